This is an optimization exercise on Yosys and OpenROAD, whose aim is small area, not a production implementation. Function was checked by simulation only, so behaviour that the tests miss may differ from the original. Order is by start time. A run may have started before the one above it ended, and the first run may already hold edits. Not every run is shown, and edits may drop behaviour that the tests do not exercise. Power is estimated from default activity; no workload was simulated.

$ cat flow/design.v
module simpleuart #(
	parameter [31:0] DEFAULT_DIV = 104  
) (
	input clk,
	input resetn,
	output ser_tx,
	input  ser_rx,
	input   [3:0] reg_div_we,
	input  [31:0] reg_div_di,
	output [31:0] reg_div_do,
	input         reg_dat_we,
	input         reg_dat_re,
	input  [31:0] reg_dat_di,
	output [31:0] reg_dat_do,
	output        reg_dat_valid,
	output        reg_dat_busy,
	output        reg_dat_wait
);
	reg [31:0] cfg_divider;
	reg [3:0] recv_state;
	reg [31:0] recv_divcnt;
	reg [7:0] recv_pattern;
	reg [7:0] recv_buf_data;
	reg recv_buf_valid;
	reg [9:0] send_pattern;
	reg [3:0] send_bitcnt;
	reg [31:0] send_divcnt;
	reg send_dummy;
	assign reg_div_do = cfg_divider;
	assign reg_dat_wait = reg_dat_we && (send_bitcnt || send_dummy);
	assign reg_dat_do = recv_buf_valid ? recv_buf_data : ~0;
	assign reg_dat_busy = send_bitcnt || send_dummy;
        assign reg_dat_valid = recv_buf_valid;
	always @(posedge clk) begin
		if (!resetn) begin
			cfg_divider <= DEFAULT_DIV;
		end else begin
			if (reg_div_we[0]) cfg_divider[ 7: 0] <= reg_div_di[ 7: 0];
			if (reg_div_we[1]) cfg_divider[15: 8] <= reg_div_di[15: 8];
			if (reg_div_we[2]) cfg_divider[23:16] <= reg_div_di[23:16];
			if (reg_div_we[3]) cfg_divider[31:24] <= reg_div_di[31:24];
		end
	end
	always @(posedge clk) begin
		if (!resetn) begin
			recv_state <= 0;
			recv_divcnt <= 0;
			recv_pattern <= 0;
			recv_buf_data <= 0;
			recv_buf_valid <= 0;
		end else begin
			recv_divcnt <= recv_divcnt + 1;
			if (reg_dat_re)
				recv_buf_valid <= 0;
			case (recv_state)
				0: begin
					if (!ser_rx)
						recv_state <= 1;
					recv_divcnt <= 0;
				end
				1: begin
					if (2*recv_divcnt > cfg_divider) begin
						recv_state <= 2;
						recv_divcnt <= 0;
					end
				end
				10: begin
					if (recv_divcnt > cfg_divider) begin
						recv_buf_data <= recv_pattern;
						recv_buf_valid <= 1;
						recv_state <= 0;
					end
				end
				default: begin
					if (recv_divcnt > cfg_divider) begin
						recv_pattern <= {ser_rx, recv_pattern[7:1]};
						recv_state <= recv_state + 1;
						recv_divcnt <= 0;
					end
				end
			endcase
		end
	end
	assign ser_tx = send_pattern[0];
	always @(posedge clk) begin
		if (reg_div_we)
			send_dummy <= 1;
		send_divcnt <= send_divcnt + 1;
		if (!resetn) begin
			send_pattern <= ~0;
			send_bitcnt <= 0;
			send_divcnt <= 0;
			send_dummy <= 1;
		end else begin
			if (send_dummy && !send_bitcnt) begin
				send_pattern <= ~0;
				send_bitcnt <= 15;
				send_divcnt <= 0;
				send_dummy <= 0;
			end else
			if (reg_dat_we && !send_bitcnt) begin
				send_pattern <= {1'b1, reg_dat_di[7:0], 1'b0};
				send_bitcnt <= 10;
				send_divcnt <= 0;
			end else
			if (send_divcnt > cfg_divider && send_bitcnt) begin
				send_pattern <= {1'b1, send_pattern[9:1]};
				send_bitcnt <= send_bitcnt - 1;
				send_divcnt <= 0;
			end
		end
	end
endmodule
module dtm #(
	parameter [31:0] DEFAULT_DIV = 1  
) (
	output ser_tx,
	input  ser_rx,
        output reg        dmi_valid,
        input             dmi_ready,
        output reg        dmi_write,
        output reg [ 6:0] dmi_addr,
        output reg [31:0] dmi_wdata,
        input      [31:0] dmi_rdata,
	input resetn,
	input clk
);
        wire uart_tx_busy;
        reg  uart_tx_vld;
        wire uart_rx_rdy;
        reg  [31:0] uart_tx_data;
        wire [31:0] uart_rx_data;
        parameter MAGIC_NUMBER = 8'h5A;
        parameter STATE_IDLE       = 0;
        parameter STATE_MAGICNUM   = 1;
        parameter STATE_ADDR       = 2;
        parameter STATE_DATA_BYTE0 = 3;
        parameter STATE_DATA_BYTE1 = 4;
        parameter STATE_DATA_BYTE2 = 5;
        parameter STATE_DATA_BYTE3 = 6;
        parameter STATE_CHECKSUM   = 7;
        wire dmi_match = dmi_valid && dmi_ready;
        reg [3:0] rx_state;
        reg [7:0] rx_checksum;
        always @(posedge clk) begin
                if (!resetn) begin
                        dmi_write <= 0;
                        dmi_addr  <= 0;
                        dmi_wdata <= 0;
                        dmi_valid <= 0;
                        rx_state  <= STATE_IDLE;
                end else if (dmi_match) begin
                        dmi_valid <= 0;
                end else if (uart_rx_rdy) begin
                        rx_checksum <= rx_checksum ^ uart_rx_data[7:0];
                        case(rx_state)
                                STATE_IDLE: begin
                                        rx_checksum <= 0;
                                        if(uart_rx_data[7:0] == MAGIC_NUMBER)
                                                rx_state <= STATE_ADDR;
                                end
                                STATE_ADDR: begin
                                        dmi_write <= uart_rx_data[7];
                                        dmi_addr  <= uart_rx_data[6:0];
                                        rx_state  <= STATE_DATA_BYTE0;
                                end
                                STATE_DATA_BYTE0: begin
                                        dmi_wdata[7:0] <= uart_rx_data[7:0];
                                        rx_state       <= STATE_DATA_BYTE1;
                                end
                                STATE_DATA_BYTE1: begin
                                        dmi_wdata[15:8] <= uart_rx_data[7:0];
                                        rx_state        <= STATE_DATA_BYTE2;
                                end
                                STATE_DATA_BYTE2: begin
                                        dmi_wdata[23:16] <= uart_rx_data[7:0];
                                        rx_state         <= STATE_DATA_BYTE3;
                                end
                                STATE_DATA_BYTE3: begin
                                        dmi_wdata[31:24] <= uart_rx_data[7:0];
                                        rx_state         <= STATE_CHECKSUM;
                                end
                                STATE_CHECKSUM: begin
                                        rx_state <= STATE_IDLE;
                                        if(rx_checksum == uart_rx_data[7:0])
                                                dmi_valid <= 1;
                                end
                        endcase
                end
        end
        reg [3:0] tx_state;
        reg [7:0] tx_checksum;
        always @(posedge clk) begin
                if (!resetn) begin
                        tx_state <= STATE_IDLE;
                        uart_tx_vld  <= 0;
                        uart_tx_data <= 0;
                        tx_checksum  <= 0;
                end else begin
                        uart_tx_vld  <= 0;
                        case(tx_state)
                                STATE_IDLE: begin
                                        if(dmi_match && !dmi_write) begin
                                                tx_state     <= STATE_MAGICNUM;
                                                uart_tx_vld  <= 1;
                                                uart_tx_data <= MAGIC_NUMBER;
                                                tx_checksum  <= 0;
                                        end
                                end
                                STATE_MAGICNUM: begin
                                        if(~uart_tx_vld && ~uart_tx_busy) begin
                                                tx_state     <= STATE_ADDR;
                                                uart_tx_vld  <= 1;
                                                uart_tx_data <= {dmi_write, dmi_addr};
                                                tx_checksum  <= tx_checksum ^ {dmi_write, dmi_addr};
                                        end
                                end
                                STATE_ADDR: begin
                                        if(~uart_tx_vld && ~uart_tx_busy) begin
                                                tx_state     <= STATE_DATA_BYTE0;
                                                uart_tx_vld  <= 1;
                                                uart_tx_data <= dmi_rdata[7:0];
                                                tx_checksum  <= tx_checksum ^ dmi_rdata[7:0];
                                        end
                                end
                                STATE_DATA_BYTE0: begin
                                        if(~uart_tx_vld && ~uart_tx_busy) begin
                                                tx_state     <= STATE_DATA_BYTE1;
                                                uart_tx_vld  <= 1;
                                                uart_tx_data <= dmi_rdata[15:8];
                                                tx_checksum  <= tx_checksum ^ dmi_rdata[15:8];
                                        end
                                end
                                STATE_DATA_BYTE1: begin
                                        if(~uart_tx_vld && ~uart_tx_busy) begin
                                                tx_state     <= STATE_DATA_BYTE2;
                                                uart_tx_vld  <= 1;
                                                uart_tx_data <= dmi_rdata[23:16];
                                                tx_checksum  <= tx_checksum ^ dmi_rdata[23:16];
                                        end
                                end
                                STATE_DATA_BYTE2: begin
                                        if(~uart_tx_vld && ~uart_tx_busy) begin
                                                tx_state     <= STATE_DATA_BYTE3;
                                                uart_tx_vld  <= 1;
                                                uart_tx_data <= dmi_rdata[31:24];
                                                tx_checksum  <= tx_checksum ^ dmi_rdata[31:24];
                                        end
                                end
                                STATE_DATA_BYTE3: begin
                                        if(~uart_tx_vld && ~uart_tx_busy) begin
                                                tx_state     <= STATE_CHECKSUM;
                                                uart_tx_vld  <= 1;
                                                uart_tx_data <= tx_checksum;
                                        end
                                end
                                STATE_CHECKSUM: begin
                                        if(~uart_tx_vld && ~uart_tx_busy) begin
                                                tx_state <= STATE_IDLE;
                                        end
                                end
                        endcase
                end
        end
	simpleuart #(
                .DEFAULT_DIV(DEFAULT_DIV)
        ) simpleuart (
		.clk         (clk),
		.resetn      (resetn),
		.ser_tx      (ser_tx),
		.ser_rx      (ser_rx),
		.reg_div_we  (4'h0),
		.reg_div_di  (32'h0),
		.reg_div_do  (),
		.reg_dat_we  (uart_tx_vld),
		.reg_dat_re  (uart_rx_rdy),
		.reg_dat_di  (uart_tx_data),
		.reg_dat_do  (uart_rx_data),
	        .reg_dat_valid(uart_rx_rdy),
	        .reg_dat_busy(uart_tx_busy),
		.reg_dat_wait()
	);
endmodule
module dm_rom #(
        parameter ROM_SIZE = 'h0
) (
        input  [11:0] fix_reg,
        input  [ 1:0] fix_size,
        input  [ 9:0] addr,
        output [31:0] rdata
);
        assign rdata = rom[addr[9:2]];
        reg  [ 7:0] rom_file [0:ROM_SIZE-1];
        wire [31:0] rom      [0:ROM_SIZE/4-1];
        initial begin
                $readmemh("dm_rom.hex", rom_file);
        end
        genvar gvi;
        generate
                for (gvi = 0; gvi < ROM_SIZE; gvi = gvi + 4) begin
                        case(gvi)
                                'h0d0 :    assign rom[gvi/4] = (fix_size<<12)|(fix_reg<< 7) | {rom_file[gvi+3],rom_file[gvi+2],rom_file[gvi+1],rom_file[gvi+0]};
                                'h0e0 :    assign rom[gvi/4] = (fix_size<<12)|(fix_reg<<20) | {rom_file[gvi+3],rom_file[gvi+2],rom_file[gvi+1],rom_file[gvi+0]};
                                'h0f4     :    assign rom[gvi/4] = (fix_reg<<20) | {rom_file[gvi+3],rom_file[gvi+2],rom_file[gvi+1],rom_file[gvi+0]};
                                'h104     :    assign rom[gvi/4] = (fix_reg<<20) | {rom_file[gvi+3],rom_file[gvi+2],rom_file[gvi+1],rom_file[gvi+0]};
                                'h0f0    :    assign rom[gvi/4] = (fix_size<<12) | {rom_file[gvi+3],rom_file[gvi+2],rom_file[gvi+1],rom_file[gvi+0]};
                                'h108    :    assign rom[gvi/4] = (fix_size<<12) | {rom_file[gvi+3],rom_file[gvi+2],rom_file[gvi+1],rom_file[gvi+0]};
                                'h128    :    assign rom[gvi/4] = (fix_size<<12) | {rom_file[gvi+3],rom_file[gvi+2],rom_file[gvi+1],rom_file[gvi+0]};
                                'h144    :    assign rom[gvi/4] = (fix_size<<12) | {rom_file[gvi+3],rom_file[gvi+2],rom_file[gvi+1],rom_file[gvi+0]};
                                default:                      assign rom[gvi/4] =                  {rom_file[gvi+3],rom_file[gvi+2],rom_file[gvi+1],rom_file[gvi+0]};
                        endcase
                end
        endgenerate
endmodule
module dm #(
	parameter NUM_HART = 1
) (
        output            interrupt,
        output reg        ndmreset,
        input             dmi_valid,
        output reg        dmi_ready,
        input             dmi_write,
        input [ 8:2]      dmi_addr,
        input [31:0]      dmi_wdata,
        output reg [31:0] dmi_rdata,
	input             bus_valid,
	output reg        bus_ready,
	input             bus_write,
	input   [19:0]    bus_addr,
	input   [31:0]    bus_wdata,
	output reg [31:0] bus_rdata,
	input resetn,
	input clk
);
        localparam ROM_SIZE = 'h164;
        localparam DMREG_SIZE = 'h41;
parameter BUS_ADDR_CORE_HALT      =  'h400;
parameter BUS_ADDR_CORE_RESUME    =  'h404;
parameter BUS_ADDR_CORE_EXCEPTION =  'h408;
parameter BUS_ADDR_DM_REQUEST     =  'h420;
parameter BUS_ADDR_DATA0     =  'h440;
parameter BUS_ADDR_DATA1     =  'h444;
parameter DMI_ADDR_DATA0          = 7'h04;
parameter DMI_ADDR_DATA1          = 7'h05;
parameter DMI_ADDR_DMCONTROL      = 7'h10;
parameter DMI_ADDR_DMSTATUS       = 7'h11;
parameter DMI_ADDR_ABSTRACTCS     = 7'h16;
parameter DMI_ADDR_COMMAND        = 7'h17;
parameter HARTSEL_MSB  = 19;
parameter HARTSEL_LSB  =  0;
parameter DMREG_MSB  = 31;
parameter DMREG_LSB  =  0;
parameter HALTREQ_MSB          = 31;
parameter HALTREQ_LSB          = 31;
parameter RESUMEREQ_MSB        = 30;
parameter RESUMEREQ_LSB        = 30;
parameter HARTRESET_MSB        = 29;
parameter HARTRESET_LSB        = 29;
parameter ACKHAVERESET_MSB     = 28;
parameter ACKHAVERESET_LSB     = 28;
parameter HASEL_MSB            = 26;
parameter HASEL_LSB            = 26;
parameter HARTSELLO_MSB        = 25;
parameter HARTSELLO_LSB        = 16;
parameter HARTSELHI_MSB        = 15;
parameter HARTSELHI_LSB        =  6;
parameter SETRESETHALTREQ_MSB  =  3;
parameter SETRESETHALTREQ_LSB  =  3;
parameter CLRRESETHALTREQ_MSB  =  2;
parameter CLRRESETHALTREQ_LSB  =  2;
parameter NDMRESET_MSB         =  1;
parameter NDMRESET_LSB         =  1;
parameter DMACTIVE_MSB         =  0;
parameter DMACTIVE_LSB         =  0;
parameter IMPEBREAK_MSB          = 22;
parameter IMPEBREAK_LSB          = 22;
parameter ALLHAVERESET_MSB       = 19;
parameter ALLHAVERESET_LSB       = 19;
parameter ANYHAVERESET_MSB       = 18;
parameter ANYHAVERESET_LSB       = 18;
parameter ALLRESUMEACK_MSB       = 17;
parameter ALLRESUMEACK_LSB       = 17;
parameter ANYRESUMEACK_MSB       = 16;
parameter ANYRESUMEACK_LSB       = 16;
parameter ALLNONEEXISTENT_MSB    = 15;
parameter ALLNONEEXISTENT_LSB    = 15;
parameter ANYNONEEXISTENT_MSB    = 14;
parameter ANYNONEEXISTENT_LSB    = 14;
parameter ALLUNAVAIL_MSB         = 13;
parameter ALLUNAVAIL_LSB         = 13;
parameter ANYUNAVAIL_MSB         = 12;
parameter ANYUNAVAIL_LSB         = 12;
parameter ALLRUNNING_MSB         = 11;
parameter ALLRUNNING_LSB         = 11;
parameter ANYRUNNING_MSB         = 10;
parameter ANYRUNNING_LSB         = 10;
parameter ALLHALTED_MSB          =  9;
parameter ALLHALTED_LSB          =  9;
parameter ANYHALTED_MSB          =  8;
parameter ANYHALTED_LSB          =  8;
parameter AUTHENTICATED_MSB      =  7;
parameter AUTHENTICATED_LSB      =  7;
parameter AUTHBUSY_MSB           =  6;
parameter AUTHBUSY_LSB           =  6;
parameter HASRESETHALTREQ_MSB    =  5;
parameter HASRESETHALTREQ_LSB    =  5;
parameter CONFSTRPTRVALID_MSB    =  4;
parameter CONFSTRPTRVALID_LSB    =  4;
parameter VERSION_MSB            =  3;
parameter VERSION_LSB            =  0;
parameter VERSION_NOPRESENT  = 4'h0;
parameter VERSION_011        = 4'h1;
parameter VERSION_013        = 4'h2;
parameter VERSION_NOTCONFORM = 4'hf;
parameter PROGBUFSIZE_MSB  = 28;
parameter PROGBUFSIZE_LSB  = 24;
parameter BUSY_MSB         = 12;
parameter BUSY_LSB         = 12;
parameter CMDERR_MSB       = 10;
parameter CMDERR_LSB       =  8;
parameter DATACOUNT_MSB    =  3;
parameter DATACOUNT_LSB    =  0;
parameter CMDERR_NONE           = 3'h0;
parameter CMDERR_BUSY           = 3'h1;
parameter CMDERR_NOTSUPPORTED   = 3'h2;
parameter CMDERR_EXCEPTION      = 3'h3;
parameter CMDERR_HALTRESUME     = 3'h4;
parameter CMDERR_BUS            = 3'h5;
parameter CMDERR_OTHER          = 3'h7;
parameter CMDTYPE_MSB           = 31;
parameter CMDTYPE_LSB           = 24;
parameter AARSIZE_MSB           = 22;
parameter AARSIZE_LSB           = 20;
parameter AARPOSTINCREMENT_MSB  = 19;
parameter AARPOSTINCREMENT_LSB  = 19;
parameter POSTEXEC_MSB          = 18;
parameter POSTEXEC_LSB          = 18;
parameter TRANSFER_MSB          = 17;
parameter TRANSFER_LSB          = 17;
parameter WRITE_MSB             = 16;
parameter WRITE_LSB             = 16;
parameter REGNO_MSB             = 15;
parameter REGNO_LSB             =  0;
parameter AAMVIRTUAL_MSB        = 23;
parameter AAMVIRTUAL_LSB        = 23;
parameter AAMSIZE_MSB           = 22;
parameter AAMSIZE_LSB           = 20;
parameter AAMPOSTINCREMENT_MSB  = 19;
parameter AAMPOSTINCREMENT_LSB  = 19;
parameter TARGETSPECIFIC_MSB    = 15;
parameter TARGETSPECIFIC_LSB    = 14;
parameter CMDTYPE_ACCESSREG   = 8'h0;
parameter CMDTYPE_QUICKACCESS = 8'h1;
parameter CMDTYPE_ACCESSMEM   = 8'h2;
parameter AARSIZE_32BITS      = 3'h2;
parameter AARSIZE_64BITS      = 3'h3;
parameter AARSIZE_128BITS     = 3'h4;
parameter REGNO_CSR_BASE      = 16'h0000;
parameter REGNO_GPR_BASE      = 16'h1000;
parameter REGNO_FPR_BASE      = 16'h1020;
parameter AAMVIRTUAL_PHYSICAL = 1'h0;
parameter AAMVIRTUAL_VIRTUAL  = 1'h1;
parameter AAMSIZE_8BITS       = 3'h0;
parameter AAMSIZE_16BITS      = 3'h1;
parameter AAMSIZE_32BITS      = 3'h2;
parameter AAMSIZE_64BITS      = 3'h3;
parameter AAMSIZE_128BITS     = 3'h4;
parameter REQUEST_VALID_MSB  = 31;
parameter REQUEST_VALID_LSB  = 31;
parameter REQUEST_NUMBER_MSB = 25;
parameter REQUEST_NUMBER_LSB = 20;
parameter REQUEST_NUMBER_RESUME  =  0;
parameter REQUEST_NUMBER_SET_GPR =  1;
parameter REQUEST_NUMBER_GET_GPR =  2;
parameter REQUEST_NUMBER_SET_CSR =  3;
parameter REQUEST_NUMBER_GET_CSR =  4;
parameter REQUEST_NUMBER_SET_MEM =  5;
parameter REQUEST_NUMBER_GET_MEM =  6;
parameter CSR_DPC = 12'h7B1;
parameter GPR_S0  = 5'h8;
parameter GPR_S1  = 5'h9;
        integer i;
        assign interrupt = haltreq;
        wire [BUSY_MSB:BUSY_LSB] busy = |dm_request[REQUEST_NUMBER_MSB:REQUEST_NUMBER_LSB];
        wire dmi_match = dmi_valid && dmi_ready;
        wire bus_match = bus_valid && bus_ready;
        always @(posedge clk) begin
                if(!resetn) begin
                        dmi_ready <= 0;
                end else if (dmi_match) begin
                        dmi_ready <= 0;
                end else if (dmi_valid) begin
                        dmi_ready <= 1;
                end
        end
        always @(posedge clk) begin
                if(!resetn) begin
                        bus_ready <= 0;
                end else if (bus_match) begin
                        bus_ready <= 0;
                end else if (bus_valid) begin
                        bus_ready <= 1;
                end
        end
        wire [DMREG_MSB:DMREG_LSB] dm_rom_rdata;
        reg  [11:0] fix_reg;
        reg  [ 1:0] fix_size;
        reg  [11:0] fix_reg_nx;
        reg  [11:0] fix_reg_gpr;
        reg  [11:0] fix_reg_csr;
        dm_rom #(
                .ROM_SIZE(ROM_SIZE)
        ) dm_rom (
                .fix_reg(fix_reg),
                .fix_size(fix_size),
                .addr(bus_addr[9:0]),
                .rdata(dm_rom_rdata)
        );
        always @(posedge clk) begin
                if(!resetn) begin
                        bus_rdata <= 0;
                end else if (bus_valid && !bus_write) begin
                        if(bus_addr < ROM_SIZE) begin
                                bus_rdata <= dm_rom_rdata;
                        end else begin
                                case(bus_addr)
                                BUS_ADDR_DM_REQUEST: bus_rdata <= dm_request;
                                BUS_ADDR_DATA0:      bus_rdata <= data0;
                                BUS_ADDR_DATA1:      bus_rdata <= data1;
                                endcase
                        end
                end
        end
        reg [DMREG_MSB:DMREG_LSB] dm_register [0:DMREG_SIZE-1];
        always @* begin
                for (i=0; i<DMREG_SIZE; i=i+1) begin
                        dm_register[i] = 32'h0;
                end
                dm_register[DMI_ADDR_DATA0] = data0;
                dm_register[DMI_ADDR_DATA1] = data1;
                dm_register[DMI_ADDR_DMCONTROL][HALTREQ_MSB:HALTREQ_LSB]   =  haltreq;
                dm_register[DMI_ADDR_DMCONTROL][NDMRESET_MSB:NDMRESET_LSB]  =  ndmreset;
                dm_register[DMI_ADDR_DMCONTROL][DMACTIVE_MSB:DMACTIVE_LSB]  =  dmactive;
                dm_register[DMI_ADDR_DMSTATUS][ALLHAVERESET_MSB:ALLHAVERESET_LSB] = hart_havereset;
                dm_register[DMI_ADDR_DMSTATUS][ANYHAVERESET_MSB:ANYHAVERESET_LSB] = hart_havereset;
                dm_register[DMI_ADDR_DMSTATUS][ALLRESUMEACK_MSB:ALLRESUMEACK_LSB] = hart_resumeack_sel;
                dm_register[DMI_ADDR_DMSTATUS][ANYRESUMEACK_MSB:ANYRESUMEACK_LSB] = hart_resumeack_sel;
                dm_register[DMI_ADDR_DMSTATUS][ALLRUNNING_MSB:ALLRUNNING_LSB] = ~hart_halt_sel;
                dm_register[DMI_ADDR_DMSTATUS][ANYRUNNING_MSB:ANYRUNNING_LSB] = ~hart_halt_sel;
                dm_register[DMI_ADDR_DMSTATUS][ALLHALTED_MSB:ALLHALTED_LSB]  =  hart_halt_sel;
                dm_register[DMI_ADDR_DMSTATUS][ANYHALTED_MSB:ANYHALTED_LSB]  =  hart_halt_sel;
                dm_register[DMI_ADDR_DMSTATUS][AUTHENTICATED_MSB:AUTHENTICATED_LSB]  = 1'h1;
                dm_register[DMI_ADDR_DMSTATUS][VERSION_MSB:VERSION_LSB]        = VERSION_013;
                dm_register[DMI_ADDR_ABSTRACTCS][BUSY_MSB:BUSY_LSB]     =  busy;
                dm_register[DMI_ADDR_ABSTRACTCS][CMDERR_MSB:CMDERR_LSB]   =  cmderr;
                dm_register[DMI_ADDR_ABSTRACTCS][DATACOUNT_MSB:DATACOUNT_LSB]=  4'h2;
        end
        always @(posedge clk) begin
                if(!resetn) begin
                        dmi_rdata <= 0;
                end else if (dmi_valid && ~dmi_write) begin
                        dmi_rdata <= (dmi_addr < DMREG_SIZE) ? dm_register[dmi_addr] : 32'h0;
                end
        end
        wire [HARTSEL_MSB:HARTSEL_LSB] dmi_wdata_hartsel = {dmi_wdata[HARTSELHI_MSB:HARTSELHI_LSB],dmi_wdata[HARTSELLO_MSB:HARTSELLO_LSB]};
        reg [HARTSEL_MSB:HARTSEL_LSB]  hartsel;
        reg [HALTREQ_MSB:HALTREQ_LSB]  haltreq;
        reg [DMACTIVE_MSB:DMACTIVE_LSB] dmactive;
        reg [CMDERR_MSB:CMDERR_LSB]   cmderr;
        reg [DMREG_MSB:DMREG_LSB] data0;
        reg [DMREG_MSB:DMREG_LSB] data1;
        always @(posedge clk) begin
                if(!resetn) begin
                        cmderr <= CMDERR_NONE;
                end else if(bus_match_write(BUS_ADDR_CORE_EXCEPTION)) begin
                        cmderr <= CMDERR_EXCEPTION;
                end else if(dmi_match_write(DMI_ADDR_ABSTRACTCS) && (&dmi_wdata[CMDERR_MSB:CMDERR_LSB])) begin
                        cmderr <= CMDERR_NONE;
                end
        end
        always @(posedge clk) begin
                if(!resetn) begin
                        ndmreset <= 1'h0;
                end else if(dmi_match_write(DMI_ADDR_DMCONTROL)) begin
                        ndmreset <= dmi_wdata[NDMRESET_MSB:NDMRESET_LSB];
                end
                if(!resetn) begin
                        dmactive <= 1'h0;
                end else if(dmi_match_write(DMI_ADDR_DMCONTROL)) begin
                        dmactive <= dmi_wdata[DMACTIVE_MSB:DMACTIVE_LSB];
                end
        end
        always @(posedge clk) begin
                if(!resetn || !dmactive) begin
                        haltreq <= 1'h0;
                end else if(dmi_match_write(DMI_ADDR_DMCONTROL)) begin
                        haltreq <= dmi_wdata[HALTREQ_MSB:HALTREQ_LSB];
                end
        end
        always @(posedge clk) begin
                if(!resetn || !dmactive) begin
                        hartsel <= 20'h0;
                end else if(dmi_match_write(DMI_ADDR_DMCONTROL)) begin
                        hartsel <= dmi_wdata_hartsel;
                end
        end
        always @(posedge clk) begin
                if(!resetn) begin
                        data0 <= 32'h0;
                end else if(dmi_match_write(DMI_ADDR_DATA0)) begin
                        data0 <= dmi_wdata;
                end else if (bus_match_write(BUS_ADDR_DATA0))begin
                        data0 <= bus_wdata;
                end
        end
        always @(posedge clk) begin
                if(!resetn) begin
                        data1 <= 32'h0;
                end else if(dmi_match_write(DMI_ADDR_DATA1)) begin
                        data1 <= dmi_wdata;
                end else if (bus_match_write(BUS_ADDR_DATA1))begin
                        data1 <= bus_wdata;
                end else if (bus_match_write(BUS_ADDR_DM_REQUEST) && aampostincrement) begin
                        data1 <= data1 + (1'h1 <<fix_size);
                end
        end
        reg hart_havereset;
        reg [NUM_HART-1:0] hart_resumeack;
        reg [NUM_HART-1:0] hart_halt;
        wire hart_resumeack_sel = (hartsel < NUM_HART) ? hart_resumeack[hartsel] : 1'b0;
        wire hart_halt_sel      = (hartsel < NUM_HART) ? hart_halt[hartsel]      : 1'b0;
        reg [DMREG_MSB:DMREG_LSB] dm_request;
        reg [AAMPOSTINCREMENT_MSB:AAMPOSTINCREMENT_LSB] aampostincrement;
        always @(posedge clk) begin
                if(!resetn) begin
                        hart_resumeack <= 0;
                end else if(dmi_match_write(DMI_ADDR_DMCONTROL) && dmi_wdata[RESUMEREQ_MSB:RESUMEREQ_LSB]) begin
                        if (dmi_wdata_hartsel < NUM_HART) hart_resumeack[dmi_wdata_hartsel] <= 1'h0;
                end else if(bus_match_write(BUS_ADDR_CORE_RESUME)) begin
                        if (bus_wdata < NUM_HART) hart_resumeack[bus_wdata] <= 1'h1;
                end
        end
        always @(posedge clk) begin
                if(!resetn) begin
                        hart_havereset <= 1'h0;
                end else if(dmi_match_write(DMI_ADDR_DMCONTROL) && dmi_wdata[ACKHAVERESET_MSB:ACKHAVERESET_LSB]) begin
                        hart_havereset <= 1'h0;
                end else if (ndmreset)begin
                        hart_havereset <= 1'h1;
                end
        end
        always @(posedge clk) begin
                if(!resetn) begin
                        hart_halt <= 0;
                end else if (bus_match_write(BUS_ADDR_CORE_HALT))begin
                        if (bus_wdata < NUM_HART) hart_halt[bus_wdata] <= 1;
                end else if (bus_match_write(BUS_ADDR_CORE_RESUME))begin
                        if (bus_wdata < NUM_HART) hart_halt[bus_wdata] <= 0;
                end
        end
        reg [DMREG_MSB:DMREG_LSB] dm_request_reg;
        reg [DMREG_MSB:DMREG_LSB] dm_request_gpr;
        reg [DMREG_MSB:DMREG_LSB] dm_request_csr;
        reg [DMREG_MSB:DMREG_LSB] dm_request_mem;
        always @* begin
                if(dmi_wdata[REGNO_MSB:REGNO_LSB]==REGNO_GPR_BASE+GPR_S0) begin
                        fix_reg_gpr  = 'h7b2;
                        if(dmi_wdata[WRITE_MSB:WRITE_LSB])  dm_request_gpr = dm_request_next(REQUEST_NUMBER_SET_CSR);
                        else                         dm_request_gpr = dm_request_next(REQUEST_NUMBER_GET_CSR);
                end else if(dmi_wdata[REGNO_MSB:REGNO_LSB]==REGNO_GPR_BASE+GPR_S1) begin
                        fix_reg_gpr  = 'h7b3;
                        if(dmi_wdata[WRITE_MSB:WRITE_LSB])  dm_request_gpr = dm_request_next(REQUEST_NUMBER_SET_CSR);
                        else                         dm_request_gpr = dm_request_next(REQUEST_NUMBER_GET_CSR);
                end else begin
                        fix_reg_gpr  = dmi_wdata[4:0];
                        if(dmi_wdata[WRITE_MSB:WRITE_LSB])  dm_request_gpr = dm_request_next(REQUEST_NUMBER_SET_GPR);
                        else                         dm_request_gpr = dm_request_next(REQUEST_NUMBER_GET_GPR);
                end
        end
        always @* begin
                fix_reg_csr  = dmi_wdata[11:0];
                if(dmi_wdata[WRITE_MSB:WRITE_LSB])  dm_request_csr = dm_request_next(REQUEST_NUMBER_SET_CSR);
                else                         dm_request_csr = dm_request_next(REQUEST_NUMBER_GET_CSR);
        end
        always @* begin
                if(dmi_wdata[WRITE_MSB:WRITE_LSB])  dm_request_mem = dm_request_next(REQUEST_NUMBER_SET_MEM);
                else                         dm_request_mem = dm_request_next(REQUEST_NUMBER_GET_MEM);
        end
        always @* begin
                fix_reg_nx   = 'b0;
                dm_request_reg  = 32'h0;
                if(dmi_wdata[TRANSFER_MSB:TRANSFER_LSB]) begin
                        if(REGNO_FPR_BASE <= dmi_wdata[REGNO_MSB:REGNO_LSB]) begin
                        end else if(REGNO_GPR_BASE <= dmi_wdata[REGNO_MSB:REGNO_LSB]) begin
                                fix_reg_nx     = fix_reg_gpr;
                                dm_request_reg = dm_request_gpr;
                        end else begin
                                fix_reg_nx     = fix_reg_csr;
                                dm_request_reg = dm_request_csr;
                        end
                end
        end
        always @(posedge clk) begin
                if(!resetn) begin
                        dm_request <= 0;
                        fix_reg    <= 0;
                        fix_size   <= 0;
                        aampostincrement <= 1'h0;
                end else if(dmi_match_write(DMI_ADDR_DMCONTROL) && dmi_wdata[RESUMEREQ_MSB:RESUMEREQ_LSB]) begin
                        dm_request <= dm_request_next(REQUEST_NUMBER_RESUME);
                end else if(dmi_match_write(DMI_ADDR_COMMAND) && (cmderr==CMDERR_NONE)) begin
                        fix_size  <= dmi_wdata[21:20];
                        case(dmi_wdata[CMDTYPE_MSB:CMDTYPE_LSB])
                                CMDTYPE_ACCESSREG: begin
                                        fix_reg    <= fix_reg_nx;
                                        dm_request <= dm_request_reg;
                                end
                                CMDTYPE_QUICKACCESS:begin
                                end
                                CMDTYPE_ACCESSMEM:begin
                                        dm_request <= dm_request_mem;
                                        aampostincrement <=  dmi_wdata[AAMPOSTINCREMENT_MSB:AAMPOSTINCREMENT_LSB];
                                end
                        endcase
                end else if (bus_match_write(BUS_ADDR_DM_REQUEST)||bus_match_write(BUS_ADDR_CORE_EXCEPTION)) begin
                        dm_request <= 32'h0;
                        aampostincrement <= 1'h0;
                end
        end
        function [DMREG_MSB:DMREG_LSB] dm_request_next;
                input [REQUEST_NUMBER_MSB:REQUEST_NUMBER_LSB] number;
                begin
                        dm_request_next = 32'h0;
                        dm_request_next[REQUEST_VALID_MSB:REQUEST_VALID_LSB]  = 1'h1;
                        dm_request_next[REQUEST_NUMBER_MSB:REQUEST_NUMBER_LSB] = number;
                        dm_request_next[HARTSEL_MSB:HARTSEL_LSB]        = hartsel;
                end
        endfunction
        function dmi_match_write;
                input [8:2] addr;
                begin
                        dmi_match_write = dmi_match && dmi_write && dmi_addr==addr;
                end
        endfunction
        function bus_match_write;
                input [19:0] addr;
                begin
                        bus_match_write = bus_match && bus_write && bus_addr==addr;
                end
        endfunction
endmodule
module debug_system (
        input         clk,
        input         resetn,
        input         ser_rx,
        output        ser_tx,
        output        interrupt,
        output        ndmreset,
        input         bus_valid,
        output        bus_ready,
        input         bus_write,
        input  [19:0] bus_addr,
        input  [31:0] bus_wdata,
        output [31:0] bus_rdata
);
        wire        dmi_valid;
        wire        dmi_ready;
        wire        dmi_write;
        wire [ 6:0] dmi_addr;
        wire [31:0] dmi_wdata;
        wire [31:0] dmi_rdata;
        dtm #(
                .DEFAULT_DIV(8)
        ) dtm (
                .ser_tx    (ser_tx),
                .ser_rx    (ser_rx),
                .dmi_valid (dmi_valid),
                .dmi_ready (dmi_ready),
                .dmi_write (dmi_write),
                .dmi_addr  (dmi_addr),
                .dmi_wdata (dmi_wdata),
                .dmi_rdata (dmi_rdata),
                .resetn    (resetn),
                .clk       (clk)
        );
        dm #(
                .NUM_HART(1)
        ) dm (
                .interrupt (interrupt),
                .ndmreset  (ndmreset),
                .dmi_valid (dmi_valid),
                .dmi_ready (dmi_ready),
                .dmi_write (dmi_write),
                .dmi_addr  (dmi_addr),
                .dmi_wdata (dmi_wdata),
                .dmi_rdata (dmi_rdata),
                .bus_valid (bus_valid),
                .bus_ready (bus_ready),
                .bus_write (bus_write),
                .bus_addr  (bus_addr),
                .bus_wdata (bus_wdata),
                .bus_rdata (bus_rdata),
                .resetn    (resetn),
                .clk       (clk)
        );
endmodule
$ cat flow/dm_rom.hex
@00000000
6F 00 80 01 6F 00 40 00 17 04 00 00 13 04 04 40
23 20 04 00 6F 00 C0 00 73 10 24 7B 73 90 34 7B
17 04 00 00 13 04 04 3E F3 24 40 F1 23 20 94 00
17 04 00 00 13 04 04 3F 03 24 04 00 E3 5A 04 FE
B7 04 10 00 93 84 F4 FF 33 74 94 00 F3 24 40 F1
E3 10 94 FE 17 04 00 00 13 04 C4 3C 03 24 04 00
13 54 44 01 13 74 F4 03 63 0C 04 02 93 04 10 00
63 0C 94 04 93 04 20 00 63 00 94 06 93 04 30 00
63 04 94 06 93 04 40 00 63 0A 94 06 93 04 50 00
63 00 94 08 93 04 60 00 63 0C 94 08 6F 00 00 00
F3 24 40 F1 17 04 00 00 13 04 04 36 23 20 94 00
17 04 00 00 13 04 04 37 23 20 94 00 73 24 20 7B
F3 24 30 7B 73 00 20 7B 17 04 00 00 13 04 84 37
03 00 04 00 6F 00 C0 07 17 04 00 00 13 04 84 36
23 00 04 00 6F 00 C0 06 17 04 00 00 13 04 84 35
83 04 04 00 73 90 04 00 6F 00 80 05 17 04 00 00
13 04 44 34 F3 24 00 00 23 00 94 00 6F 00 40 04
17 04 00 00 13 04 04 33 97 04 00 00 93 84 C4 32
03 24 04 00 83 A4 04 00 23 80 84 00 6F 00 40 02
17 04 00 00 13 04 04 31 97 04 00 00 93 84 C4 30
83 A4 04 00 83 84 04 00 23 20 94 00 6F 00 40 00
17 04 00 00 13 04 04 2D 23 20 04 00 6F F0 5F ED
6F 00 00 00
$ cat flow/run.sh
#!/bin/bash
# synth_recipe.tcl (not shown) runs the flow's synth.tcl, then flattens the netlist and writes it again
# the make line also repeats each setting of config.mk as NAME=value (left out here)
make -C /OpenROAD-flow-scripts/flow DESIGN_CONFIG=/design/flow/config.mk WORK_HOME=/design/flow/orfs CLKGATE_MAP_FILE= SYNTH_SCRIPT=/design/flow/synth_recipe.tcl finish
$ cat flow/config.mk
export PLATFORM = sky130hd
export DESIGN_NAME = debug_system
export DESIGN_NICKNAME = debug_system
export VERILOG_FILES = /design/flow/design.v
export SDC_FILE = /design/flow/constraint.sdc
export NUM_CORES = 4
export LEC_CHECK = 0
export CAP_MARGIN = 20
export CORE_MARGIN = 2
export CORE_UTILIZATION = 40
export SLEW_MARGIN = 20
$ cat flow/constraint.sdc
create_clock -name core_clock -period 8.0 [get_ports {clk}]
set_input_delay 1.6000 -clock core_clock [delete_from_list [all_inputs] [get_ports {clk}]]
set_output_delay 1.6000 -clock core_clock [all_outputs]
set_load 0.01 [all_outputs]
==> results.cfg, run 1 <==
[outcome]
status = finished clean

[routing]
firstDrtPassIters = 7
drt-initial-drc-count = 2365
drt-wirelength-per-cell_um = 24.3
antenna_left = 0
via_count = 19900
drt-total-wl_um = 77500
route.detailed.drc = 0
vias_per_cell = 6.22

[clocking]
hold_buffers = 0
cts_inserted_buffers = 42
clk_path_buf_depth = 3
post_cts_buffers = 0
htree_levels = 2
path_clk_slew_ps = 60
cts_resized = 0
clock_latency_ps = 590
cts-root-buf = clkbuf_16
clock-sinks = 367
cts_tree = yes

[pwr]
peakVddDrop_mv = 0.128
leakage_uw = 0.00797
powerDensity_mw_per_mm2 = 192
total_power_uw = 4380

[logic_synthesis]
netlist.area_leader.share_pct = 35.7
yosysSeqAreaShare_pct = 36.9
ys.flop_type = dfxtp_1
ys_warn_count = 5
netlist_area_mm2 = 0.0201
async_flop_share_pct = 0
syn-mean-instance-area_um2 = 8.02
syn-instance-count = 2508
syn-num-nets = 2586
synth_edf_count = 8
synthTopCellsByArea = dfxtp_1 36%, nor2_1 5.8%, a21oi_1 5.1%
ys_types = 94
netlist.top_cell.by_area = dfxtp_1
ys_ff_latch = 367

[critical_path]
cp.arrival_ps = 5840
cp_data_required_time_ps = 8510
slowest_stage = nor3b_1
start_kind = input port
slowest_delay_ps = 830
cp_max_fo = 24
end_kind = flip-flop
critical-path-top-delay-family = simple AND/OR/NAND/NOR gates
criticalPathCategory = in -> reg
reg2reg_slack_ps = 4560
rr_startpoint = dm.fix_size[1]
rr_endpoint = dm.data1[26]
path_buf_inv = 2
ff2ff_path_depth = 11
crit_chain = clkdlybuf4s50_1 > buf_4 > nor3b_1 > nand2_1 > nor3_2 > or3_1 > o211ai_1 > a21oi_1

[die]
initial_utilization_pct = 40.4
core_area_mm2 = 0.0499
io_pins = 93
dieArea_mm2 = 0.0521
std_cell_rows = 82
die_h_um = 228
fp.dieW_um = 228

[worst_hold_path]
hp-start = dm.bus_rdata[20]
worst_hold_path.num_cells = 2
hp-class = reg -> reg
min_to = dm.bus_rdata[20]

[placed_design]
place_area_mm2 = 0.0213
port_buffers = 92
hpwl_um = 56000
gp_congestion = 1.03

[grt]
grt_pass1_wl_um = 116000
antenna_found_initial = 0
grt_pass1_vias = 18600
grt_max_degree = 67
grt.overflow.total = 0
track_usage_pct = 28.8

[sta]
setup_viol = 0
fin_crit_ps = 5330
max_freq_mhz = 188
worst_pin_slew_ps = 1110
slew_headroom_pct = 25.8
fin_worst_skew_ps = 19.2
slew_violations = 0
hold_slack_ps = 452
fin_tns_setup_ps = 0
timing.final.crit_share_pct = 66.6
rsz0062_at_grt = false
final-hold-violation-count = 0

[layout]
nets = 2567
insertedDiodeCount = 0
final_common_cell = dfxtp_1
areaGrowthSynthToFinish_pct = 13.5
final_cell_mix = 359 x dfxtp_1, 308 x nor2_1, 233 x nand2_1, 206 x a21oi_1, 128 x o21ai_0
final_area_mm2 = 0.0228
drive_gt1_share_pct = 6.11

[flow_run]
drv_cap = 0
-- worst max-delay path by stage --
stage                      start          endpoint  slack, ps  depth (start not counted)
finish               bus_addr[6]       dm.data1[5]       2670                          8
floorplan           bus_addr[16]  dm.dm_request[0]       4430                          8
detailed placement   bus_addr[6]      dm.data1[24]       2260                          8
global placement     bus_addr[6]      dm.data1[24]       2290                          8
global route         bus_addr[6]      dm.data1[24]       2470                          8
CTS                  bus_addr[6]       dm.data1[5]       2820                          8
-- final cells by class --
cell class / count / area [um^2]
well taps: 672 / 841
fillers: 5032 / 27000
multi-input cells: 1905 / 11700
flip-flops and latches: 367 / 7430
repair buffers: 129 / 1190
inverters: 44 / 170
clock inverters: 14 / 196
clock buffers: 62 / 1280
-- power by group --
group          internal [uW]  leakage [uW]  switching, uW
logic                    136       0.00427            295
clock network           1240      0.000729            809
registers               1870       0.00297           33.3
-- worst register-to-register path, stage by stage, from the launching register on --
cell,delay [ps]
dfxtp_1,400
nor2_1,160
ha_1,180
inv_1,50
fa_1,390
nor2b_1,180
o21a_1,400
o2111ai_1,470
nor2_1,480
a311oi_1,200
a211o_1,260
and3_1,170
-- kinds of logic after synthesis --
| kind of cell | share of synthesized area (%) |
|---|---|
| xor+xnor | 4.35 |
| mux | 5.04 |
| compound gates | 23.7 |
| flops | 36.9 |
| buf+inv | 5.00 |
| simple gates | 23.7 |
| fa+ha+maj | 1.34 |
-- cells in the mapped netlist, drive strengths merged (9+ instances only) --
cell type,number
and3,21
mux2i,99
nand3,81
or3,27
a221oi,20
nand2b,34
nand2,233
o211ai,25
inv,42
and4,11
nor2b,21
buf,62
xnor2,45
nor4,50
xor2,55
ha,20
nand3b,15
o21ai,139
a22oi,61
dfxtp,359
a21oi,207
nand4,37
nor3b,15
o2111ai,9
a211oi,65
a31oi,22
a22o,41
nor3,52
nor2,313
a222oi,9
clkbuf,130
a21o,14
and2,17
-- metal layers --
layer  up-vias  GRT usage, %  wire length (um)
li1       9130             -                 -
met1      9605          40.0             33500
met2       942          43.5             33400
met3       173          6.64              7640
met4         0          10.6              2940
met5         -             0                 0
-- per-stage QoR --
stage	worst slack, ps	util (%)	std cells
2_1_floorplan	4430	-	2508
6_report	2670	45.8	3193
3_3_place_gp	2290	42.8	3116
4_1_cts	2820	45.8	3192
3_5_place_dp	2260	42.8	3116
5_1_grt	2470	45.8	3193
==> inputs of run 2 (changes only) <==
==> flow/design.v (replaced) <==
module simpleuart (
        input      clk,
        input      resetn,
        input      ser_rx,
        output     rx_bit_en,
        output     rx_bit,
        output reg rx_done
);
        reg [3:0] recv_state;
        reg [3:0] recv_divcnt;
        wire half = recv_divcnt[2] & recv_divcnt[0];
        wire full = recv_divcnt[3] & recv_divcnt[0];
        assign rx_bit_en = (recv_state != 0) && (recv_state != 1) && (recv_state != 10) && full;
        assign rx_bit    = ser_rx;
        always @(posedge clk) begin
                recv_divcnt <= recv_divcnt + 1;
                rx_done     <= 0;
                case (recv_state)
                        0: begin
                                if (!ser_rx)
                                        recv_state <= 1;
                                recv_divcnt <= 0;
                        end
                        1: begin
                                if (half) begin
                                        recv_state  <= 2;
                                        recv_divcnt <= 0;
                                end
                        end
                        10: begin
                                if (full) begin
                                        rx_done    <= 1;
                                        recv_state <= 0;
                                end
                        end
                        default: begin
                                if (full) begin
                                        recv_state  <= recv_state + 1;
                                        recv_divcnt <= 0;
                                end
                        end
                endcase
                if (!resetn) begin
                        recv_state <= 0;
                        rx_done    <= 0;
                end
        end
endmodule
module dtm (
        input             clk,
        input             resetn,
        input             ser_rx,
        output            ser_tx,
        output reg        dmi_valid,
        input             dmi_ready,
        output reg        dmi_write,
        output reg [ 6:0] dmi_addr,
        output reg [31:0] dmi_wdata,
        input      [31:0] dmi_rdata_nx       
);
        wire dmi_match = dmi_valid && dmi_ready;
        wire rx_bit_en, rx_bit, rx_done;
        simpleuart uart (
                .clk       (clk),
                .resetn    (resetn),
                .ser_rx    (ser_rx),
                .rx_bit_en (rx_bit_en),
                .rx_bit    (rx_bit),
                .rx_done   (rx_done)
        );
        localparam R_IDLE = 3'd0, R_ADDR = 3'd1, R_D0 = 3'd4, R_D1 = 3'd5, R_D2 = 3'd6,
                   R_D3 = 3'd7, R_CKS = 3'd2;
        reg [2:0] rx_state;
        reg [7:0] rx_cks;
        wire rx_data = rx_state[2];
        always @(posedge clk) begin
                if (rx_bit_en) begin
                        rx_cks <= {rx_bit ^ (rx_cks[0] & (rx_state != R_IDLE)), rx_cks[7:1]};
                        if (rx_data)
                                dmi_wdata <= {rx_bit, dmi_wdata[31:1]};
                end
                if (dmi_match)
                        dmi_valid <= 0;
                if (rx_done) begin
                        case (rx_state)
                                R_IDLE: begin
                                        rx_cks <= 0;
                                        if (rx_cks == 8'h5A)
                                                rx_state <= R_ADDR;
                                end
                                R_ADDR: begin
                                        {dmi_write, dmi_addr} <= rx_cks;
                                        rx_state <= R_D0;
                                end
                                R_D0:    rx_state <= R_D1;
                                R_D1:    rx_state <= R_D2;
                                R_D2:    rx_state <= R_D3;
                                R_D3:    rx_state <= R_CKS;
                                default: begin
                                        rx_state <= R_IDLE;
                                        if (rx_cks == 8'h00)
                                                dmi_valid <= 1;
                                end
                        endcase
                end
                if (!resetn) begin
                        dmi_valid <= 0;
                        rx_state  <= R_IDLE;
                end
        end
        reg [2:0] tx_byte;
        reg [3:0] tx_slot;      
        reg [3:0] tx_div;       
        reg [7:0] tx_cks;       
        reg [31:0] dmi_rdata;
        wire tx_first = (tx_slot == 6) && (tx_div == 8);
        wire tx_idle  = (tx_byte == 0) && tx_first;
        wire tx_go    = dmi_match && !dmi_write;
        wire tx_tick  = (tx_div == 9);
        wire tx_rdata = (tx_byte == 2) || (tx_byte == 3) || (tx_byte == 4) || (tx_byte == 5);
        wire [7:0] magic = 8'h5A;
        wire tx_bit = (tx_byte == 0) ? magic[tx_slot[2:0]] :
                      tx_rdata ? dmi_rdata[{tx_byte[2], tx_byte[0], tx_slot[2:0]}] : tx_cks[0];
        assign ser_tx = tx_slot[3] ? tx_bit : (tx_slot != 7);
        always @(posedge clk) begin
                if (tx_byte == 7) begin
                        tx_byte <= 0;
                end else if (tx_idle && !tx_go) begin
                end else if (tx_tick) begin
                        if (tx_slot == 0) begin
                                tx_slot <= 6;
                                tx_div  <= 8;
                                tx_byte <= tx_byte + 1;
                        end else begin
                                tx_slot <= tx_slot + 1;
                                tx_div  <= 0;
                        end
                end else begin
                        tx_div <= tx_div + 1;
                end
                if (!resetn) begin
                        tx_byte <= 0;
                        tx_slot <= 6;
                        tx_div  <= 8;
                end
        end
        always @(posedge clk) begin
                if ((tx_byte == 1) && tx_first)
                        tx_cks <= {dmi_write, dmi_addr};
                else if (tx_slot[3] && tx_tick)
                        tx_cks <= {tx_cks[0] ^ (tx_rdata & tx_bit), tx_cks[7:1]};
        end
        genvar gi;
        generate
                for (gi = 0; gi < 4; gi = gi + 1) begin : rdb
                        always @(posedge clk) begin
                                if (dmi_valid && !dmi_write && !(tx_byte == gi + 2))
                                        dmi_rdata[gi*8 +: 8] <= dmi_rdata_nx[gi*8 +: 8];
                        end
                end
        endgenerate
endmodule
module dm_rom (
        input      [11:0] fix_reg,
        input      [ 1:0] fix_size,
        input      [ 8:2] addr,       
        output     [31:0] rdata
);
        reg [31:0] word;
        always @* begin
                case (addr)
                7'd0: word = 32'h0180006f;
                7'd1: word = 32'h0040006f;
                7'd2: word = 32'h00000417;
                7'd3: word = 32'h40040413;
                7'd4: word = 32'h00042023;
                7'd5: word = 32'h00c0006f;
                7'd6: word = 32'h7b241073;
                7'd7: word = 32'h7b349073;
                7'd8: word = 32'h00000417;
                7'd9: word = 32'h3e040413;
                7'd10: word = 32'hf14024f3;
                7'd11: word = 32'h00942023;
                7'd12: word = 32'h00000417;
                7'd13: word = 32'h3f040413;
                7'd14: word = 32'h00042403;
                7'd15: word = 32'hfe045ae3;
                7'd16: word = 32'h001004b7;
                7'd17: word = 32'hfff48493;
                7'd18: word = 32'h00947433;
                7'd19: word = 32'hf14024f3;
                7'd20: word = 32'hfe9410e3;
                7'd21: word = 32'h00000417;
                7'd22: word = 32'h3cc40413;
                7'd23: word = 32'h00042403;
                7'd24: word = 32'h01445413;
                7'd25: word = 32'h03f47413;
                7'd26: word = 32'h02040c63;
                7'd27: word = 32'h00100493;
                7'd28: word = 32'h04940c63;
                7'd29: word = 32'h00200493;
                7'd30: word = 32'h06940063;
                7'd31: word = 32'h00300493;
                7'd32: word = 32'h06940463;
                7'd33: word = 32'h00400493;
                7'd34: word = 32'h06940a63;
                7'd35: word = 32'h00500493;
                7'd36: word = 32'h08940063;
                7'd37: word = 32'h00600493;
                7'd38: word = 32'h08940c63;
                7'd39: word = 32'h0000006f;
                7'd40: word = 32'hf14024f3;
                7'd41: word = 32'h00000417;
                7'd42: word = 32'h36040413;
                7'd43: word = 32'h00942023;
                7'd44: word = 32'h00000417;
                7'd45: word = 32'h37040413;
                7'd46: word = 32'h00942023;
                7'd47: word = 32'h7b202473;
                7'd48: word = 32'h7b3024f3;
                7'd49: word = 32'h7b200073;
                7'd50: word = 32'h00000417;
                7'd51: word = 32'h37840413;
                7'd52: word = 32'h00040003;
                7'd53: word = 32'h07c0006f;
                7'd54: word = 32'h00000417;
                7'd55: word = 32'h36840413;
                7'd56: word = 32'h00040023;
                7'd57: word = 32'h06c0006f;
                7'd58: word = 32'h00000417;
                7'd59: word = 32'h35840413;
                7'd60: word = 32'h00040483;
                7'd61: word = 32'h00049073;
                7'd62: word = 32'h0580006f;
                7'd63: word = 32'h00000417;
                7'd64: word = 32'h34440413;
                7'd65: word = 32'h000024f3;
                7'd66: word = 32'h00940023;
                7'd67: word = 32'h0440006f;
                7'd68: word = 32'h00000417;
                7'd69: word = 32'h33040413;
                7'd70: word = 32'h00000497;
                7'd71: word = 32'h32c48493;
                7'd72: word = 32'h00042403;
                7'd73: word = 32'h0004a483;
                7'd74: word = 32'h00848023;
                7'd75: word = 32'h0240006f;
                7'd76: word = 32'h00000417;
                7'd77: word = 32'h31040413;
                7'd78: word = 32'h00000497;
                7'd79: word = 32'h30c48493;
                7'd80: word = 32'h0004a483;
                7'd81: word = 32'h00048483;
                7'd82: word = 32'h00942023;
                7'd83: word = 32'h0040006f;
                7'd84: word = 32'h00000417;
                7'd85: word = 32'h2d040413;
                7'd86: word = 32'h00042023;
                7'd87: word = 32'hed5ff06f;
                7'd88: word = 32'h0000006f;
                default: word = 32'hxxxxxxxx;
                endcase
        end
        wire reg7  = addr == 7'h34;                                    
        wire reg20 = addr == 7'h38 || addr == 7'h3d || addr == 7'h41;   
        wire size  = addr == 7'h34 || addr == 7'h38 || addr == 7'h3c || addr == 7'h42 ||
                     addr == 7'h4a || addr == 7'h51;                      
        assign rdata = word | ({32{reg7}} & {13'b0, fix_reg, 7'b0}) | ({32{reg20}} & {fix_reg, 20'b0})
                            | ({32{size}} & {18'b0, fix_size, 12'b0});
endmodule
module dm (
        output            interrupt,
        output reg        ndmreset,
        input             dmi_valid,
        output reg        dmi_ready,
        input             dmi_write,
        input      [ 6:0] dmi_addr,
        input      [31:0] dmi_wdata,
        output reg [31:0] dmi_rdata_nx,     
        input             bus_valid,
        output reg        bus_ready,
        input             bus_write,
        input      [19:0] bus_addr,
        input      [31:0] bus_wdata,
        output reg [31:0] bus_rdata,
        input             resetn,
        input             clk
);
        wire dmi_wr     = dmi_valid && dmi_ready && dmi_write;
        wire wr_data0   = dmi_wr && dmi_addr == 7'h04;
        wire wr_data1   = dmi_wr && dmi_addr == 7'h05;
        wire wr_dmctrl  = dmi_wr && dmi_addr == 7'h10;
        wire wr_abscs   = dmi_wr && dmi_addr == 7'h16;
        wire wr_command = dmi_wr && dmi_addr == 7'h17;
        wire bus_mbox   = bus_addr[19:8] == 12'h004 && bus_addr[1:0] == 2'b00;
        wire a400       = bus_mbox && bus_addr[7:2] == 6'h00;
        wire a404       = bus_mbox && bus_addr[7:2] == 6'h01;
        wire a408       = bus_mbox && bus_addr[7:2] == 6'h02;
        wire a420       = bus_mbox && bus_addr[7:2] == 6'h08;
        wire a440       = bus_mbox && bus_addr[7:2] == 6'h10;
        wire a444       = bus_mbox && bus_addr[7:2] == 6'h11;
        wire bus_wr     = bus_valid && bus_ready && bus_write;
        wire bus_wdata0 = bus_wdata == 32'h0;
        always @(posedge clk) begin
                dmi_ready <= resetn && (dmi_valid ^ dmi_ready);
                bus_ready <= resetn && (bus_valid ^ bus_ready);
        end
        reg        haltreq, dmactive, cmderr, havereset, resumeack, halt;
        reg [19:0] hartsel;
        reg [31:0] data0, data1;
        reg        req_v;
        reg [ 2:0] req_n;
        reg [19:0] req_hs;
        reg [11:0] fix_reg;
        reg [ 1:0] fix_size;
        reg        aampost;
        assign interrupt = haltreq;
        wire busy = req_v && req_n != 0;
        wire [19:0] wdata_hartsel = {dmi_wdata[15:6], dmi_wdata[25:16]};
        always @(posedge clk) begin
                if (wr_dmctrl) begin
                        ndmreset <= dmi_wdata[1];
                        dmactive <= dmi_wdata[0];
                end
                if (!dmactive) begin
                        haltreq <= 0;
                        hartsel <= 0;
                end else if (wr_dmctrl) begin
                        haltreq <= dmi_wdata[31];
                        hartsel <= wdata_hartsel;
                end
                if (bus_wr && a408)
                        cmderr <= 1;
                else if (wr_abscs && (&dmi_wdata[10:8]))
                        cmderr <= 0;
                if (wr_dmctrl && dmi_wdata[28])
                        havereset <= 0;
                else if (ndmreset)
                        havereset <= 1;
                if (wr_dmctrl && dmi_wdata[30]) begin
                        if (wdata_hartsel == 0)
                                resumeack <= 0;
                end else if (bus_wr && a404 && bus_wdata0) begin
                        resumeack <= 1;
                end
                if (bus_wr && a400 && bus_wdata0)
                        halt <= 1;
                else if (bus_wr && a404 && bus_wdata0)
                        halt <= 0;
                if (!resetn) begin
                        ndmreset  <= 0;
                        dmactive  <= 0;
                        haltreq   <= 0;
                        hartsel   <= 0;
                        cmderr    <= 0;
                        havereset <= 0;
                        resumeack <= 0;
                        halt      <= 0;
                end
        end
        wire [31:0] data1_inc = data1 + (32'd1 << fix_size);
        always @(posedge clk) begin
                if (wr_data0)
                        data0 <= dmi_wdata;
                else if (bus_wr && a440)
                        data0 <= bus_wdata;
                if (wr_data1)
                        data1 <= dmi_wdata;
                else if (bus_wr && a444)
                        data1 <= bus_wdata;
                else if (bus_wr && a420 && aampost)
                        data1 <= data1_inc;
                if (!resetn) begin
                        data0 <= 0;
                        data1 <= 0;
                end
        end
        wire [15:0] regno   = dmi_wdata[15:0];
        wire        cmd_wr  = dmi_wdata[16];
        wire        cmd_gpr = regno[15:5] == 11'h080;           
        wire        cmd_csr = regno[15:12] == 4'h0;
        wire        cmd_s01 = regno[15:1] == 15'h0804;         
        reg  [11:0] fix_reg_nx;
        reg  [ 2:0] req_n_reg;
        always @* begin
                if (cmd_csr) begin
                        fix_reg_nx = regno[11:0];
                        req_n_reg  = cmd_wr ? 3'd3 : 3'd4;
                end else if (cmd_s01) begin
                        fix_reg_nx = {11'h3d9, regno[0]};   
                        req_n_reg  = cmd_wr ? 3'd3 : 3'd4;
                end else if (cmd_gpr) begin
                        fix_reg_nx = {7'h0, regno[4:0]};
                        req_n_reg  = cmd_wr ? 3'd1 : 3'd2;
                end else begin
                        fix_reg_nx = 12'h0;
                        req_n_reg  = 3'd0;
                end
                if (!dmi_wdata[17])
                        fix_reg_nx = 12'h0;
        end
        always @(posedge clk) begin
                if (wr_dmctrl && dmi_wdata[30]) begin
                        req_v  <= 1;
                        req_n  <= 0;
                        req_hs <= hartsel;
                end else if (wr_command && !cmderr) begin
                        fix_size <= dmi_wdata[21:20];
                        case (dmi_wdata[31:24])
                                8'h00: begin
                                        fix_reg <= fix_reg_nx;
                                        req_v   <= dmi_wdata[17] && (cmd_csr || cmd_gpr);
                                        req_n   <= req_n_reg;
                                        req_hs  <= hartsel;
                                end
                                8'h02: begin
                                        req_v   <= 1;
                                        req_n   <= cmd_wr ? 3'd5 : 3'd6;
                                        req_hs  <= hartsel;
                                        aampost <= dmi_wdata[19];
                                end
                                default: ;
                        endcase
                end else if (bus_wr && (a420 || a408)) begin
                        req_v   <= 0;
                        aampost <= 0;
                end
                if (!resetn) begin
                        req_v    <= 0;
                        fix_reg  <= 0;
                        fix_size <= 0;
                        aampost  <= 0;
                end
        end
        wire hart0 = hartsel == 0;
        always @* begin
                dmi_rdata_nx = 32'h0;
                case (dmi_addr)
                        7'h04: dmi_rdata_nx = data0;
                        7'h05: dmi_rdata_nx = data1;
                        7'h10: dmi_rdata_nx = {haltreq, 29'h0, ndmreset, dmactive};
                        7'h11: dmi_rdata_nx = {12'h0, havereset, havereset, {2{hart0 & resumeack}}, 4'h0,
                                               {2{~(hart0 & halt)}}, {2{hart0 & halt}}, 1'b1, 3'h0, 4'h2};
                        7'h16: dmi_rdata_nx = {19'h0, busy, 2'b00, cmderr, cmderr, 4'h0, 4'h2};
                        default: ;
                endcase
        end
        wire [31:0] rom_rdata;
        dm_rom dm_rom (
                .fix_reg  (fix_reg),
                .fix_size (fix_size),
                .addr     (bus_addr[8:2]),
                .rdata    (rom_rdata)
        );
        wire in_rom = bus_addr < 20'h164;
        always @(posedge clk) begin
                if (bus_valid && !bus_write) begin
                        if (in_rom)
                                bus_rdata <= rom_rdata;
                        else if (a420)
                                bus_rdata <= {req_v, 8'h0, {3{req_v}} & req_n, {20{req_v}} & req_hs};
                        else if (a440)
                                bus_rdata <= data0;
                        else if (a444)
                                bus_rdata <= data1;
                end
                if (!resetn)
                        bus_rdata <= 0;
        end
endmodule
module debug_system (
        input         clk,
        input         resetn,
        input         ser_rx,
        output        ser_tx,
        output        interrupt,
        output        ndmreset,
        input         bus_valid,
        output        bus_ready,
        input         bus_write,
        input  [19:0] bus_addr,
        input  [31:0] bus_wdata,
        output [31:0] bus_rdata
);
        wire        dmi_valid;
        wire        dmi_ready;
        wire        dmi_write;
        wire [ 6:0] dmi_addr;
        wire [31:0] dmi_wdata;
        wire [31:0] dmi_rdata_nx;
        dtm dtm (
                .clk          (clk),
                .resetn       (resetn),
                .ser_rx       (ser_rx),
                .ser_tx       (ser_tx),
                .dmi_valid    (dmi_valid),
                .dmi_ready    (dmi_ready),
                .dmi_write    (dmi_write),
                .dmi_addr     (dmi_addr),
                .dmi_wdata    (dmi_wdata),
                .dmi_rdata_nx (dmi_rdata_nx)
        );
        dm dm (
                .interrupt    (interrupt),
                .ndmreset     (ndmreset),
                .dmi_valid    (dmi_valid),
                .dmi_ready    (dmi_ready),
                .dmi_write    (dmi_write),
                .dmi_addr     (dmi_addr),
                .dmi_wdata    (dmi_wdata),
                .dmi_rdata_nx (dmi_rdata_nx),
                .bus_valid    (bus_valid),
                .bus_ready    (bus_ready),
                .bus_write    (bus_write),
                .bus_addr     (bus_addr),
                .bus_wdata    (bus_wdata),
                .bus_rdata    (bus_rdata),
                .resetn       (resetn),
                .clk          (clk)
        );
endmodule
removed: flow/dm_rom.hex
==> results.cfg, run 2 <==
[outcome]
status = finished clean

[logic_synthesis]
syn-num-nets = 1926
synth_mux_area_share_pct = 9.69
yosysSeqAreaShare_pct = 40.5
synth-adder-area-share_pct = 2.69
syn-instance-count = 1835
synth_top_family_by_area = compound AO/OA/AOI/OAI gates
ys_warn_count = 4
ys_types = 80
synthTopCellsByCount = 197 x nor2_1, 176 x dfxtp_1, 141 x nand2_1
synthMostInstantiatedCell = nor2_1
synth_simple_gate_area_share_pct = 19.3
async_flop_share_pct = 0
synthTopCellsByArea = dfxtp_1 22%, edfxtp_1 19%, mux2i_1 6.9%
synth_edf_count = 100
netlist.top_cell.by_area = dfxtp_1
synth_compound_area_share_pct = 22.5
ys_ff_latch = 276
synthXorXnorAreaFrac_pct = 1.36
netlist.area_leader.share_pct = 21.9
syn-mean-instance-area_um2 = 8.78
netlist_area_mm2 = 0.0161
ys.flop_type = dfxtp_1

[clocking]
htree_levels = 1
clk_path_buf_depth = 3
cts_inserted_buffers = 30
clock-sinks = 276
path_clk_slew_ps = 60
cts_resized = 0
hold_buffers = 0
clock_latency_ps = 570
post_cts_buffers = 0
cts-root-buf = clkbuf_16
cts_tree = yes

[sta]
max_freq_mhz = 187
setup_viol = 0
fin_worst_skew_ps = 18.0
final-hold-violation-count = 0
timing.final.crit_share_pct = 66.9
rsz0062_at_grt = false
slew_violations = 0
fin_tns_setup_ps = 0
fin_crit_ps = 5350
slew_headroom_pct = 22.8
worst_pin_slew_ps = 1130

[pwr]
leakage_uw = 0.00653
seq_power_share_pct = 44.8
p_int_uw = 2510
power.share.clock_pct = 44.1
powerDensity_mw_per_mm2 = 181
p_sw_uw = 842
peakVddDrop_mv = 0.158
netSwitchingFraction_pct = 25.1
power_frac_comb_pct = 11.1

[layout]
insertedDiodeCount = 0
final_common_cell = nor2_1
nets = 1937
multiInputGateArea_mm2 = 0.00899
final_cell_mix = 197 x nor2_1, 176 x dfxtp_1, 140 x nand2_1, 125 x a21oi_1, 112 x o21ai_0
fill_cells = 3835
regArea_mm2 = 0.00653
final_area_mm2 = 0.0185
areaGrowthSynthToFinish_pct = 14.7
drive_gt1_share_pct = 8.50

[routing]
drt-initial-drc-count = 1888
drt-total-wl_um = 59700
antenna_left = 0
firstDrtPassIters = 6
drt-wirelength-per-cell_um = 24.9
vias_per_cell = 6.37
route.detailed.drc = 0
via_count = 15300

[die]
dieArea_mm2 = 0.0419
io_pins = 93
core_area_mm2 = 0.0397
std_cell_rows = 73
initial_utilization_pct = 40.6
fp.dieW_um = 205
die_h_um = 205

[grt]
grt_pass1_wl_um = 88700
antenna_found_initial = 0
grt.overflow.total = 0
grt_max_degree = 77
track_usage_pct = 27.8
grt_pass1_vias = 14100

[critical_path]
crit_chain = clkdlybuf4s50_1 > buf_4 > inv_1 > ha_1 > buf_4 > nor3b_1 > buf_4 > nand2_1 > or3_1 > nand3_1 > buf_4 > o221a_2
reg2reg_slack_ps = 4550
cp_max_fo = 28
start_kind = input port
slowest_stage = nand3_1
criticalPathCategory = in -> reg
slowest_delay_ps = 920
critical-path-top-delay-family = simple AND/OR/NAND/NOR gates
cp.arrival_ps = 5810
cp_data_required_time_ps = 8460
end_kind = flip-flop
path_buf_inv = 6
path_common_cell = buf_4

[placed_design]
hpwl_um = 43700
gp_congestion = 0.988
place_area_mm2 = 0.0174
port_buffers = 92

[flow_run]
drv_cap = 0

[worst_hold_path]
hp-class = reg -> reg
==> run 2: changes by cell type in the layout (fill, tap and decap cells not counted), sizes merged, moves of 28 or more <==
cell	before	now
mux2	2	36
dfxtp	359	176
nand2	233	141
nor2	313	198
xnor2	45	17
a21oi	207	126
edfxtp	8	100
a22oi	61	22
xor2	55	8
a22o	41	3
==> run 2: through the flow <==
step / cells / total power (uW) / utilization [%] / hold slack [ps] / setup WS [ps]
2_1_floorplan: 1835 / 1760 / - / 424 / 3970
3_3_place_gp: 2338 / 1890 / 43.8 / 444 / 2300
3_5_place_dp: 2338 / 1890 / 43.8 / 446 / 2180
4_1_cts: 2394 / 3360 / 46.5 / 459 / 2750
5_1_grt: 2395 / 3460 / 46.5 / 473 / 2480
6_report: 2395 / 3350 / 46.5 / 460 / 2650
==> run 2: worst paths after layout <==
check	from	cells past startpoint	end
setup / recovery	bus_addr[3]	12	dm.data1[14]
hold / removal	dm.hartsel[3]	0	dm.req_hs[3]
setup reg to reg	dm.bus_ready	7	dm.data1[14]
hold reg to reg	dm.hartsel[3]	0	dm.req_hs[3]
==> run 2: cell type report <==
class                      count  share of cell area (%)
multi-input combinational   1387                    48.6
sequential                   276                    35.3
timing repair buffer         123                    6.24
clock buffer                  40                    4.54
tap                          525                    3.55
clock inverter                16                    1.16
inverter                      28                   0.568
==> run 2: power by group through the flow <==
stage / clock, uW / sequential [uW] / combinational (uW)
floorplan: 0 / 1510 / 251
global placement: 0 / 1530 / 358
detailed placement: 0 / 1530 / 360
CTS: 1490 / 1500 / 363
global route: 1550 / 1500 / 404
finish: 1480 / 1500 / 371
==> run 2: layer usage <==
metal	vias up	global-route usage, %	routed length [um]
met5	-	0	17
met4	2	11.7	2550
met3	135	4.50	5890
met2	865	41.0	24900
met1	7310	40.1	26300
li1	6939	-	-
==> run 2: cell families (layout without fill, tap and decap cells) <==
| family | after synthesis | count (layout) |
|---|---|---|
| mux | 149 | 149 |
| buf+inv | 172 | 207 |
| xor+xnor | 25 | 25 |
| simple gates | 633 | 633 |
| compound gates | 546 | 546 |
| fa+ha+maj | 34 | 34 |
| flops | 276 | 276 |
==> inputs of run 3 (changes only) <==
==> flow/flow/run.sh (new file) <==
#!/bin/bash
# Layout flow: the standard ORFS flow (standard.sh) unchanged, except that
# Yosys's ABC step runs an area-oriented script (deep AIG optimisation, then
# area-recovering technology mapping) in place of ORFS's delay-oriented one.
# The registers, the synthesis passes and every later step are the standard ones.
set -euo pipefail
rm -rf scripts_abc
cp -r "$FLOW_HOME/scripts" scripts_abc
cp flow/abc_area_deep.script scripts_abc/abc_speed.script
bash standard.sh SCRIPTS_DIR="$PWD/scripts_abc" > standard.log 2>&1
==> flow/flow/abc_area_deep.script (new file) <==
strash
&get -n
&deepsyn -T 120
&dch
&nf -a -R 1000
&put
mfs3 -a
==> flow/standard.sh (new file) <==
#!/bin/bash
# synth_recipe.tcl (not shown) runs the flow's synth.tcl, then flattens the netlist and writes it again
# the make line also repeats each setting of config.mk as NAME=value (left out here)
make -C /OpenROAD-flow-scripts/flow DESIGN_CONFIG=/design/flow/config.mk WORK_HOME=/design/flow/orfs CLKGATE_MAP_FILE= SYNTH_SCRIPT=/design/flow/synth_recipe.tcl "${@:-finish}"
--- a/flow/config.mk
+++ b/flow/config.mk
@@ -9,3 +9,4 @@
 export CORE_MARGIN = 2
 export CORE_UTILIZATION = 40
+export CTS_BUF_LIST = sky130_fd_sc_hd__clkbuf_2
 export SLEW_MARGIN = 20
removed: flow/run.sh
==> results.cfg, run 3 <==
[outcome]
status = finished clean

[logic_synthesis]
syn-mean-instance-area_um2 = 9.38
synth_compound_area_share_pct = 25.5
synthTopCellsByArea = dfxtp_1 26%, edfxtp_1 23%, nand2_1 6.3%
synth_top_family_by_area = compound AO/OA/AOI/OAI gates
netlist.area_leader.share_pct = 26.5
synth_mux_area_share_pct = 0.667
async_flop_share_pct = 0
synthXorXnorAreaFrac_pct = 1.71
ys.flop_type = dfxtp_1
yosysSeqAreaShare_pct = 49.0
ys_warn_count = 4
synth_simple_gate_area_share_pct = 18.6
ys_types = 58
synth_edf_count = 100
ys_ff_latch = 276
synthMostInstantiatedCell = nand2_1
syn-num-nets = 1511
synth-adder-area-share_pct = 3.25
synthTopCellsByCount = 223 x nand2_1, 176 x dfxtp_1, 109 x nor2_1, 109 x o21ai_0, 100 x edfxtp_1
netlist.top_cell.by_area = dfxtp_1
syn-instance-count = 1420
netlist_area_mm2 = 0.0133

[clocking]
cts_resized = 0
cts-root-buf = clkbuf_2
cts_tree = yes
htree_levels = 3
clock-sinks = 276
path_clk_slew_ps = 110
cts_inserted_buffers = 71
hold_buffers = 0
post_cts_buffers = 0
clock_latency_ps = 900
clk_path_buf_depth = 3

[die]
initial_utilization_pct = 40.7
die_h_um = 186
std_cell_rows = 66
fp.dieW_um = 186
io_pins = 93
dieArea_mm2 = 0.0348
core_area_mm2 = 0.0327

[layout]
fill_cells = 3235
final_cell_mix = 223 x nand2_1, 176 x dfxtp_1, 112 x clkbuf_2, 109 x o21ai_0, 105 x nor2_1
final_common_cell = nand2_1
nets = 1703
areaGrowthSynthToFinish_pct = 18.1
drive_gt1_share_pct = 9.11
finalCoreUtilization_pct = 48.1

[critical_path]
reg2reg_slack_ps = 3960
rr_endpoint = dm.data1[31]
cp_max_fo = 8
rr_startpoint = dm.fix_size[1]
criticalPathCategory = in -> reg
cp.arrival_ps = 6590
ff2ff_path_depth = 19
start_kind = input port
end_kind = flip-flop
cp_data_required_time_ps = 8800

[sta]
timing.final.crit_share_pct = 72.3
fin_tns_setup_ps = 0
slew_headroom_pct = 23.7
worst_pin_slew_ps = 1140
finalWorstSetupSlack_ps = 2220
max_freq_mhz = 173
fin_crit_ps = 5780
rsz0062_at_grt = false
fin_worst_skew_ps = 63.2
slew_violations = 0
final-hold-violation-count = 0
setup_viol = 0
hold_slack_ps = 449

[flow_run]
drv_cap = 0

[placed_design]
dpl_worst_slack_ps = 1480
hpwl_um = 42300
gp_congestion = 1.04
port_buffers = 92

[pwr]
powerDensity_mw_per_mm2 = 182
leakage_uw = 0.00571
peakVddDrop_mv = 0.125
total_power_uw = 2860

[routing]
vias_per_cell = 6.41
via_count = 13500
drt-initial-drc-count = 2156
drt-wirelength-per-cell_um = 27.0
antenna_left = 0
drt-total-wl_um = 57000
route.detailed.drc = 0
firstDrtPassIters = 7

[grt]
grt_max_degree = 38
antenna_found_initial = 2
grt.overflow.total = 0
grt_pass1_vias = 12700
grt_pass1_wl_um = 84300
track_usage_pct = 32.1

[worst_hold_path]
worst_hold_path.num_cells = 0
hp-class = reg -> reg
min_to = dm.req_hs[5]
hp-start = dm.hartsel[5]
[run 3: changes by cell type after synthesis, sizes merged, moves of 25 or more]
cell	change
clkbuf	-120
mux2i	-110
nor2	-89
nand2	+82
a22o	+58
a211oi	-50
a22oi	+45
clkinv	+42
a21oi	-39
mux2	-29
nand3	-27
inv	-26
a31oi	-25
[run 3: layout make-up]
type | count | area (um^2) | area share [%]
diodes | 1 | 2.50 | 0.0159
clock buffers | 112 | 561 | 3.56
clock inverters | 17 | 136 | 0.867
inverters | 44 | 165 | 1.05
multi-input cells | 1100 | 6660 | 42.3
flip-flops and latches | 276 | 6530 | 41.5
well taps | 442 | 553 | 3.52
repair buffers | 119 | 1130 | 7.19
[run 3: kinds of logic after synthesis]
family,after synthesis
xor+xnor,26
buf+inv,44
mux,8
simple gates,542
fa+ha+maj,34
compound gates,490
flops,276
[run 3: through the flow]
| stage | cells | cell area [um^2] |
|---|---|---|
| 6_report | 2111 | 15700 |
| 5_1_grt | 2111 | 15700 |
| 4_1_cts | 2110 | 15700 |
| 3_5_place_dp | 1981 | 15000 |
| 3_3_place_gp | 1980 | 15000 |
| 2_1_floorplan | 1420 | 13300 |
[run 3: report_power, final]
part           total, uW  internal, uW  switching, uW
registers           1500          1470           32.2
clock network       1030           436            596
logic                331           123            208
total               2860          2020            836
[run 3: worst max-delay path, stage by stage]
cell             delay (ps)
clkdlybuf4s50_1         400
nor4_1                  410
nand3_1                 210
nor3_1                  810
nand3_1                 300
nor2_1                  230
and3_1                  370
and3_1                  260
and3_1                  230
nand4_1                 150
nor2b_1                 170
and3_1                  230
nand4_1                 160
nor2b_1                 190
and3_1                  220
and3_1                  210
nand4_1                 120
xor2_1                  170
o21ai_0                 140
[run 3: how the worst max path moves through the flow]
stage	startpoint	end	cells after the start
3_5_place_dp	bus_addr[16]	dm.data1[31]	19
5_1_grt	bus_addr[16]	dm.data1[31]	19
4_1_cts	bus_addr[16]	dm.data1[31]	19
2_1_floorplan	bus_addr[16]	dm.data0[11]	7
3_3_place_gp	bus_addr[16]	dm.data1[31]	19
6_report	bus_addr[12]	dm.data1[31]	19
[run 3: metal layers]
metal | wire length, um | part of all wire [%] | GRT usage [%] | vias to the layer above
li1 | - | - | - | 5938
met1 | 24900 | 44 | 47.6 | 6524
met2 | 22700 | 40 | 44.0 | 929
met4 | 2160 | 3.8 | 11.8 | 2
met3 | 7250 | 13 | 9.07 | 148
met5 | 13 | 0.023 | 0 | -
==> inputs of run 4 (changes only) <==
--- a/flow/design.v
+++ b/flow/design.v
@@ -69,13 +69,12 @@
                 .rx_done   (rx_done)
         );
-        localparam R_IDLE = 3'd0, R_ADDR = 3'd1, R_D0 = 3'd4, R_D1 = 3'd5, R_D2 = 3'd6,
-                   R_D3 = 3'd7, R_CKS = 3'd2;
+        localparam R_IDLE = 3'd0, R_ADDR = 3'd1, R_D0 = 3'd2, R_D1 = 3'd3, R_D2 = 3'd4,
+                   R_D3 = 3'd5, R_CKS = 3'd6;
         reg [2:0] rx_state;
         reg [7:0] rx_cks;
-        wire rx_data = rx_state[2];
         always @(posedge clk) begin
                 if (rx_bit_en) begin
                         rx_cks <= {rx_bit ^ (rx_cks[0] & (rx_state != R_IDLE)), rx_cks[7:1]};
-                        if (rx_data)
+                        if (rx_state >= R_D0 && rx_state <= R_D3)
                                 dmi_wdata <= {rx_bit, dmi_wdata[31:1]};
                 end
==> flow/flow/run.sh (replaced) <==
#!/bin/bash
# Layout flow: the standard ORFS flow (standard.sh) with three changes:
#  - Yosys's ABC step runs an area-oriented script (deep AIG optimisation, then
#    area-recovering mapping) in place of ORFS's delay-oriented one; the
#    synthesis passes and the registers are the standard ones;
#  - port buffers are sky130_fd_sc_hd__buf_1 (every input and output port still
#    gets its own buffer);
#  - clock tree synthesis uses clkbuf_4 buffers over clusters of at most 8
#    registers and no dummy loads.
# All output goes to standard.log and ORFS's own logs under orfs/logs.
set -euo pipefail
rm -rf scripts_abc
cp -r "$FLOW_HOME/scripts" scripts_abc
cp flow/abc_area_deep.script scripts_abc/abc_speed.script
bash standard.sh SCRIPTS_DIR="$PWD/scripts_abc" \
  BUFFER_PORTS_ARGS="-buffer_cell sky130_fd_sc_hd__buf_1" \
  CTS_ARGS="-sink_clustering_enable -repair_clock_nets -dont_use_dummy_load -buf_list sky130_fd_sc_hd__clkbuf_4 -sink_clustering_size 8 -sink_clustering_max_diameter 40" \
  > standard.log 2>&1
==> flow/flow/abc_area_deep.script (replaced) <==
strash
&get -n
&deepsyn -T 400
&dch -x
&nf -a -R 1000 -F 8 -A 8 -C 32
&put
mfs3 -a
--- a/flow/config.mk
+++ b/flow/config.mk
@@ -8,5 +8,4 @@
 export CAP_MARGIN = 20
 export CORE_MARGIN = 2
-export CORE_UTILIZATION = 40
-export CTS_BUF_LIST = sky130_fd_sc_hd__clkbuf_2
+export CORE_UTILIZATION = 50
 export SLEW_MARGIN = 20
==> results.cfg, run 4 <==
[logic_synthesis]
synthMostInstantiatedCell = dfxtp_1
synth_edf_count = 100
syn-num-nets = 1417
synthTopCellsByArea = dfxtp_1 27%, edfxtp_1 23%, a221o_1 4.1%
yosysSeqAreaShare_pct = 50.1
netlist_area_mm2 = 0.0130
ys_warn_count = 4
ys.flop_type = dfxtp_1
async_flop_share_pct = 0
netlist.top_cell.by_area = dfxtp_1
netlist.area_leader.share_pct = 27.0
ys_ff_latch = 276
syn-instance-count = 1326
synthTopCellsByCount = 176 x dfxtp_1, 130 x nand2_1, 111 x nor2_1
ys_types = 54
syn-mean-instance-area_um2 = 9.83

[clocking]
cts_resized = 0
clock-sinks = 276
post_cts_buffers = 0
htree_levels = 2
clock_latency_ps = 710
hold_buffers = 0
cts_inserted_buffers = 44
clk_path_buf_depth = 3
cts-root-buf = clkbuf_4
cts_tree = yes
path_clk_slew_ps = 80

[critical_path]
crit_chain = buf_1 > nor4_1 > nand3_1 > nor4_1 > nand2_1 > nor3_1 > nand4_1 > clkinv_1 > o211ai_1 > nor2b_1 > and3_1 > and3_1 > and3_1 > and3_1 > and3_1 > and3_1 > and3_1 > and3_1 > and3_1 > and3_1 > and3_1 > and3_1 > nor3_1 > a221o_1
slowest_stage = nor3_1
critical-path-top-delay-family = simple AND/OR/NAND/NOR gates
path_common_cell = and3_1
cp_max_fo = 5
path_buf_inv = 2
cp_data_required_time_ps = 8530
slowest_delay_ps = 630
cp.arrival_ps = 7130
end_kind = flip-flop
criticalPathCategory = in -> reg
start_kind = input port

[pwr]
leakage_uw = 0.00518
seq_power_share_pct = 57.9
p_sw_uw = 769
netSwitchingFraction_pct = 29.1
p_int_uw = 1880
power.share.clock_pct = 26.8
peakVddDrop_mv = 0.165
power_frac_comb_pct = 15.2
powerDensity_mw_per_mm2 = 183

[routing]
drt-wirelength-per-cell_um = 28.1
firstDrtPassIters = 9
vias_per_cell = 7.07
drt-total-wl_um = 51500
route.detailed.drc = 0
via_count = 12900
drt-initial-drc-count = 2315
antenna_left = 0

[sta]
slew_headroom_pct = 21.4
timing.final.crit_share_pct = 82.5
fin_worst_skew_ps = 150
worst_pin_slew_ps = 1170
setup_viol = 0
fin_crit_ps = 6600
final-hold-violation-count = 0
max_freq_mhz = 152
finalWorstSetupSlack_ps = 1400
fin_tns_setup_ps = 0
slew_violations = 0
rsz0062_at_grt = false

[die]
core_area_mm2 = 0.0258
dieArea_mm2 = 0.0274
io_pins = 93
initial_utilization_pct = 50.4
fp.dieW_um = 165
die_h_um = 165
std_cell_rows = 59

[placed_design]
hpwl_um = 37700
dp.cells = 1783
port_buffers = 92
dpl_worst_slack_ps = 899
place_area_mm2 = 0.0141
gp_congestion = 1.03

[grt]
grt_pass1_wl_um = 74400
antenna_found_initial = 1
track_usage_pct = 37.1
grt_pass1_vias = 11600
grt_max_degree = 39
grt.overflow.total = 0

[layout]
fin_cells = 1831
final_cell_mix = 176 x dfxtp_1, 130 x nand2_1, 106 x nor2_1, 103 x a21oi_1, 100 x edfxtp_1
final_common_cell = dfxtp_1
drive_gt1_share_pct = 5.75
final_area_mm2 = 0.0145
nets = 1588
areaGrowthSynthToFinish_pct = 10.9

[outcome]
status = finished clean

[flow_run]
drv_cap = 0

[worst_hold_path]
hp-class = reg -> reg
run 4: power by group through the flow:
stage | Combinational, uW | Clock, uW | Sequential [uW]
2_1_floorplan | 262 | 0 | 1550
3_3_place_gp | 392 | 0 | 1560
3_5_place_dp | 389 | 0 | 1560
4_1_cts | 392 | 721 | 1530
5_1_grt | 441 | 780 | 1540
6_report | 403 | 711 | 1530
run 4: cell families after synthesis:
group,share of synthesized area (%)
compound gates,26.6
simple gates,16.2
flops,50.1
buf+inv,2.10
fa+ha+maj,3.32
xor+xnor,0.739
mux,0.931
run 4: routing by layer:
layer | vias up | GRT usage [%] | share of wire, %
met1 | 6097 | 53.1 | 40
met5 | - | 0 | 0
li1 | 5595 | - | -
met2 | 1049 | 51.7 | 41
met3 | 200 | 10.3 | 14
met4 | 0 | 17.5 | 5.5
run 4: worst reg2reg max path, delay by kind of cell (launching register included):
family	cells	cell delay [ps]
DFF	1	520
and+or+nand+nor	16	3120
AOI/OAI and AO/OA	4	750
xor gates and xnor gates	1	150
adders and majority gates	1	270
run 4: cell type report:
cell class / count / area [um^2]
Multi-Input combinational cell: 977 / 6270
Antenna cell: 1 / 2.50
Clock buffer: 44 / 330
Timing Repair Buffer: 125 / 633
Inverter: 73 / 274
Sequential cell: 276 / 6530
Tap cell: 335 / 419
Fill cell: 2351 / 11400
run 4: per-stage QoR:
step	util, %	total power (uW)	hold slack, ps
6_report	55.9	2650	440
5_1_grt	55.9	2760	468
4_1_cts	55.7	2640	442
3_5_place_dp	54.4	1950	432
3_3_place_gp	54.4	1950	424
2_1_floorplan	-	1810	428
run 4: worst paths after layout:
check                                 startpoint                to  slack [ps]  depth (start not counted)
worst max-delay path                bus_addr[16]      dm.data1[29]        1400                         24
worst min-delay path            dm.bus_rdata[17]  dm.bus_rdata[17]         440                          2
worst max register to register    dm.fix_size[0]      dm.data1[31]        3030                         22
worst min register to register  dm.bus_rdata[17]  dm.bus_rdata[17]         440                          2
==> inputs of run 5 (changes only) <==
--- a/flow/design.v
+++ b/flow/design.v
@@ -358,5 +358,16 @@
                 end
         end
-        wire [31:0] data1_inc = data1 + (32'd1 << fix_size);
+        wire [32:0] inc_c;
+        assign inc_c[0] = fix_size == 2'd0;
+        assign inc_c[1] = fix_size == 2'd1 || (inc_c[0] && data1[0]);
+        assign inc_c[2] = fix_size == 2'd2 || (inc_c[1] && data1[1]);
+        assign inc_c[3] = fix_size == 2'd3 || (inc_c[2] && data1[2]);
+        genvar gi;
+        generate
+                for (gi = 4; gi <= 32; gi = gi + 1) begin : inc_chain
+                        assign inc_c[gi] = inc_c[gi - 1] && data1[gi - 1];
+                end
+        endgenerate
+        wire [31:0] data1_inc = data1 ^ inc_c[31:0];
         always @(posedge clk) begin
                 if (wr_data0)
==> flow/flow/run.sh (replaced) <==
#!/bin/bash
# Layout flow: the standard ORFS flow (standard.sh) with these changes:
#  - Yosys's ABC step runs an area-oriented script (deep AIG optimisation, then
#    area-recovering mapping) in place of ORFS's delay-oriented one, and
#    Yosys does not pre-map XOR/AND patterns to half/full adder cells
#    (ADDER_MAP_FILE empty), so ABC optimises that logic too; the synthesis
#    passes and the registers are the standard ones;
#  - port buffers are sky130_fd_sc_hd__buf_1 (every input and output port still
#    gets its own buffer);
#  - clock tree synthesis uses clkbuf_4 buffers over clusters of at most 8
#    registers and no dummy loads.
# All output goes to standard.log and ORFS's own logs under orfs/logs.
set -euo pipefail
rm -rf scripts_abc
cp -r "$FLOW_HOME/scripts" scripts_abc
cp flow/abc_area_deep.script scripts_abc/abc_speed.script
bash standard.sh SCRIPTS_DIR="$PWD/scripts_abc" ADDER_MAP_FILE= \
  BUFFER_PORTS_ARGS="-buffer_cell sky130_fd_sc_hd__buf_1" \
  CTS_ARGS="-sink_clustering_enable -repair_clock_nets -dont_use_dummy_load -buf_list sky130_fd_sc_hd__clkbuf_4 -sink_clustering_size 8 -sink_clustering_max_diameter 40" \
  > standard.log 2>&1
==> results.cfg, run 5 <==
[outcome]
status = stopped before the end
stop_stage = 1_2_yosys
first-error = ERROR: ABC failed with status 6

[logic_synthesis]
ys_warn_count = 4
==> inputs of run 6 (changes only) <==
--- a/flow/design.v
+++ b/flow/design.v
@@ -10,9 +10,13 @@
         reg [3:0] recv_divcnt;
         wire half = recv_divcnt[2] & recv_divcnt[0];
+        wire [3:0] divcnt_inc = {recv_divcnt[3] ^ (&recv_divcnt[2:0]), recv_divcnt[2] ^ (&recv_divcnt[1:0]),
+                                 recv_divcnt[1] ^ recv_divcnt[0], ~recv_divcnt[0]};
+        wire [3:0] state_inc  = {recv_state[3] ^ (&recv_state[2:0]), recv_state[2] ^ (&recv_state[1:0]),
+                                 recv_state[1] ^ recv_state[0], ~recv_state[0]};
         wire full = recv_divcnt[3] & recv_divcnt[0];
         assign rx_bit_en = (recv_state != 0) && (recv_state != 1) && (recv_state != 10) && full;
         assign rx_bit    = ser_rx;
         always @(posedge clk) begin
-                recv_divcnt <= recv_divcnt + 1;
+                recv_divcnt <= divcnt_inc;
                 rx_done     <= 0;
                 case (recv_state)
@@ -36,5 +40,5 @@
                         default: begin
                                 if (full) begin
-                                        recv_state  <= recv_state + 1;
+                                        recv_state  <= state_inc;
                                         recv_divcnt <= 0;
                                 end
@@ -76,5 +80,5 @@
                 if (rx_bit_en) begin
                         rx_cks <= {rx_bit ^ (rx_cks[0] & (rx_state != R_IDLE)), rx_cks[7:1]};
-                        if (rx_state >= R_D0 && rx_state <= R_D3)
+                        if (rx_state == R_D0 || rx_state == R_D1 || rx_state == R_D2 || rx_state == R_D3)
                                 dmi_wdata <= {rx_bit, dmi_wdata[31:1]};
                 end
@@ -114,4 +118,9 @@
         reg [31:0] dmi_rdata;
         wire tx_first = (tx_slot == 6) && (tx_div == 8);
+        wire [2:0] byte_inc = {tx_byte[2] ^ (&tx_byte[1:0]), tx_byte[1] ^ tx_byte[0], ~tx_byte[0]};
+        wire [3:0] slot_inc = {tx_slot[3] ^ (&tx_slot[2:0]), tx_slot[2] ^ (&tx_slot[1:0]),
+                               tx_slot[1] ^ tx_slot[0], ~tx_slot[0]};
+        wire [3:0] div_inc  = {tx_div[3] ^ (&tx_div[2:0]), tx_div[2] ^ (&tx_div[1:0]),
+                               tx_div[1] ^ tx_div[0], ~tx_div[0]};
         wire tx_idle  = (tx_byte == 0) && tx_first;
         wire tx_go    = dmi_match && !dmi_write;
@@ -130,11 +139,11 @@
                                 tx_slot <= 6;
                                 tx_div  <= 8;
-                                tx_byte <= tx_byte + 1;
+                                tx_byte <= byte_inc;
                         end else begin
-                                tx_slot <= tx_slot + 1;
+                                tx_slot <= slot_inc;
                                 tx_div  <= 0;
                         end
                 end else begin
-                        tx_div <= tx_div + 1;
+                        tx_div <= div_inc;
                 end
                 if (!resetn) begin
@@ -463,5 +472,7 @@
                 .rdata    (rom_rdata)
         );
-        wire in_rom = bus_addr < 20'h164;
+        wire [6:0] widx = bus_addr[8:2];
+        wire in_rom = bus_addr[19:9] == 11'h0 &&
+                      (!widx[6] || (!widx[5] && (!widx[4] || !widx[3] || widx[2:0] == 3'b000)));
         always @(posedge clk) begin
                 if (bus_valid && !bus_write) begin
==> flow/flow/run.sh (replaced) <==
#!/bin/bash
# Layout flow: the standard ORFS flow (standard.sh) with these changes:
#  - Yosys's ABC step runs an area-oriented script (deep AIG optimisation, then
#    area-recovering mapping) in place of ORFS's delay-oriented one, and
#    Yosys does not pre-map XOR/AND patterns to half/full adder cells
#    (ADDER_MAP_FILE empty), so ABC optimises that logic too; the synthesis
#    passes and the registers are the standard ones. Should ABC fail, synthesis
#    is retried with a plainer area script, then with ORFS's own script;
#  - port buffers are sky130_fd_sc_hd__buf_1 (every input and output port still
#    gets its own buffer);
#  - clock tree synthesis uses clkbuf_4 buffers over clusters of at most 8
#    registers and no dummy loads.
# Each step's output goes to its own log here (synth_*.log, standard.log) and
# to ORFS's logs under orfs/logs.
set -uo pipefail
rm -rf scripts_abc
cp -r "$FLOW_HOME/scripts" scripts_abc
ARGS=(SCRIPTS_DIR="$PWD/scripts_abc" ADDER_MAP_FILE=
  BUFFER_PORTS_ARGS="-buffer_cell sky130_fd_sc_hd__buf_1"
  CTS_ARGS="-sink_clustering_enable -repair_clock_nets -dont_use_dummy_load -buf_list sky130_fd_sc_hd__clkbuf_4 -sink_clustering_size 8 -sink_clustering_max_diameter 40")
ok=0
for s in abc_area_deep.script abc_fallback.script; do
  cp "flow/$s" scripts_abc/abc_speed.script
  if bash standard.sh "${ARGS[@]}" synth > "synth_${s%.script}.log" 2>&1; then ok=1; break; fi
done
if [[ $ok == 0 ]]; then
  cp "$FLOW_HOME/scripts/abc_speed.script" scripts_abc/abc_speed.script
  bash standard.sh "${ARGS[@]}" synth > synth_orfs.log 2>&1 || exit 1
fi
bash standard.sh "${ARGS[@]}" > standard.log 2>&1
==> flow/flow/abc_fallback.script (new file) <==
strash
&get -n
&deepsyn -T 300
&dch
&nf -a -R 1000
&put
==> results.cfg, run 6 <==
[clocking]
cts-root-buf = clkbuf_4
clock_latency_ps = 690
path_clk_slew_ps = 90
hold_buffers = 0
htree_levels = 2
cts_resized = 0
cts_tree = yes
clk_path_buf_depth = 3
post_cts_buffers = 0
cts_inserted_buffers = 45
clock-sinks = 276

[sta]
max_freq_mhz = 137
slew_violations = 0
rsz0062_at_grt = false
fin_crit_ps = 7290
slew_headroom_pct = 22.9
worst_pin_slew_ps = 1150
timing.final.crit_share_pct = 91.1
hold_slack_ps = 446
fin_worst_skew_ps = 83.0
finalWorstSetupSlack_ps = 714
setup_viol = 0
fin_tns_setup_ps = 0
final-hold-violation-count = 0

[pwr]
powerDensity_mw_per_mm2 = 182
leakage_uw = 0.00476
peakVddDrop_mv = 0.122

[placed_design]
port_buffers = 92
gp_congestion = 0.954
dp.cells = 1708
dpl_worst_slack_ps = 105
place_area_mm2 = 0.0133
hpwl_um = 33400

[logic_synthesis]
ys_ff_latch = 276
syn-instance-count = 1264
synthTopCellsByArea = dfxtp_1 29%, edfxtp_1 24%, nand2_1 4.6%
syn-num-nets = 1321
synth_edf_count = 100
netlist_area_mm2 = 0.0123
async_flop_share_pct = 0
ys.flop_type = dfxtp_1
synthTopCellsByCount = 176 x dfxtp_1, 150 x nand2_1, 108 x nor2_1
netlist.top_cell.by_area = dfxtp_1
netlist.area_leader.share_pct = 28.7
synthMostInstantiatedCell = dfxtp_1
yosysSeqAreaShare_pct = 53.1
syn-mean-instance-area_um2 = 9.72
ys_types = 58
ys_warn_count = 4

[outcome]
status = finished clean

[layout]
fin_cells = 1755
drive_gt1_share_pct = 6.16
final_common_cell = dfxtp_1
areaGrowthSynthToFinish_pct = 11.1
final_cell_mix = 176 x dfxtp_1, 149 x nand2_1, 103 x nor2_1, 100 x edfxtp_1, 97 x a21oi_1
final_area_mm2 = 0.0137
nets = 1488

[critical_path]
start_kind = input port
cp_data_required_time_ps = 8590
cp_max_fo = 6
cp.arrival_ps = 7870
critical-path-top-delay-family = simple AND/OR/NAND/NOR gates
end_kind = flip-flop
path_common_cell = and3_1
slowest_stage = and4_1
path_buf_inv = 1
criticalPathCategory = in -> reg
slowest_delay_ps = 310

[grt]
grt_pass1_vias = 10800
grt_max_degree = 40
track_usage_pct = 35.1
grt.overflow.total = 0
antenna_found_initial = 2
grt_pass1_wl_um = 68700

[routing]
via_count = 11900
drt-total-wl_um = 46100
route.detailed.drc = 0
antenna_left = 0
firstDrtPassIters = 8
drt-initial-drc-count = 1827
vias_per_cell = 6.75
drt-wirelength-per-cell_um = 26.3

[die]
initial_utilization_pct = 50.7
io_pins = 93
dieArea_mm2 = 0.0258
die_h_um = 161
fp.dieW_um = 161
core_area_mm2 = 0.0242
std_cell_rows = 57

[flow_run]
drv_cap = 0

[worst_hold_path]
hp-class = reg -> reg
-- run 6: cells by family after synthesis --
kind of cell	count (synthesis)	synth area share [%]
compound gates	441	25.6
xor+xnor	15	1.07
buf+inv	63	1.92
flops	276	53.1
mux	7	0.631
simple gates	462	17.7
-- run 6: path summary, 6_finish.rpt --
check / end / from / slack (ps) / cells after the start
worst min register to register: dm.bus_rdata[26] / dm.bus_rdata[26] / 450 / 2
worst max-delay path: dm.data1[29] / bus_addr[14] / 710 / 29
worst min-delay path: dm.bus_rdata[26] / dm.bus_rdata[26] / 450 / 2
worst max register to register: dm.data1[29] / dm.bus_ready / 2300 / 23
-- run 6: worst reg2reg max path: stages, from the launching register on --
cell and delay [ps]:
dfxtp_1 370, nand3_1 150, nor2_1 190, nand3_1 180, a21oi_1 240, and3_1 290, and4_1 310, and3_1 220
and2_0 240, and3_1 230, and2_0 240, and3_1 220, and2_0 240, and3_1 220, and2_0 240, and3_1 260
and2_0 280, and3_1 230, and2_0 240, and3_1 230, and2_0 250, and3_1 260, nor3_1 70, a221o_1 270
-- run 6: metrics by stage --
step	total power [uW]	util [%]
after floorplan	1680	-
after global placement	1790	54.8
after detailed placement	1790	54.9
after CTS	2490	56.2
after global routing	2580	56.3
final	2480	56.3
-- run 6: routing by layer --
layer	part of all wire (%)	vias to the layer above	GRT usage, %
met3	12	121	8.19
met5	0	-	0
li1	-	5284	-
met2	43	812	51.9
met1	41	5637	50.3
met4	3.8	0	13.1
-- run 6: power breakdown --
part | switching, uW | internal, uW | leakage (uW)
clock network | 458 | 257 | 0.000207
registers | 30.5 | 1470 | 0.00236
logic | 175 | 89.8 | 0.00219
-- run 6: area by class of cell --
| class | instances | area [um^2] |
|---|---|---|
| multi-input combinational | 925 | 5580 |
| clock buffer | 45 | 338 |
| fill | 2302 | 10600 |
| tap | 324 | 405 |
| sequential | 276 | 6530 |
| antenna | 2 | 5.00 |
| inverter | 63 | 236 |
| timing repair buffer | 120 | 557 |
==> inputs of run 7 (changes only) <==
--- a/flow/config.mk
+++ b/flow/config.mk
@@ -9,3 +9,4 @@
 export CORE_MARGIN = 2
 export CORE_UTILIZATION = 50
+export GPL_TIMING_DRIVEN = 0
 export SLEW_MARGIN = 20
==> results.cfg, run 7 <==
[routing]
antenna_left = 0
drt-wirelength-per-cell_um = 26.0
drt-initial-drc-count = 1814
drt-total-wl_um = 45100
vias_per_cell = 6.73
via_count = 11700
route.detailed.drc = 0
firstDrtPassIters = 9

[clocking]
clock-sinks = 276
htree_levels = 2
hold_buffers = 0
clock_latency_ps = 690
cts_inserted_buffers = 45
cts-root-buf = clkbuf_4
clk_path_buf_depth = 3
cts_tree = yes
path_clk_slew_ps = 70

[logic_synthesis]
ys_ff_latch = 276
synthTopCellsByCount = 176 x dfxtp_1, 141 x nand2_1, 113 x nor2_1
synth_edf_count = 100
syn-instance-count = 1248
async_flop_share_pct = 0
ys_warn_count = 4
netlist_area_mm2 = 0.0122
netlist.area_leader.share_pct = 28.8
ys_types = 57
synthMostInstantiatedCell = dfxtp_1
synthTopCellsByArea = dfxtp_1 29%, edfxtp_1 25%, nand2_1 4.3%
netlist.top_cell.by_area = dfxtp_1
syn-num-nets = 1305
syn-mean-instance-area_um2 = 9.81
ys.flop_type = dfxtp_1
yosysSeqAreaShare_pct = 53.3

[sta]
setup_viol = 0
worst_pin_slew_ps = 1260
timing.final.crit_share_pct = 96.1
max_freq_mhz = 130
slew_headroom_pct = 16.1
slew_violations = 0
hold_slack_ps = 456
fin_crit_ps = 7690
final-hold-violation-count = 0
fin_worst_skew_ps = 103
rsz0062_at_grt = false
finalWorstSetupSlack_ps = 310

[grt]
grt_pass1_wl_um = 66600
grt_pass1_vias = 10800
grt_max_degree = 35
antenna_found_initial = 3
grt.overflow.total = 0
track_usage_pct = 34.4

[worst_hold_path]
hp-start = dm.bus_rdata[31]
worst_hold_path.num_cells = 2
hp-class = reg -> reg

[layout]
final_area_mm2 = 0.0137
final_cell_mix = 176 x dfxtp_1, 140 x nand2_1, 109 x nor2_1, 100 x edfxtp_1, 92 x a21oi_1
final_common_cell = dfxtp_1
drive_gt1_share_pct = 6.47
areaGrowthSynthToFinish_pct = 12.3
fill_cells = 2261
regArea_mm2 = 0.00653
nets = 1465
multiInputGateArea_mm2 = 0.00559

[critical_path]
slowest_stage = nor2_1
ff2ff_path_depth = 23
path_common_cell = o21ai_0
crit_chain = buf_2 > clkinv_1 > nor2_1 > o22ai_1 > nand2_1 > o21ai_0 > nor2_1 > o21ai_0 > a2111oi_1 > a21oi_1 > nand2_1 > clkinv_1 > o211ai_1 > o21ai_0 > o41ai_1 > nand2_1 > a2111oi_0 > nor2_1 > a221oi_1 > o21ai_0
criticalPathCategory = in -> reg
cp.arrival_ps = 8140
reg2reg_slack_ps = 2040
cp_data_required_time_ps = 8450
critPathLaunch = bus_addr[6]
rr_startpoint = dm.bus_ready
cp_max_fo = 23
start_kind = input port
slowest_delay_ps = 820
end_kind = flip-flop

[placed_design]
hpwl_um = 33300
gp_congestion = 0.953
place_area_mm2 = 0.0133
dpl_worst_slack_ps = -482
port_buffers = 92

[die]
die_h_um = 160
std_cell_rows = 57
io_pins = 93
fp.dieW_um = 160
dieArea_mm2 = 0.0257
initial_utilization_pct = 50.6
core_area_mm2 = 0.0242

[flow_run]
drv_cap = 0

[pwr]
peakVddDrop_mv = 0.113
leakage_uw = 0.00463
powerDensity_mw_per_mm2 = 178

[outcome]
status = finished clean
==> run 7: worst paths after layout <==
kind | endpoint
setup reg to reg | dm.data1[31]
setup / recovery | dm.bus_rdata[5]
hold / removal | dm.bus_rdata[31]
hold reg to reg | dm.bus_rdata[31]
==> run 7: critical path, delay by kind of cell <==
| kind | cells | cell delay [ps] |
|---|---|---|
| AO/OA/AOI/OAI | 11 | 3930 |
| AND/OR/NAND/NOR | 6 | 1600 |
| buffers and inverters | 3 | 1000 |
==> run 7: area by class of cell <==
type                       instances  area share (%)
timing repair buffer             113            4.64
antenna                            3          0.0546
clock buffer                      45            2.46
multi-input combinational        908            40.6
inverter                          64            1.75
tap                              324            2.95
sequential                       276            47.5
==> run 7: kinds of logic (layout without fill, tap and decap cells) <==
kind of cell	Yosys count	after routing	share of synthesized area, %
compound gates	438	438	25.7
xor+xnor	17	17	1.22
buf+inv	64	222	1.96
flops	276	276	53.3
mux	8	8	0.726
other cells	0	3	0
simple gates	445	445	17.0
==> run 7: power by group <==
part	total [uW]	switching [uW]	internal, uW
registers	1480	22.6	1460
logic	246	165	81.2
clock network	722	465	257
==> run 7: layer usage <==
layer	share of wire, %	vias up	wire, um	GRT usage, %
li1	-	5215	-	-
met1	41	5507	18300	47.6
met2	42	779	18900	51.2
met3	12	153	5440	8.19
met4	5.2	2	2360	15.5
met5	0.018	-	8	0
==> run 7: timing repair <==
item,in CTS,in global routing
setup endpoints to repair,0,7
buffers inserted,0,2
resized for setup,0,9
==> run 7: stage by stage <==
stage / TNS (ps) / instances / utilization [%] / total power (uW)
floorplan: 0 / 1248 / - / 1650
global placement: -42150 / 1664 / 53.7 / 1740
detailed placement: -1810 / 1682 / 55.1 / 1750
CTS: 0 / 1727 / 56.5 / 2450
global route: 0 / 1732 / 56.8 / 2530
finish: 0 / 1733 / 56.8 / 2450
==> inputs of run 8 (changes only) <==
==> flow/flow/abc_area_deep.script (replaced) <==
strash
&get -n
&deepsyn -T 900
&dch -x
&nf -a -R 1000 -F 8 -A 8 -C 32
&put
mfs3 -a
--- a/flow/config.mk
+++ b/flow/config.mk
@@ -9,4 +9,3 @@
 export CORE_MARGIN = 2
 export CORE_UTILIZATION = 50
-export GPL_TIMING_DRIVEN = 0
 export SLEW_MARGIN = 20
==> results.cfg, run 8 <==
[die]
die_h_um = 161
core_area_mm2 = 0.0243
initial_utilization_pct = 50.9
dieArea_mm2 = 0.0260
std_cell_rows = 57
fp.dieW_um = 161
io_pins = 93

[clocking]
cts-root-buf = clkbuf_4
cts_tree = yes
post_cts_buffers = 0
path_clk_slew_ps = 80
htree_levels = 2
cts_inserted_buffers = 45
clock_latency_ps = 700
clock-sinks = 276
hold_buffers = 0
cts_resized = 0
clk_path_buf_depth = 3

[critical_path]
cp_max_fo = 5
cp_data_required_time_ps = 8570
crit_cells = 28
path_common_cell = and3_1
cp.arrival_ps = 7920
slowest_stage = or3_1
path_buf_inv = 1
rr_startpoint = dm.bus_ready
critPathLaunch = bus_addr[9]
ff2ff_path_depth = 25
criticalPathCategory = in -> reg
start_kind = input port
critical-path-top-delay-family = simple AND/OR/NAND/NOR gates
slowest_delay_ps = 390
end_kind = flip-flop

[worst_hold_path]
worst_hold_path.num_cells = 2
hp-class = reg -> reg
hp-start = dm.bus_rdata[3]

[sta]
worst_pin_slew_ps = 1120
max_freq_mhz = 136
timing.final.crit_share_pct = 91.9
fin_crit_ps = 7350
fin_tns_setup_ps = 0
rsz0062_at_grt = false
setup_viol = 0
slew_violations = 0
fin_worst_skew_ps = 116
slew_headroom_pct = 24.9
hold_slack_ps = 438
final-hold-violation-count = 0
finalWorstSetupSlack_ps = 648

[routing]
drt-wirelength-per-cell_um = 26.7
drt-total-wl_um = 47200
vias_per_cell = 6.78
antenna_left = 0
firstDrtPassIters = 9
route.detailed.drc = 0
drt-initial-drc-count = 1986
via_count = 12000

[logic_synthesis]
netlist_area_mm2 = 0.0124
synth_edf_count = 100
ys_warn_count = 4
synth_simple_gate_area_share_pct = 19.4
ys_ff_latch = 276
synthXorXnorAreaFrac_pct = 1.13
synthTopCellsByCount = 176 x dfxtp_1, 159 x nand2_1, 127 x nor2_1
synth-adder-area-share_pct = 0
synth_mux_area_share_pct = 1.26
syn-mean-instance-area_um2 = 9.70
netlist.top_cell.by_area = dfxtp_1
syn-num-nets = 1334
async_flop_share_pct = 0
ys.flop_type = dfxtp_1
synth_top_family_by_area = compound AO/OA/AOI/OAI gates
synthTopCellsByArea = dfxtp_1 28%, edfxtp_1 24%, nand2_1 4.8%
synthMostInstantiatedCell = dfxtp_1
ys_types = 58
syn-instance-count = 1277
netlist.area_leader.share_pct = 28.4
yosysSeqAreaShare_pct = 52.7
synth_compound_area_share_pct = 24.2

[layout]
fin_cells = 1767
nets = 1500
finalCoreUtilization_pct = 56.5
fill_cells = 2268
areaGrowthSynthToFinish_pct = 10.9
drive_gt1_share_pct = 5.90
final_common_cell = dfxtp_1
final_cell_mix = 176 x dfxtp_1, 159 x nand2_1, 123 x nor2_1, 100 x edfxtp_1, 92 x buf_1

[grt]
grt_pass1_vias = 11000
antenna_found_initial = 1
track_usage_pct = 35.7
grt_max_degree = 35
grt_pass1_wl_um = 69600
grt.overflow.total = 0

[pwr]
leakage_uw = 0.00467
peakVddDrop_mv = 0.144
powerDensity_mw_per_mm2 = 178

[placed_design]
gp_congestion = 0.999
hpwl_um = 34500
port_buffers = 92
dpl_worst_slack_ps = 90.1
dp.cells = 1720

[flow_run]
drv_cap = 0

[outcome]
status = finished clean
==> run 8: path summary, 6_finish.rpt <==
kind | endpoint | slack, ps
worst max-delay path | dm.data1[29] | 650
worst min-delay path | dm.bus_rdata[3] | 440
worst max register to register | dm.data1[29] | 2020
worst min register to register | dm.bus_rdata[3] | 440
==> run 8: cell families after synthesis <==
logic type | count (synthesis)
compound gates | 420
xor+xnor | 16
buf+inv | 43
flops | 276
mux | 11
simple gates | 511
==> run 8: per-stage QoR <==
step                      total power (uW)  area [um^2]
after floorplan                       1630        12400
after global placement                1730        13400
after detailed placement              1730        13400
after CTS                             2440        13700
after global routing                  2520        13700
final                                 2440        13700
==> run 8: worst min-delay path, delay by kind of cell (launching register included) <==
kind	cells	cell delay (ps)
DFF	1	310
and+or+nand+nor	2	90
==> run 8: cell type report <==
cell class / count / area (um^2) / share of cell area, %
repair buffers: 119 / 548 / 3.99
clock buffers: 45 / 338 / 2.46
inverters: 43 / 161 / 1.18
diodes: 2 / 5.00 / 0.0364
flip-flops and latches: 276 / 6530 / 47.5
multi-input cells: 958 / 5750 / 41.9
well taps: 324 / 405 / 2.95
==> run 8: power breakdown <==
group / leakage (uW) / switching [uW] / internal [uW] / total, uW
Clock: 0.000207 / 472 / 257 / 729
Sequential: 0.00229 / 22.7 / 1450 / 1480
Combinational: 0.00217 / 159 / 73.8 / 233
Total: 0.00467 / 653 / 1790 / 2440
==> run 8: routing by layer <==
| metal | GRT usage [%] | wire length [um] |
|---|---|---|
| met2 | 51.8 | 20000 |
| met4 | 13.6 | 1870 |
| met1 | 50.7 | 19600 |
| met3 | 9.96 | 5680 |
| met5 | 0 | 0 |
==> inputs of run 9 (changes only) <==
==> flow/flow/abc_area_deep.script (replaced) <==
strash
&get -n
&deepsyn -T 400
&dch -x
&nf -a -R 1000 -F 8 -A 8 -C 32
&put
mfs3 -a
--- a/flow/config.mk
+++ b/flow/config.mk
@@ -8,4 +8,4 @@
 export CAP_MARGIN = 20
 export CORE_MARGIN = 2
-export CORE_UTILIZATION = 50
+export CORE_UTILIZATION = 58
 export SLEW_MARGIN = 20
==> results.cfg, run 9 <==
[outcome]
status = finished clean

[flow_run]
drv_cap = 0

[pwr]
powerDensity_mw_per_mm2 = 180
leakage_uw = 0.00458
peakVddDrop_mv = 0.134

[grt]
track_usage_pct = 40.9
antenna_found_initial = 2
grt.overflow.total = 0
grt_max_degree = 41
grt_pass1_vias = 11000
grt_pass1_wl_um = 68000

[critical_path]
crit_cells = 26
ff2ff_path_depth = 22
start_kind = input port
critical-path-top-delay-family = simple AND/OR/NAND/NOR gates
slowest_delay_ps = 430
path_buf_inv = 1
cp_max_fo = 5
cp_data_required_time_ps = 8580
rr_startpoint = dm.bus_ready
end_kind = flip-flop
criticalPathCategory = in -> reg
path_common_cell = and3_1
slowest_stage = and4_1
cp.arrival_ps = 7860
critPathLaunch = bus_addr[14]

[logic_synthesis]
syn-instance-count = 1248
ys_types = 57
syn-num-nets = 1305
netlist_area_mm2 = 0.0122
synthMostInstantiatedCell = dfxtp_1
yosysSeqAreaShare_pct = 53.3
netlist.area_leader.share_pct = 28.8
ys_ff_latch = 276
ys.flop_type = dfxtp_1
syn-mean-instance-area_um2 = 9.81
synth-adder-area-share_pct = 0
ys_warn_count = 4
async_flop_share_pct = 0
synthTopCellsByCount = 176 x dfxtp_1, 141 x nand2_1, 113 x nor2_1
synth_mux_area_share_pct = 0.726
synth_top_family_by_area = compound AO/OA/AOI/OAI gates
synthTopCellsByArea = dfxtp_1 29%, edfxtp_1 25%, nand2_1 4.3%
synth_edf_count = 100
netlist.top_cell.by_area = dfxtp_1
synth_compound_area_share_pct = 25.7
synth_simple_gate_area_share_pct = 17.0
synthXorXnorAreaFrac_pct = 1.22

[clocking]
clock-sinks = 276
htree_levels = 2
path_clk_slew_ps = 90
cts-root-buf = clkbuf_4
cts_inserted_buffers = 43
cts_tree = yes
post_cts_buffers = 0
hold_buffers = 0
clock_latency_ps = 690
clk_path_buf_depth = 3
cts_resized = 0

[die]
initial_utilization_pct = 58.6
die_h_um = 149
dieArea_mm2 = 0.0223
io_pins = 93
core_area_mm2 = 0.0209
std_cell_rows = 53
fp.dieW_um = 149

[sta]
rsz0062_at_grt = false
max_freq_mhz = 137
final-hold-violation-count = 0
worst_pin_slew_ps = 1160
timing.final.crit_share_pct = 91.0
slew_headroom_pct = 22.2
fin_crit_ps = 7280
fin_tns_setup_ps = 0
setup_viol = 0
fin_worst_skew_ps = 80.9
slew_violations = 0

[worst_hold_path]
worst_hold_path.num_cells = 2
hp-start = dm.bus_rdata[28]
hp-class = reg -> reg

[placed_design]
port_buffers = 92
hpwl_um = 33500
gp_congestion = 1.00
dp.cells = 1644

[routing]
drt-initial-drc-count = 1893
route.detailed.drc = 0
antenna_left = 0
vias_per_cell = 7.11
drt-total-wl_um = 45800
via_count = 12000
drt-wirelength-per-cell_um = 27.1
firstDrtPassIters = 12

[layout]
final_common_cell = dfxtp_1
drive_gt1_share_pct = 5.88
fin_cells = 1689
final_cell_mix = 176 x dfxtp_1, 141 x nand2_1, 111 x nor2_1, 100 x edfxtp_1, 93 x a21oi_1
areaGrowthSynthToFinish_pct = 10.5
nets = 1471
-- run 9: cell count changes in the layout (fill, tap and decap cells not counted), sizes merged, moves of 12 or more --
cell,before,now
nand2,159,141
a222oi,29,49
nor3,55,43
clkinv,43,64
a21oi,79,93
nor2,127,113
nand2b,25,11
-- run 9: path summary, 6_finish.rpt --
check / end / slack, ps
max: dm.data1[29] / 720
min: dm.bus_rdata[28] / 450
max reg2reg: dm.data1[29] / 2210
min reg2reg: dm.bus_rdata[28] / 450
-- run 9: final cells by class --
cell class | count | area, um^2
repair buffers | 121 | 564
diodes | 2 | 5.00
fillers | 1721 | 7370
inverters | 64 | 240
flip-flops and latches | 276 | 6530
multi-input cells | 908 | 5520
well taps | 275 | 344
clock buffers | 43 | 323
-- run 9: power breakdown --
group / total (uW) / internal, uW / leakage (uW) / switching (uW)
combinational: 249 / 82.0 / 0.00217 / 167
clock: 699 / 246 / 0.000198 / 453
sequential: 1480 / 1460 / 0.00221 / 22.9
-- run 9: through the flow --
step / area (um^2) / total power (uW) / utilization, % / setup WS [ps] / hold slack (ps)
global route: 13500 / 2510 / 64.7 / 241 / 475
CTS: 13500 / 2430 / 64.7 / 850 / 456
global placement: 13200 / 1750 / 63.1 / 436 / 434
finish: 13500 / 2430 / 64.7 / 721 / 451
floorplan: 12200 / 1650 / - / 1100 / 431
detailed placement: 13200 / 1750 / 63.1 / 152 / 442
-- run 9: tightest hold or removal path, delay by kind of cell, from the launching register on --
| kind | cells | cell delay, ps |
|---|---|---|
| AOI/OAI and AO/OA | 1 | 50 |
| DFF | 1 | 320 |
| and+or+nand+nor | 1 | 50 |
-- run 9: logic make-up (layout without fill, tap and decap cells) --
family | count (synthesis) | count (layout)
mux | 8 | 8
other cells | 0 | 2
flops | 276 | 276
compound gates | 438 | 438
simple gates | 445 | 445
buf+inv | 64 | 228
xor+xnor | 17 | 17
-- run 9: routing by layer --
layer	vias to the layer above	part of all wire (%)	wire length [um]	track usage [%]
met5	-	0.028	13	0
met4	2	5.1	2350	17.7
met3	198	13	6170	10.7
met2	944	43	19600	60.4
met1	5624	39	17700	57.0
li1	5233	-	-	-
==> inputs of run 10 (changes only) <==
--- a/flow/design.v
+++ b/flow/design.v
@@ -159,13 +159,8 @@
                         tx_cks <= {tx_cks[0] ^ (tx_rdata & tx_bit), tx_cks[7:1]};
         end
-        genvar gi;
-        generate
-                for (gi = 0; gi < 4; gi = gi + 1) begin : rdb
-                        always @(posedge clk) begin
-                                if (dmi_valid && !dmi_write && !(tx_byte == gi + 2))
-                                        dmi_rdata[gi*8 +: 8] <= dmi_rdata_nx[gi*8 +: 8];
-                        end
-                end
-        endgenerate
+        always @(posedge clk) begin
+                if (dmi_valid && !dmi_write)
+                        dmi_rdata <= dmi_rdata_nx;
+        end
 endmodule
 module dm_rom (
==> results.cfg, run 10 <==
[pwr]
total_power_uw = 2440
p_sw_uw = 655
netSwitchingFraction_pct = 26.9
power.share.clock_pct = 29.4
peakVddDrop_mv = 0.136
leakage_uw = 0.00459
powerDensity_mw_per_mm2 = 180
power_frac_comb_pct = 10.1
seq_power_share_pct = 60.5
p_int_uw = 1780

[logic_synthesis]
async_flop_share_pct = 0
syn-mean-instance-area_um2 = 9.90
yosysSeqAreaShare_pct = 53.1
netlist.top_cell.by_area = dfxtp_1
synthTopCellsByCount = 176 x dfxtp_1, 128 x nand2_1, 113 x nor2_1
ys_types = 59
ys_ff_latch = 276
synthTopCellsByArea = dfxtp_1 29%, edfxtp_1 24%, a222oi_1 4.1%
netlist_area_mm2 = 0.0123
synth_edf_count = 100
synthMostInstantiatedCell = dfxtp_1
netlist.area_leader.share_pct = 28.7
syn-instance-count = 1242
ys_warn_count = 4
ys.flop_type = dfxtp_1
syn-num-nets = 1299

[sta]
setup_viol = 0
max_freq_mhz = 136
slew_violations = 0
fin_tns_setup_ps = 0
fin_crit_ps = 7360
fin_worst_skew_ps = 92.3
worst_pin_slew_ps = 1130
timing.final.crit_share_pct = 92.1
final-hold-violation-count = 0
rsz0062_at_grt = false
slew_headroom_pct = 23.8

[routing]
firstDrtPassIters = 8
via_count = 12100
drt-initial-drc-count = 2155
antenna_left = 0
drt-wirelength-per-cell_um = 26.8
drt-total-wl_um = 45000
route.detailed.drc = 0
vias_per_cell = 7.20

[grt]
busiest_layer = met2
track_usage_pct = 40.0
use_met1_pct = 55.8
met3_usage_pct = 12.6
grt.overflow.total = 0
grt_pass1_vias = 11100
grt_pass1_wl_um = 67100
grt_max_degree = 44
grtUsageMet2_pct = 57.6
antenna_found_initial = 3

[critical_path]
cp.arrival_ps = 8000
slowest_stage = nor4_1
slowest_delay_ps = 370
path_common_cell = and3_1
path_buf_inv = 2
cp_max_fo = 5
end_kind = flip-flop
cp_data_required_time_ps = 8640
criticalPathCategory = in -> reg
critical-path-top-delay-family = simple AND/OR/NAND/NOR gates
start_kind = input port

[layout]
final_cell_mix = 176 x dfxtp_1, 128 x nand2_1, 109 x nor2_1, 100 x edfxtp_1, 91 x buf_1
nets = 1463
finalCoreUtilization_pct = 65.0
areaGrowthSynthToFinish_pct = 10.3
drive_gt1_share_pct = 5.77
final_common_cell = dfxtp_1

[die]
core_area_mm2 = 0.0209
std_cell_rows = 53
dieArea_mm2 = 0.0224
die_h_um = 150
initial_utilization_pct = 58.9
fp.dieW_um = 150
io_pins = 93

[clocking]
htree_levels = 2
post_cts_buffers = 0
clock-sinks = 276
cts_tree = yes
cts_resized = 0
path_clk_slew_ps = 90
clk_path_buf_depth = 3
hold_buffers = 0
cts_inserted_buffers = 44
cts-root-buf = clkbuf_4
clock_latency_ps = 710

[outcome]
status = finished clean

[placed_design]
port_buffers = 92
hpwl_um = 32200
gp_congestion = 1.01

[flow_run]
drv_cap = 0

[worst_hold_path]
hp-class = reg -> reg
run 10: layout make-up:
class,instances,area (um^2)
diodes,2,5.00
multi-input cells,911,5610
inverters,55,206
well taps,275,344
fillers,1759,7320
repair buffers,118,542
flip-flops and latches,276,6530
clock buffers,44,330
run 10: worst reg2reg max path, delay by kind of cell (launching register included):
kind,cells,cell delay (ps)
flip-flops,1,360
AO/OA/AOI/OAI,2,400
AND/OR/NAND/NOR,22,4780
XOR/XNOR,1,170
buffers and inverters,1,160
run 10: final timing paths:
check,start,to,slack [ps],depth (start not counted)
hold / removal,dm.bus_rdata[5],dm.bus_rdata[5],450,2
hold reg to reg,dm.bus_rdata[5],dm.bus_rdata[5],450,2
setup reg to reg,dm.bus_ready,dm.data1[31],2100,26
setup / recovery,bus_addr[9],dm.data1[31],640,30
run 10: cells by family after synthesis:
kind of cell              share of synthesized area, %
muxes                                             1.07
AOI/OAI and AO/OA                                 25.5
buffers and inverters                             1.68
DFF                                               53.1
and+or+nand+nor                                   17.6
xor gates and xnor gates                          1.07
run 10: metrics by stage:
stage / setup WS, ps / instances / area [um^2] / hold slack [ps]
after floorplan: 745 / 1242 / 12300 / 431
after global placement: 283 / 1635 / 13200 / 433
after detailed placement: 46.0 / 1635 / 13200 / 438
after CTS: 713 / 1679 / 13600 / 451
after global routing: 1.03 / 1680 / 13600 / 482
final: 635 / 1681 / 13600 / 450
run 10: per-layer routing:
layer / share of wire [%] / wire length, um
met2: 42 / 18700
met1: 39 / 17400
met4: 4.9 / 2200
met5: 0.029 / 13
met3: 15 / 6690
run 10: power groups by stage:
stage	registers, uW	logic [uW]	clock network (uW)
after floorplan	1500	138	0
after global placement	1510	238	0
after detailed placement	1510	235	0
after CTS	1470	236	721
after global routing	1480	265	773
final	1480	247	717
==> inputs of run 11 (changes only) <==
--- a/flow/config.mk
+++ b/flow/config.mk
@@ -8,4 +8,4 @@
 export CAP_MARGIN = 20
 export CORE_MARGIN = 2
-export CORE_UTILIZATION = 58
+export CORE_UTILIZATION = 64
 export SLEW_MARGIN = 20
==> results.cfg, run 11 <==
[placed_design]
port_buffers = 92
hpwl_um = 32300
place_area_mm2 = 0.0132
gp_congestion = 1.06

[die]
fp.dieW_um = 143
core_area_mm2 = 0.0188
io_pins = 93
die_h_um = 143
dieArea_mm2 = 0.0203
initial_utilization_pct = 65.5
std_cell_rows = 50

[grt]
track_usage_pct = 44.7
grtUsageMet2_pct = 64.0
grt_pass1_vias = 11400
busiest_layer = met2
antenna_found_initial = 2
use_met1_pct = 61.8
grt_pass1_wl_um = 68000
grt.overflow.total = 0
grt_max_degree = 44
met3_usage_pct = 15.0

[logic_synthesis]
ys_ff_latch = 276
ys.flop_type = dfxtp_1
netlist.top_cell.by_area = dfxtp_1
synthTopCellsByArea = dfxtp_1 29%, edfxtp_1 24%, a222oi_1 4.1%
synthMostInstantiatedCell = dfxtp_1
async_flop_share_pct = 0
syn-mean-instance-area_um2 = 9.90
syn-instance-count = 1242
synth_edf_count = 100
netlist_area_mm2 = 0.0123
ys_warn_count = 4
syn-num-nets = 1299
netlist.area_leader.share_pct = 28.7
yosysSeqAreaShare_pct = 53.1
ys_types = 59
synthTopCellsByCount = 176 x dfxtp_1, 128 x nand2_1, 113 x nor2_1

[critical_path]
cp_data_required_time_ps = 8550
criticalPathCategory = in -> reg
slowest_delay_ps = 330
end_kind = flip-flop
slowest_stage = nor4_2
start_kind = input port
path_common_cell = and3_1
cp.arrival_ps = 7980
cp_max_fo = 5

[layout]
final_cell_mix = 176 x dfxtp_1, 128 x nand2_1, 108 x nor2_1, 100 x edfxtp_1, 91 x buf_1
fill_cells = 1415
drive_gt1_share_pct = 6.13
final_common_cell = dfxtp_1
areaGrowthSynthToFinish_pct = 10.1
nets = 1463
final_area_mm2 = 0.0135

[flow_run]
drv_cap = 0

[clocking]
clock_latency_ps = 680
cts_tree = yes
cts_inserted_buffers = 44
path_clk_slew_ps = 80
clk_path_buf_depth = 3
cts-root-buf = clkbuf_4
clock-sinks = 276
htree_levels = 2

[sta]
timing.final.crit_share_pct = 92.8
slew_headroom_pct = 19.8
hold_slack_ps = 445
fin_worst_skew_ps = 102
slew_violations = 0
fin_crit_ps = 7430
final-hold-violation-count = 0
worst_pin_slew_ps = 1200
max_freq_mhz = 135
setup_viol = 0

[routing]
vias_per_cell = 7.56
antenna_left = 0
drt-total-wl_um = 45400
via_count = 12400
firstDrtPassIters = 12
drt-initial-drc-count = 2424
route.detailed.drc = 0
drt-wirelength-per-cell_um = 27.7

[pwr]
peakVddDrop_mv = 0.211
powerDensity_mw_per_mm2 = 181
leakage_uw = 0.00460

[worst_hold_path]
hp-class = reg -> reg

[outcome]
status = finished clean
run 11: changes by cell type in the layout (fill, tap and decap cells not counted), sizes merged:
| cell | before | now |
|---|---|---|
| diode | 2 | 1 |
run 11: area by class of cell:
cell class | count | area [um^2] | share of cell area (%)
Tap cell | 234 | 293 | 2.16
Antenna cell | 1 | 2.50 | 0.0185
Clock buffer | 44 | 330 | 2.44
Multi-Input combinational cell | 911 | 5630 | 41.6
Sequential cell | 276 | 6530 | 48.2
Inverter | 55 | 206 | 1.53
Timing Repair Buffer | 118 | 542 | 4.00
run 11: final timing paths:
path	cells past startpoint	to	slack, ps	from
setup / recovery	29	dm.data1[31]	570	bus_addr[13]
hold / removal	2	dm.bus_rdata[30]	450	dm.bus_rdata[30]
setup reg to reg	25	dm.data1[31]	1940	dm.bus_ready
hold reg to reg	2	dm.bus_rdata[30]	450	dm.bus_rdata[30]
run 11: cell families after synthesis:
family	Yosys count	share of synthesized area, %
buf+inv	55	1.68
simple gates	457	17.6
mux	11	1.07
compound gates	428	25.5
flops	276	53.1
xor+xnor	15	1.07
run 11: what timing repair did:
action | 4_1_cts | 5_1_grt
setup endpoints to repair | 0 | 4
resized for setup | 0 | 6
hold buffers | 0 | 0
setup buffers | 0 | 0
run 11: power by group:
group | switching [uW] | total [uW] | internal [uW] | leakage, uW
logic | 173 | 251 | 77.2 | 0.00211
clock network | 464 | 716 | 252 | 0.000202
registers | 21.6 | 1480 | 1450 | 0.00228
run 11: through the flow:
| step | total power [uW] | setup TNS (ps) | cells | setup slack [ps] | util [%] |
|---|---|---|---|---|---|
| 3_3_place_gp | 1740 | 0 | 1594 | 256 | 70.2 |
| 2_1_floorplan | 1640 | 0 | 1242 | 745 | - |
| 3_5_place_dp | 1740 | -125 | 1594 | -102 | 70.2 |
| 6_report | 2440 | 0 | 1639 | 574 | 72.1 |
| 4_1_cts | 2430 | 0 | 1638 | 472 | 71.9 |
| 5_1_grt | 2510 | -7.20 | 1639 | -7.20 | 72.1 |
run 11: per-layer routing:
layer,vias up,routed length (um),share of wire (%)
met5,-,10,0.022
met4,2,2580,5.7
met3,245,7830,17
met2,1215,18700,41
met1,5687,16300,36
li1,5242,-,-
run 11: critical path: cells and delay by family:
kind	cells	cell delay (ps)
AO/OA/AOI/OAI	2	400
buffers and inverters	1	70
AND/OR/NAND/NOR	25	5760
XOR/XNOR	1	170

afterwards: timing with drivers on the ports:
Ports are ideal in the flow. The routed layouts listed here were re-timed in OpenROAD. Step 1 sets driving cells, clkbuf_16 on the clock port and buf_2 on the other inputs (assumed; they add their load-dependent delay and slew). Step 2 adds t to the input delays and takes it off the output delays; t is the mean of the earliest and latest rising clock arrival at the registers after step 1. Input paths then give back, and output paths get back, about the clock's delay inside the block. a / b / c = no drivers / after step 1 / after step 2; a / b = the first two.
| run | t, ns | setup WS [ns] | cell pins on the clock port's net |
|---|---|---|---|
| run 1 | 0.639 | 2.674 / 2.708 / 2.070 | 1 |
| run 2 | 0.619 | 2.650 / 2.684 / 2.065 | 1 |
| run 3 | 0.915 | 2.215 / 2.232 / 1.317 | 1 |
| run 4 | 0.679 | 1.402 / 1.427 / 0.748 | 1 |
| run 6 | 0.694 | 0.714 / 0.740 / 0.046 | 1 |
| run 7 | 0.684 | 0.310 / 0.328 / -0.356 | 1 |
| run 8 | 0.682 | 0.648 / 0.666 / -0.017 | 1 |
| run 9 | 0.695 | 0.721 / 0.744 / 0.050 | 1 |
| run 10 | 0.708 | 0.635 / 0.657 / -0.050 | 1 |
| run 11 | 0.675 | 0.574 / 0.596 / -0.079 | 1 |
Met with ideal ports but missed after step 2: setup timing in run 7, run 8, run 10 and run 11. For run 3, which loses most, drivers alone change the setup slack by +0.017 ns; drivers and shift together by -0.898 ns.
